Source: an optimization exercise on an open RTL-to-GDS flow (aim: small area). Production flows keep margins and buffers that such runs may drop. Where RTL was checked, it was by simulation tests only, not by an equivalence proof against the original. Order is by start time. A run may have started before the one above it ended, and the first run may already hold edits. The series may have gaps, and a smaller design here may also do less where the tests do not look. Only the layout flow was run in runs 5 to 7; the RTL was not checked for function there. The clock port is modelled as an ideal driver; clocking choices that lean on that would not hold on a real chip. Power is estimated from default activity; no workload was simulated.

==> design.v <==
`timescale 1ns / 1ps
module LCD_Keypad_Top (clk, rst, data, rs, rw, e,
                       row, col, anode, seven_seg, PIN, key_flag);
input wire clk, rst;
input [3:0] row;
output [3:0] col;
output wire [7:0] data;
output wire [3:0] anode;
output wire [6:0] seven_seg;
output wire [1:0] PIN;
output wire rs, rw, e;
output wire key_flag;
function [4:0] key_of;
    input [5:0] rc;      
    begin
        case (rc)
            6'b000000: key_of = 5'b00001;
            6'b000001: key_of = 5'b00010;
            6'b000010: key_of = 5'b00011;
            6'b000011: key_of = 5'b10001;
            6'b000100: key_of = 5'b00010;
            6'b000101: key_of = 5'b00011;
            6'b000110: key_of = 5'b10001;
            6'b000111: key_of = 5'b00100;
            6'b001000: key_of = 5'b00011;
            6'b001001: key_of = 5'b10001;
            6'b001010: key_of = 5'b00100;
            6'b001011: key_of = 5'b00101;
            6'b001100: key_of = 5'b10001;
            6'b001101: key_of = 5'b00100;
            6'b001110: key_of = 5'b00101;
            6'b001111: key_of = 5'b00110;
            6'b010000: key_of = 5'b00100;
            6'b010001: key_of = 5'b00101;
            6'b010010: key_of = 5'b00110;
            6'b010011: key_of = 5'b10010;
            6'b010100: key_of = 5'b00101;
            6'b010101: key_of = 5'b00110;
            6'b010110: key_of = 5'b10010;
            6'b010111: key_of = 5'b00111;
            6'b011000: key_of = 5'b00110;
            6'b011001: key_of = 5'b10010;
            6'b011010: key_of = 5'b00111;
            6'b011011: key_of = 5'b01000;
            6'b011100: key_of = 5'b00001;
            6'b011101: key_of = 5'b00010;
            6'b011110: key_of = 5'b00011;
            6'b011111: key_of = 5'b10001;
            6'b100000: key_of = 5'b00111;
            6'b100001: key_of = 5'b01000;
            6'b100010: key_of = 5'b01001;
            6'b100011: key_of = 5'b10011;
            6'b100100: key_of = 5'b01000;
            6'b100101: key_of = 5'b01001;
            6'b100110: key_of = 5'b10011;
            6'b100111: key_of = 5'b00000;
            6'b101000: key_of = 5'b01001;
            6'b101001: key_of = 5'b10011;
            6'b101010: key_of = 5'b00000;
            6'b101011: key_of = 5'b10110;
            6'b101100: key_of = 5'b00100;
            6'b101101: key_of = 5'b00101;
            6'b101110: key_of = 5'b00110;
            6'b101111: key_of = 5'b10010;
            6'b110000: key_of = 5'b00000;
            6'b110001: key_of = 5'b10110;
            6'b110010: key_of = 5'b10101;
            6'b110011: key_of = 5'b10100;
            6'b110100: key_of = 5'b00111;
            6'b110101: key_of = 5'b01000;
            6'b110110: key_of = 5'b01001;
            6'b110111: key_of = 5'b10011;
            6'b111000: key_of = 5'b00000;
            6'b111001: key_of = 5'b10110;
            6'b111010: key_of = 5'b10101;
            6'b111011: key_of = 5'b10100;
            6'b111100: key_of = 5'b01111;
            6'b111101: key_of = 5'b01111;
            6'b111110: key_of = 5'b01111;
            6'b111111: key_of = 5'b01111;
        endcase
    end
endfunction
function [6:0] seg_of;
    input [4:0] k;
    begin
        case (k)
            5'b00000: seg_of = 7'b0000001;
            5'b00001: seg_of = 7'b1001111;
            5'b00010: seg_of = 7'b0010010;
            5'b00011: seg_of = 7'b0000110;
            5'b00100: seg_of = 7'b1001100;
            5'b00101: seg_of = 7'b0100100;
            5'b00110: seg_of = 7'b0100000;
            5'b00111: seg_of = 7'b0001111;
            5'b01000: seg_of = 7'b0000000;
            5'b01001: seg_of = 7'b0001100;
            5'b10001: seg_of = 7'b0001000;
            5'b10010: seg_of = 7'b1100000;
            5'b10011: seg_of = 7'b0110001;
            5'b10100: seg_of = 7'b1000010;
            5'b10101: seg_of = 7'b0110000;
            5'b10110: seg_of = 7'b0111000;
            5'b01111: seg_of = 7'b1100010;
            default: seg_of = 7'bxxxxxxx;
        endcase
    end
endfunction
reg [3:0] rsh;
always @(posedge clk) rsh <= {rsh[2:0], rst};
wire reset = &rsh;
localparam KS_INIT = 2'd0, KS_WAIT = 2'd1, KS_READ = 2'd2, KS_SHIFT = 2'd3;
reg [1:0] ks;
reg [9:0] kc;
reg [1:0] ct;            
reg [4:0] kdec;
wire k_wait = (ks == KS_WAIT);
wire k_read = (ks == KS_READ);
wire k_flag = (k_wait & (kc[0] & ~kc[2] & ~kc[3] & kc[4] & kc[8] & ~kc[9])) | (k_read & (~kc[0] & ~kc[1] & ~kc[2] & kc[3] & ~kc[4] & kc[5] & ~kc[7] & kc[8] & kc[9]));
always @(posedge clk) begin
    if (reset | k_flag | ~(k_wait | k_read))
        kc <= 10'd0;
    else
        kc <= {kc[8:0], ~(kc[9] ^ kc[6])};
end
always @(posedge clk) begin
    if (reset) begin
        ks <= KS_INIT;
        kdec <= 5'b01111;
    end else begin
        case (ks)
            KS_INIT: begin
                ct <= 2'd0;
                ks <= KS_WAIT;
            end
            KS_WAIT: if (k_flag) ks <= KS_READ;
            KS_READ: begin
                kdec <= key_of({row, ct});
                if (k_flag) ks <= KS_SHIFT;
            end
            KS_SHIFT: begin
                ct <= ct + 2'd1;
                ks <= KS_WAIT;
            end
        endcase
    end
end
assign col = ~(4'b1000 >> ct);
assign seven_seg = seg_of(kdec);
reg [4:0] kb0, kb1;
reg kflag;
always @(posedge clk) begin
    kb0 <= kdec;
    kb1 <= kb0;
    kflag <= ~(reset | (kb1[3] & kb1[2]));
end
assign key_flag = kflag;
reg [8:0] dc;
reg co;
reg [1:0] sel;
wire dv_t = (dc[0] & dc[1] & ~dc[2] & ~dc[3] & ~dc[4] & ~dc[5] & dc[6] & ~dc[7] & ~dc[8]);
always @(posedge clk) begin
    if (reset | dv_t)
        dc <= 9'd0;
    else
        dc <= {dc[7:0], ~(dc[8] ^ dc[4])};
    if (reset) begin
        co <= 1'b0;
        sel <= 2'd0;
    end else if (dv_t) begin
        co <= ~co;
        if (~co) sel <= sel + 2'd1;
    end
end
assign anode = ~(4'b1000 >> sel);
reg [7:0] ldata;
reg le, lf, lx;
reg [14:0] lc;
reg start_out;
wire lD = ~le & ~lf & ~lx;
wire lrs = ~ldata[7] & (ldata[6] | ldata[5]);
wire lflag = lD & (lrs ? (lc[0] & lc[1] & ~lc[2] & ~lc[3] & lc[4] & ~lc[5] & ~lc[6] & lc[7] & lc[8] & ~lc[9] & lc[10] & lc[11] & ~lc[13] & lc[14]) :
                   ldata[2] ? (lc[9] & ~lc[10] & ~lc[11] & lc[12]) :
                   (ldata[1] | ldata[0]) ? (~lc[1] & ~lc[3] & lc[4] & ~lc[10] & lc[11] & ~lc[12] & lc[13] & lc[14]) : 1'b1);
wire cap = lf & start_out;
reg [7:0] dw;
always @(posedge clk) begin
    if (~lD | lflag)
        lc <= 15'd0;
    else
        lc <= {lc[13:0], ~(lc[14] ^ lc[13])};
    if (reset) begin
        ldata <= 8'd0;
        le <= 1'b1;
        lf <= 1'b1;
        lx <= 1'b0;
    end else begin
        if (cap) ldata <= dw;
        le <= le ^ lx;
        lf <= (lf & ~cap) | (~le & lx);
        lx <= ~lx & (le ? ~lf : lflag);
    end
end
assign data = ldata;
assign rs = lrs;
assign e = le;
assign rw = 1'b0;
localparam S_INIT = 4'd0, S_ENTER = 4'd1, S_SHIFT = 4'd2, S_LOAD = 4'd3, S_KEY = 4'd4,
           S_IDLE = 4'd5, S_HOME = 4'd6, S_MATCH = 4'd7, S_INVAL = 4'd8, S_DONE = 4'd9;
reg [3:0] st;
reg [4:0] cnt;
reg ready;
reg [1:0] bst;           
reg [18:0] bc;
reg [1:0] pin_idx;
reg pin_f, pin_ok;
wire kf = kflag;
wire [4:0] kin = kb1;
wire pin_flag = (pin_idx == 2'd0);
wire s_load = (st == S_LOAD);
wire idle_flag = ((st == S_IDLE) & ~pin_flag) | s_load;
wire complete = (st == S_DONE) & ~reset;
wire count_flag = ((st == S_INIT)  & (cnt == 5'd6))  |
                  ((st == S_ENTER) & (cnt == 5'd15)) |
                  ((st == S_SHIFT) & (cnt == 5'd1))  |
                  ((st == S_HOME)  & (cnt == 5'd2))  |
                  ((st == S_MATCH) & (cnt == 5'd16)) |
                  ((st == S_INVAL) & (cnt == 5'd16)) |
                  ((st == S_KEY)   & (cnt == 5'd1));
wire wait_flag = bst[0];
wire read = ready & kf;
wire bc_t = (bc[0] & ~bc[1] & ~bc[2] & ~bc[3] & bc[4] & bc[5] & bc[6] & ~bc[7] & bc[8] & ~bc[9] & ~bc[10] & bc[11] & ~bc[12] & bc[13] & ~bc[14] & ~bc[15] & bc[16] & bc[17] & ~bc[18]);
wire [4:0] pin_exp = ~pin_f ? 5'b10001 :              
                     (pin_idx == 2'd3) ? 5'b00100 :   
                     (pin_idx == 2'd2) ? 5'b01001 :   
                                         5'b10110;    
wire check_PIN = pin_flag & pin_ok;
reg [7:0] dw_n;
always @(*) begin
    case (st)
        S_INIT:
            case (cnt)
                5'd3: dw_n = 8'h01;
                5'd4: dw_n = 8'h02;
                5'd5: dw_n = 8'h06;
                5'd6: dw_n = 8'hC6;
                default: dw_n = 8'hxx;
            endcase
        S_ENTER:
            case (cnt)
                5'd0: dw_n = 8'h45;
                5'd1: dw_n = 8'h6e;
                5'd2: dw_n = 8'h74;
                5'd3: dw_n = 8'h65;
                5'd4: dw_n = 8'h72;
                5'd5: dw_n = 8'h20;
                5'd6: dw_n = 8'h34;
                5'd7: dw_n = 8'h20;
                5'd8: dw_n = 8'h64;
                5'd9: dw_n = 8'h69;
                5'd10: dw_n = 8'h67;
                5'd11: dw_n = 8'h20;
                5'd12: dw_n = 8'h50;
                5'd13: dw_n = 8'h49;
                5'd14: dw_n = 8'h4e;
                default: dw_n = 8'hxx;
            endcase
        S_SHIFT: dw_n = 8'hC6;
        S_LOAD:  dw_n = {1'b0, kin[4], ~kin[4], ~kin[4], kin[3:0]};
        S_KEY:   dw_n = dw;
        S_HOME:  dw_n = 8'h02;
        S_MATCH:
            case (cnt)
                5'd0: dw_n = 8'h44;
                5'd1: dw_n = 8'h6f;
                5'd2: dw_n = 8'h6f;
                5'd3: dw_n = 8'h72;
                5'd4: dw_n = 8'h20;
                5'd5: dw_n = 8'h69;
                5'd6: dw_n = 8'h73;
                5'd7: dw_n = 8'h20;
                5'd8: dw_n = 8'h55;
                5'd9: dw_n = 8'h6e;
                5'd10: dw_n = 8'h6c;
                5'd11: dw_n = 8'h6f;
                5'd12: dw_n = 8'h63;
                5'd13: dw_n = 8'h6b;
                5'd14: dw_n = 8'h65;
                5'd15: dw_n = 8'h64;
                default: dw_n = 8'hxx;
            endcase
        S_INVAL:
            case (cnt)
                5'd0: dw_n = 8'h49;
                5'd1: dw_n = 8'h6e;
                5'd2: dw_n = 8'h76;
                5'd3: dw_n = 8'h61;
                5'd4: dw_n = 8'h6c;
                5'd5: dw_n = 8'h69;
                5'd6: dw_n = 8'h64;
                5'd7: dw_n = 8'h20;
                5'd8: dw_n = 8'h50;
                5'd9: dw_n = 8'h49;
                5'd10: dw_n = 8'h4e;
                5'd11: dw_n = 8'h20;
                5'd12: dw_n = 8'h20;
                5'd13: dw_n = 8'h20;
                5'd14: dw_n = 8'h20;
                5'd15: dw_n = 8'h20;
                default: dw_n = 8'hxx;
            endcase
        default: dw_n = 8'h00;
    endcase
end
always @(posedge clk) begin
    start_out <= lf & ~idle_flag & ~complete;
    ready <= ~((kf | wait_flag) & s_load);
    dw <= dw_n;
    if (reset)
        cnt <= 5'd3;
    else if (count_flag | idle_flag)
        cnt <= 5'd0;
    else if (start_out & lf)
        cnt <= cnt + 5'd1;
    if (reset)
        bst <= 2'b00;
    else begin
        case (bst)
            2'b00: if (read) bst <= 2'b01;
            2'b01: if (bc_t) bst <= 2'b11;
            2'b11: bst <= kf ? 2'b01 : 2'b00;
            default: bst <= 2'b00;
        endcase
    end
    if (bst == 2'b01)
        bc <= {bc[17:0], ~(bc[18] ^ bc[5])};
    else
        bc <= 19'd0;
    if (reset) begin
        pin_f <= 1'b0;
        pin_idx <= 2'd3;
    end else if (read & s_load) begin
        pin_f <= 1'b1;
        if (pin_f) pin_idx <= pin_idx - 2'd1;
        pin_ok <= (pin_ok | ~pin_f) & (kin == pin_exp);
    end
    if (reset)
        st <= S_INIT;
    else begin
        case (st)
            S_INIT:  if (count_flag) st <= S_ENTER;
            S_ENTER: if (count_flag) st <= S_SHIFT;
            S_SHIFT: if (count_flag) st <= S_LOAD;
            S_LOAD:  if (read) st <= S_KEY;
            S_KEY:   if (count_flag) st <= S_IDLE;
            S_IDLE:  if (pin_flag) st <= S_HOME;
                     else if (ready) st <= S_LOAD;
            S_HOME:  if (count_flag) st <= check_PIN ? S_MATCH : S_INVAL;
            S_MATCH: if (count_flag) st <= S_DONE;
            S_INVAL: if (count_flag) st <= S_DONE;
            S_DONE:  st <= S_DONE;
            default: st <= S_INIT;
        endcase
    end
end
assign PIN = pin_idx;
endmodule
==> run.sh <==
#!/bin/bash
# synth_recipe.tcl (not shown) runs the flow's synth.tcl, then flattens the netlist and writes it again
# the make line also repeats each setting of config.mk as NAME=value (left out here)
make -C /OpenROAD-flow-scripts/flow DESIGN_CONFIG=/design/flow/config.mk WORK_HOME=/design/flow/orfs CLKGATE_MAP_FILE= SYNTH_SCRIPT=/design/flow/synth_recipe.tcl finish
==> config.mk <==
export PLATFORM = sky130hd
export DESIGN_NAME = LCD_Keypad_Top
export DESIGN_NICKNAME = LCD_Keypad_Top
export VERILOG_FILES = /design/flow/design.v
export SDC_FILE = /design/flow/constraint.sdc
export NUM_CORES = 4
export LEC_CHECK = 0
export ABC_AREA = 1
export CAP_MARGIN = 20
export CORE_MARGIN = 2
export CORE_UTILIZATION = 40
export SLEW_MARGIN = 20
==> constraint.sdc <==
create_clock -name core_clock -period 10.0 [get_ports {clk}]
set_input_delay 2.0000 -clock core_clock [delete_from_list [all_inputs] [get_ports {clk}]]
set_output_delay 2.0000 -clock core_clock [all_outputs]
set_load 0.01 [all_outputs]
==> impl_results.md, run 1 <==
* Most frequent cells in the layout: nand2_1 (133), inv_1 (116), nor2_1 (110), dfxtp_1 (105), a21oi_1 (48)
* Share of cells above drive strength 1 at 0.07320
* WL per Instance at 12.81 microns
* Setup repair after global routing missed its margin: false
* DP HPWL at 9053 microns
* Final period utilization at 0.4234
* Min Tclk post-route at 4.234 ns
* Area post-placement at 6165 sq um
* Post-route antenna net violation count at 0
* First-pass GRT wire length at 21430 microns
* HP Class: reg -> reg
* Ys async rst share at 0
* Syn_area_per_cell at 7.489 sq um
* Max clock buf depth at 2
* Pre-Repair DR Iteration Count at 5
* TritonCTS Buffers at 17
* Global Route Usage Sum at 0.1793
* PostCTS Resize Cnt at 0
* Clk pin slew, worst setup/hold paths at 0.05 ns
* Worst Slack Setup Final at 5.766 ns
* DR DRC count at 0
* Count of pins over their slew limit at 0
* Synthesized instance count at 759
* Most common cell after layout, fill and taps aside: nand2_1
* Fmax at 236.2 MHz
* Initial antenna violation count at 0
* NetSw at 918.7 uW
* Maximum VDD drop at 0.2055 mV
* CTS tree: yes
* Drt first-iter violations at 250
* Clock sink count at 116
* Hold buffers post-CTS at 0
* Final setup viols at 0
* H-tree depth at 4
* Syn. warnings at 1
* Internal power at 1.470 mW
* Synthesized cell area at 5684 sq um
* Post-DR vias/cell at 4.921
* Post-synthesis sequential area ratio at 0.4279
* Primary FF master, synth: dfxtp_1
* Actual slew at the worst max-slew pin at 0.7879 ns
* Logic pwr share at 0.397
* Clock Power Share at 0.263
* Final Cell Area at 6779 sq um
* Post-synth net total at 802
* CORE AREA at 13880 sq um
* Synth unique cells at 43
* Place WS at 6.174 ns
* Final Net Count at 836
* Clock skew at 0.009535 ns
* Total wire length at 12630 microns
* DIE WIDTH at 123.2 microns
* Root buffer cell: clkbuf_16
* Switching share of power at 0.3846
* Vias at 4852
* Die Ht at 123.2 microns
* Worst Path Max Fanout at 7
* Footprint of the multi-input gates at 2711 sq um
* Outcome: no timing/DRC/antenna violations
* Sequential share of power at 0.340
* Vias in the first global route at 4625
* GP Congestion at 0.9281
* Fillers at 1379
* Post-route setup TNS at 0 ns
* Die ar. at 15180 sq um
* Number of buffers added on ports at 33
* FP Rows at 43
* CP endpoint kind: output pin
* CP Class: reg -> out
* Ports at 35
* Static Leak at 3.022 nW
* Largest net degree at the start of global routing at 25
* Worst path arrival time at 2.23 ns
* Post-synth EDFFs at 11
* Slew HR at 0.4741
* Number of max-cap violations at 0
* Diode count at 0
* Initial Util at 0.4095
* Clock latency (worst-skew pair) at 0.41 ns
* Data required time of the critical path at 8.00 ns
* Cell area power density at 352.3 nW/um^2
* Worst setup SP type: register
* Final hold vios at 0
* Final Core Density at 0.4884
* Sequential Area at 2432 sq um
* Global route overflow at 0
* Flop and latch count out of synthesis at 116
* Setup Fix Bufs, Post-CTS at 0
* P&R area growth vs syn at 19.26%
==> stage by stage <==
step,instances,hold WS [ns],total power [mW]
3_5_place_dp,954,0.3121,1.763
5_1_grt,986,0.3263,2.584
2_1_floorplan,759,0.3096,1.438
6_report,986,0.3188,2.389
4_1_cts,986,0.3240,2.405
3_3_place_gp,954,0.3105,1.748
==> final timing paths <==
check / start / endpoint / slack (ns) / cells after the start
setup reg to reg: cnt[3]$_SDFFE_PP0P_ / dw[1]$_DFFE_PN_ / 7.91 / 6
hold reg to reg: kb0[3]$_DFF_P_ / kb1[3]$_DFF_P_ / 0.32 / 0
setup / recovery: kdec[0]$_SDFFE_PP1P_ / seven_seg[3] / 5.77 / 6
hold / removal: kb0[3]$_DFF_P_ / kb1[3]$_DFF_P_ / 0.32 / 0
==> power by group through the flow <==
stage	Sequential [mW]	Combinational (mW)	Clock, mW
4_1_cts	0.813	0.952	0.640
3_5_place_dp	0.820	0.943	0
3_3_place_gp	0.813	0.935	0
2_1_floorplan	0.773	0.665	0
6_report	0.813	0.949	0.627
5_1_grt	0.837	1.09	0.658
==> worst max-delay path, stage by stage, from the launching register on <==
cell             delay [ns]
dfxtp_1                0.46
inv_1                  0.14
ha_1                   0.31
nor2_1                 0.12
o21ai_0                0.09
a31oi_1                0.14
clkdlybuf4s50_1        0.56
==> kinds of logic (layout without fill, tap and decap cells) <==
family / count (synthesis) / in the layout / synth area share
xor gates and xnor gates: 4 / 4 / 0.006163
adders and majority gates: 37 / 37 / 0.08144
AOI/OAI and AO/OA: 129 / 129 / 0.1321
buffers and inverters: 141 / 188 / 0.09509
and+or+nand+nor: 331 / 331 / 0.2567
other: 1 / 1 / 0.0006597
DFF: 116 / 116 / 0.4279
==> per-layer routing <==
metal	part of all wire	vias up	global-route usage
met3	0.037	18	0.03921
met5	0	-	0
met2	0.47	119	0.2854
met1	0.48	2208	0.2287
met4	0.019	0	0.09020
li1	-	2507	-
==> flip-flops by register name (all words and copies together) (netlist names), 5 cells and up <==
signal,cells
dc,9
kb1,5
bc,19
kc,10
kb0,5
dw,8
cnt,5
lc,15
ldata,8
kdec,5
==> cell usage after synthesis (all sizes together) (2+ instances only) <==
library cell | n | share of area
o22ai | 2 | 0.0022
a211oi | 2 | 0.0026
o311ai | 2 | 0.0031
a21boi | 2 | 0.0026
ha | 37 | 0.081
o2111ai | 5 | 0.0077
o211ai | 6 | 0.0079
nand2 | 142 | 0.098
a21oi | 50 | 0.045
nor4 | 5 | 0.0055
nor2 | 119 | 0.086
nand3b | 4 | 0.0075
o221ai | 2 | 0.0031
edfxtp | 11 | 0.058
clkinv | 2 | 0.0013
xor2 | 4 | 0.0062
clkbuf | 13 | 0.0088
o21ai | 42 | 0.037
or2 | 3 | 0.0033
inv | 120 | 0.079
a31oi | 5 | 0.0055
buf | 6 | 0.0057
nand4 | 11 | 0.012
nor3 | 8 | 0.0070
o31ai | 7 | 0.0092
dfxtp | 105 | 0.37
nand3 | 39 | 0.037
==> cell type report <==
cell class,count,share of cell area
Inverter,122,0.06755
Multi-Input combinational cell,502,0.4000
Clock buffer,24,0.07272
Tap cell,180,0.03322
Sequential cell,116,0.3588
Timing Repair Buffer,34,0.04983
Clock inverter,8,0.01790
==> run 2, diff against run 1 <==
--- a/config.mk
+++ b/config.mk
@@ -10,3 +10,6 @@
 export CORE_MARGIN = 2
 export CORE_UTILIZATION = 40
+export CTS_BUF_LIST = sky130_fd_sc_hd__clkbuf_4
+export CTS_CLUSTER_DIAMETER = 100
+export CTS_CLUSTER_SIZE = 30
 export SLEW_MARGIN = 20
==> impl_results.md, run 2 <==
* Slew HR at 0.4780 (+0.003907)
* Area post-placement at 6165 sq um (unchanged)
* Global Route Usage Sum at 0.1758 (-0.003476)
* Synth unique cells at 43 (unchanged)
* Internal power at 1.256 mW (-15%)
* First-pass GRT wire length at 21120 microns (-1.5%)
* Clock sink count at 116 (unchanged)
* Post-synth net total at 802 (unchanged)
* Final setup viols at 0 (unchanged)
* Clk pin slew, worst setup/hold paths at 0.10 ns (+0.05 ns)
* Number of buffers added on ports at 33 (unchanged)
* Final period utilization at 0.4360 (+0.01259)
* DP HPWL at 9053 microns (unchanged)
* Data required time of the critical path at 8.00 ns (about the same)
* Most numerous cell in the Yosys netlist: nand2_1
* Post-DR vias/cell at 4.929 (+0.17%)
* Worst r2r src: cnt[3]$_SDFFE_PP0P_
* DR DRC count at 0 (unchanged)
* Ports at 35 (unchanged)
* Synthesized instance count at 759 (unchanged)
* Static Leak at 2.895 nW (-4.2%)
* PostCTS Resize Cnt at 0 (unchanged)
* Synth cell count leaders: nand2_1 (133), inv_1 (116), nor2_1 (110)
* Hold buffers post-CTS at 0 (unchanged)
* Max clock buf depth at 2 (unchanged)
* FF-to-FF setup slack at 7.89 ns (-0.02 ns)
* Most frequent cells in the layout: nand2_1 (133), inv_1 (116), nor2_1 (110), dfxtp_1 (105), a21oi_1 (48)
* Most common cell after layout, fill and taps aside: nand2_1
* Ys async rst share at 0 (unchanged)
* Tot Pwr at 2.140 mW (-10%)
* Synth area leader: dfxtp_1
* Clock latency (worst-skew pair) at 0.52 ns (+0.11 ns)
* Post-route antenna net violation count at 0 (unchanged)
* Worst Path Max Fanout at 7 (unchanged)
* Setup Fix Bufs, Post-CTS at 0 (unchanged)
* Flop and latch count out of synthesis at 116 (unchanged)
* Most flop-heavy register: bc
* Count of pins over their slew limit at 0 (unchanged)
* Cell area power density at 330.0 nW/um^2 (-6.3%)
* CP Class: reg -> out
* GP Congestion at 0.9281 (unchanged)
* Vias in the first global route at 4586 (-0.84%)
* Worst reg-to-reg path cell count at 6 (unchanged)
* Clock Power Share at 0.178 (-0.085)
* H-tree depth at 4 (unchanged)
* Critical path origin: kdec[0]$_SDFFE_PP1P_
* Post-synth EDFFs at 11 (unchanged)
* Sequential share of power at 0.378 (+0.038)
* DIE WIDTH at 123.2 microns (unchanged)
* Drt first-iter violations at 309 (+24%)
* Final Cell Area at 6484 sq um (-4.4%)
* P&R area growth vs syn at 14.07%
* CTS tree: yes
* Synth area leaders: dfxtp_1 (37%), nand2_1 (8.8%), ha_1 (8.1%)
* Initial antenna violation count at 0 (unchanged)
* Maximum VDD drop at 0.1811 mV (-12%)
* Final hold slack at 0.3241 ns (+0.005238 ns)
* Final hold vios at 0 (unchanged)
* Die ar. at 15180 sq um (unchanged)
* Top-area cell type share of the netlist area at 0.3698 (unchanged)
* Min Tclk post-route at 4.360 ns (+0.1259 ns)
* Setup repair after global routing missed its margin: false
* Syn. warnings at 1 (unchanged)
* NetSw at 883.7 uW (-3.8%)
* Synthesized cell area at 5684 sq um (unchanged)
* Setup crit end: seven_seg[3]
* Pre-Repair DR Iteration Count at 5 (unchanged)
* Number of flip-flops in the largest register at 19 (unchanged)
* Logic pwr share at 0.444 (+0.047)
* Share of cells above drive strength 1 at 0.07568 (+0.002481)
* Primary FF master, synth: dfxtp_1
* TritonCTS Buffers at 17 (unchanged)
* WL per Instance at 12.67 microns (-1.1%)
* CP endpoint kind: output pin
* Vias at 4865 (+0.27%)
* Largest net degree at the start of global routing at 25 (unchanged)
* HP Class: reg -> reg
* Syn_area_per_cell at 7.489 sq um (unchanged)
* Worst setup SP type: register
* Root buffer cell: clkbuf_4
* Post-route setup TNS at 0 ns (unchanged)
* Fmax at 229.4 MHz (-2.9%)
* Post-synthesis sequential area ratio at 0.4279 (unchanged)
* Fillers at 1422 (+3.1%)
* Placed Cells at 954 (unchanged)
* Global route overflow at 0 (unchanged)
* Final Net Count at 836 (unchanged)
* FP Rows at 43 (unchanged)
* Worst path arrival time at 2.36 ns (+0.13 ns)
* Outcome: no timing/DRC/antenna violations
* Die Ht at 123.2 microns (unchanged)
* Actual slew at the worst max-slew pin at 0.7821 ns (-0.005854 ns)
* CORE AREA at 13880 sq um (unchanged)
* Clock skew at 0.01974 ns (+0.01020 ns)
* Number of max-cap violations at 0 (unchanged)
* Switching share of power at 0.4130 (+0.02840)
* Total wire length at 12510 microns (-0.98%)
* Initial Util at 0.4095 (unchanged)
* Fin cells at 987 (+0.10%)
* Worst r2r dst: dw[1]$_DFFE_PN_
* Biggest regs: bc x19, lc x15, kc x10
## run 2: cell count changes in the layout (fill, tap and decap cells not counted), sizes merged
cell    change
bufinv      +1
diode       +1
clkbuf      -3
clkinv      +2
## run 2: worst min path at each step
stage | slack, ns | from | depth (start not counted) | end
6_report | 0.32 | kb0[3]$_DFF_P_ | 0 | kb1[3]$_DFF_P_
3_5_place_dp | 0.31 | kb0[1]$_DFF_P_ | 0 | kb1[1]$_DFF_P_
5_1_grt | 0.33 | kb0[3]$_DFF_P_ | 0 | kb1[3]$_DFF_P_
3_3_place_gp | 0.31 | kb0[4]$_DFF_P_ | 0 | kb1[4]$_DFF_P_
2_1_floorplan | 0.31 | kb0[0]$_DFF_P_ | 0 | kb1[0]$_DFF_P_
4_1_cts | 0.34 | kb0[3]$_DFF_P_ | 0 | kb1[3]$_DFF_P_
## run 2: routing by layer
metal,share of wire,global-route usage
met1,0.47,0.2260
met2,0.46,0.2816
met3,0.052,0.04889
met4,0.016,0.06463
met5,0,0
## run 2: per-stage QoR
| step | util | worst slack (ns) |
|---|---|---|
| after global routing | 0.4669 | 5.430 |
| after CTS | 0.4669 | 5.607 |
| final | 0.4671 | 5.640 |
| after global placement | 0.4441 | 6.145 |
| after detailed placement | 0.4441 | 6.174 |
| after floorplan | - | 6.805 |
## run 2: critical path, cell delays in order, from the launching register on
cell             delay [ns]
dfxtp_1                0.48
inv_1                  0.14
ha_1                   0.31
nor2_1                 0.12
o21ai_0                0.09
a31oi_1                0.14
clkdlybuf4s50_1        0.56
## run 2: kinds of logic after synthesis
logic type / synth area share
buf+inv: 0.09509
other cells: 0.0006597
simple gates: 0.2567
flops: 0.4279
xor+xnor: 0.006163
fa+ha+maj: 0.08144
compound gates: 0.1321
## run 2: power by group through the flow
stage / combinational, mW / clock [mW] / sequential (mW)
after floorplan: 0.665 / 0 / 0.773
after CTS: 0.951 / 0.391 / 0.810
after detailed placement: 0.943 / 0 / 0.820
after global placement: 0.935 / 0 / 0.813
after global routing: 1.09 / 0.412 / 0.834
final: 0.949 / 0.381 / 0.810
## run 2: area by class of cell
type / instances / area [sq um] / share of cell area
multi-input cells: 502 / 2711 / 0.4182
diodes: 1 / 2.502 / 0.0003860
repair buffers: 34 / 337.8 / 0.05210
flip-flops and latches: 116 / 2432 / 0.3751
clock inverters: 11 / 158.9 / 0.02451
clock buffers: 21 / 157.7 / 0.02431
inverters: 122 / 457.9 / 0.07063
well taps: 180 / 225.2 / 0.03474
==> run 3, diff against run 2 <==
==> design.v (replaced) <==
`timescale 1ns / 1ps
module LCD_Keypad_Top (clk, rst, data, rs, rw, e,
                       row, col, anode, seven_seg, PIN, key_flag);
input wire clk, rst;
input [3:0] row;
output [3:0] col;
output wire [7:0] data;
output wire [3:0] anode;
output wire [6:0] seven_seg;
output wire [1:0] PIN;
output wire rs, rw, e;
output wire key_flag;
localparam [111:0] SEG_TAB = 112'b1000010_0110000_0111000_0000001_0110001_0001100_0000000_0001111_1100000_0100000_0100100_1001100_0001000_0000110_0010010_1001111;    
localparam [127:0] ASCII_TAB = 128'h44454630433938374236353441333231;  
localparam [127:0] START_MSG = 128'h204e4950206769642034207265746e45;
localparam [127:0] MATCH_MSG = 128'h64656b636f6c6e5520736920726f6f44;
localparam [127:0] INVAL_MSG = 128'h20202020204e49502064696c61766e49;
reg [3:0] rsh;
always @(posedge clk) rsh <= {rsh[2:0], rst};
wire reset = &rsh;
localparam KS_INIT = 2'd0, KS_WAIT = 2'd1, KS_READ = 2'd2, KS_SHIFT = 2'd3;
reg [1:0] ks;
reg [9:0] kc;
reg [1:0] ct;            
reg kv;                  
reg [3:0] ki;            
wire k_wait = (ks == KS_WAIT);
wire k_read = (ks == KS_READ);
wire k_flag = (k_wait & (kc[0] & ~kc[2] & ~kc[3] & kc[4] & kc[8] & ~kc[9])) | (k_read & (~kc[0] & ~kc[1] & ~kc[2] & kc[3] & ~kc[4] & kc[5] & ~kc[7] & kc[8] & kc[9]));
wire [3:0] kbase = (row == 4'b1110) ? 4'd12 :
                   (row == 4'b1101) ? 4'd8 :
                   (row == 4'b1011) ? 4'd4 :
                   (row == 4'b0111) ? 4'd0 : row;
always @(posedge clk) begin
    if (reset | k_flag | ~(k_wait | k_read))
        kc <= 10'd0;
    else
        kc <= {kc[8:0], ~(kc[9] ^ kc[6])};
end
always @(posedge clk) begin
    if (reset) begin
        ks <= KS_INIT;
        kv <= 1'b0;
    end else begin
        case (ks)
            KS_INIT: begin
                ct <= 2'd0;
                ks <= KS_WAIT;
            end
            KS_WAIT: if (k_flag) ks <= KS_READ;
            KS_READ: begin
                kv <= (row != 4'b1111);
                ki <= kbase + {2'b00, ct};
                if (k_flag) ks <= KS_SHIFT;
            end
            KS_SHIFT: begin
                ct <= ct + 2'd1;
                ks <= KS_WAIT;
            end
        endcase
    end
end
assign col = ~(4'b1000 >> ct);
assign seven_seg = kv ? SEG_TAB[7*ki +: 7] : 7'b1100010;
reg [4:0] kb0, kb1;
reg kflag;
always @(posedge clk) begin
    kb0 <= {kv, ki};
    kb1 <= kb0;
    kflag <= ~reset & kb1[4];
end
assign key_flag = kflag;
reg [8:0] dc;
reg co;
reg [1:0] sel;
wire dv_t = (dc[0] & dc[1] & ~dc[2] & ~dc[3] & ~dc[4] & ~dc[5] & dc[6] & ~dc[7] & ~dc[8]);
always @(posedge clk) begin
    if (reset | dv_t)
        dc <= 9'd0;
    else
        dc <= {dc[7:0], ~(dc[8] ^ dc[4])};
    if (reset) begin
        co <= 1'b0;
        sel <= 2'd0;
    end else if (dv_t) begin
        co <= ~co;
        if (~co) sel <= sel + 2'd1;
    end
end
assign anode = ~(4'b1000 >> sel);
reg [7:0] ldata;
reg le, lf, lx;
reg [14:0] lc;
reg start_out;
wire lD = ~le & ~lf & ~lx;
wire lrs = ~ldata[7] & (ldata[6] | ldata[5]);
wire lflag = lD & (lrs ? (lc[0] & lc[1] & ~lc[2] & ~lc[3] & lc[4] & ~lc[5] & ~lc[6] & lc[7] & lc[8] & ~lc[9] & lc[10] & lc[11] & ~lc[13] & lc[14]) :
                   ldata[2] ? (lc[9] & ~lc[10] & ~lc[11] & lc[12]) :
                   (ldata[1] | ldata[0]) ? (~lc[1] & ~lc[3] & lc[4] & ~lc[10] & lc[11] & ~lc[12] & lc[13] & lc[14]) : 1'b1);
wire cap = lf & start_out;
reg [7:0] dw;
always @(posedge clk) begin
    if (~lD | lflag)
        lc <= 15'd0;
    else
        lc <= {lc[13:0], ~(lc[14] ^ lc[13])};
    if (reset) begin
        ldata <= 8'd0;
        le <= 1'b1;
        lf <= 1'b1;
        lx <= 1'b0;
    end else begin
        if (cap) ldata <= dw;
        le <= le ^ lx;
        lf <= (lf & ~cap) | (~le & lx);
        lx <= ~lx & (le ? ~lf : lflag);
    end
end
assign data = ldata;
assign rs = lrs;
assign e = le;
assign rw = 1'b0;
localparam S_INIT = 4'd0, S_ENTER = 4'd1, S_SHIFT = 4'd2, S_LOAD = 4'd3, S_KEY = 4'd4,
           S_IDLE = 4'd5, S_HOME = 4'd6, S_MATCH = 4'd7, S_INVAL = 4'd8, S_DONE = 4'd9;
reg [3:0] st;
reg [4:0] cnt;
reg ready;
reg [1:0] bst;           
reg [18:0] bc;
reg [1:0] pin_idx;
reg pin_f, pin_ok;
wire kf = kflag;
wire [4:0] kin = kb1;
wire pin_flag = (pin_idx == 2'd0);
wire s_load = (st == S_LOAD);
wire idle_flag = ((st == S_IDLE) & ~pin_flag) | s_load;
wire complete = (st == S_DONE) & ~reset;
wire count_flag = ((st == S_INIT)  & cnt[2] & cnt[1]) |
                  ((st == S_ENTER) & (&cnt[3:0])) |
                  ((st == S_SHIFT) & cnt[0]) |
                  ((st == S_HOME)  & cnt[1]) |
                  ((st == S_MATCH) & cnt[4]) |
                  ((st == S_INVAL) & cnt[4]) |
                  ((st == S_KEY)   & cnt[0]);
wire wait_flag = bst[0];
wire read = ready & kf;
wire bc_t = (bc[0] & ~bc[1] & ~bc[2] & ~bc[3] & bc[4] & bc[5] & bc[6] & ~bc[7] & bc[8] & ~bc[9] & ~bc[10] & bc[11] & ~bc[12] & bc[13] & ~bc[14] & ~bc[15] & bc[16] & bc[17] & ~bc[18]);
wire pin_hit = kin[4] & (kin[3:0] == (~pin_f ? 4'd3 :
                                      ~pin_idx[1] ? 4'd13 :   
                                      pin_idx[0] ? 4'd4 :    
                                                   4'd10));   
wire check_PIN = pin_flag & pin_ok;
reg [7:0] dw_n;
always @(*) begin
    case (st)
        S_INIT:
            case (cnt[2:0])
                3'd3: dw_n = 8'h01;
                3'd4: dw_n = 8'h02;
                3'd5: dw_n = 8'h06;
                default: dw_n = 8'hxx;
            endcase
        S_ENTER: dw_n = START_MSG[8*cnt[3:0] +: 8];
        S_SHIFT: dw_n = 8'hC6;
        S_LOAD:  dw_n = kin[4] ? ASCII_TAB[8*kin[3:0] +: 8] : 8'h3F;
        S_KEY:   dw_n = dw;
        S_HOME:  dw_n = 8'h02;
        S_MATCH: dw_n = MATCH_MSG[8*cnt[3:0] +: 8];
        S_INVAL: dw_n = INVAL_MSG[8*cnt[3:0] +: 8];
        S_IDLE, S_DONE: dw_n = 8'h00;
        default: dw_n = 8'hxx;
    endcase
end
always @(posedge clk) begin
    start_out <= lf & ~idle_flag & ~complete;
    ready <= ~((kf | wait_flag) & s_load);
    dw <= dw_n;
    if (reset)
        cnt <= 5'd3;
    else if (count_flag | idle_flag)
        cnt <= 5'd0;
    else if (cap)
        cnt <= cnt + 5'd1;
    if (reset)
        bst <= 2'b00;
    else begin
        case (bst)
            2'b00: if (read) bst <= 2'b01;
            2'b01: if (bc_t) bst <= 2'b11;
            default: bst <= kf ? 2'b01 : 2'b00;
        endcase
    end
    if (bst == 2'b01)
        bc <= {bc[17:0], ~(bc[18] ^ bc[5])};
    else
        bc <= 19'd0;
    if (reset) begin
        pin_f <= 1'b0;
        pin_idx <= 2'd3;
    end else if (read & s_load) begin
        pin_f <= 1'b1;
        if (pin_f) pin_idx <= {pin_idx[1] & pin_idx[0], ~pin_idx[0]};
        pin_ok <= (pin_ok | ~pin_f) & pin_hit;
    end
    if (reset)
        st <= S_INIT;
    else begin
        case (st)
            S_INIT:  if (count_flag) st <= S_ENTER;
            S_ENTER: if (count_flag) st <= S_SHIFT;
            S_SHIFT: if (count_flag) st <= S_LOAD;
            S_LOAD:  if (read) st <= S_KEY;
            S_KEY:   if (count_flag) st <= S_IDLE;
            S_IDLE:  if (pin_flag) st <= S_HOME;
                     else if (ready) st <= S_LOAD;
            S_HOME:  if (count_flag) st <= check_PIN ? S_MATCH : S_INVAL;
            S_MATCH: if (count_flag) st <= S_DONE;
            S_INVAL: if (count_flag) st <= S_DONE;
            S_DONE:  st <= S_DONE;
            default: st <= 4'bxxxx;
        endcase
    end
end
assign PIN = pin_idx;
endmodule
==> flow/run.sh (new file) <==
#!/bin/bash
# Own layout flow: the standard layout (standard.sh), with three changes:
#  - synthesis maps logic with an area-oriented ABC script (flow/area.abc) and
#    skips ORFS's half/full-adder extraction; everything before and after the
#    ABC call (fsm/share skipped, flip-flop mapping, flatten, renames) is the
#    standard synthesis script unchanged, so the registers are the same;
#  - ports are buffered with sky130_fd_sc_hd__buf_1;
#  - CTS uses small clock buffers and no dummy loads.
# Each tool's full output goes to the ORFS logs; make's output to flow_make.log.
set -euo pipefail
W=$PWD
F=$W/flow
# the standard synthesis script, with ORFS's synth.tcl replaced by a copy
# that takes its ABC script from MY_ABC_SCRIPT
sed "s#^source \$::env(SCRIPTS_DIR)/synth.tcl\$#source $W/my_synth.tcl#" synth_recipe.tcl > my_synth_recipe.tcl
grep -q "my_synth.tcl" my_synth_recipe.tcl
awk '{print} /^source \$::env\(SCRIPTS_DIR\)\/synth_preamble.tcl$/ {print "if { [env_var_exists_and_non_empty MY_ABC_SCRIPT] } { lset abc_args 1 $::env(MY_ABC_SCRIPT) }"}' \
    "$FLOW_HOME/scripts/synth.tcl" > my_synth.tcl
grep -q "MY_ABC_SCRIPT" my_synth.tcl
CTS="-sink_clustering_enable -repair_clock_nets -dont_use_dummy_load -buf_list $(cat $F/cts_bufs.txt) $(cat $F/cts_args.txt)"
bash standard.sh \
    SYNTH_SCRIPT=$W/my_synth_recipe.tcl MY_ABC_SCRIPT=$F/area.abc ADDER_MAP_FILE= \
    "BUFFER_PORTS_ARGS=-buffer_cell sky130_fd_sc_hd__buf_1" \
    "CTS_ARGS=$CTS" \
    finish > $W/flow_make.log 2>&1
test -s out/final.def
==> flow/area.abc (new file) <==
strash
ifraig
dc2
dch -f
amap
topo
==> flow/cts_args.txt (new file) <==
-sink_clustering_size 30 -sink_clustering_max_diameter 100
==> flow/cts_bufs.txt (new file) <==
sky130_fd_sc_hd__clkbuf_2 sky130_fd_sc_hd__clkbuf_4
==> standard.sh (new file) <==
#!/bin/bash
# synth_recipe.tcl (not shown) runs the flow's synth.tcl, then flattens the netlist and writes it again
# the make line also repeats each setting of config.mk as NAME=value (left out here)
make -C /OpenROAD-flow-scripts/flow DESIGN_CONFIG=/design/flow/config.mk WORK_HOME=/design/flow/orfs CLKGATE_MAP_FILE= SYNTH_SCRIPT=/design/flow/synth_recipe.tcl "${@:-finish}"
--- a/config.mk
+++ b/config.mk
@@ -10,6 +10,3 @@
 export CORE_MARGIN = 2
 export CORE_UTILIZATION = 40
-export CTS_BUF_LIST = sky130_fd_sc_hd__clkbuf_4
-export CTS_CLUSTER_DIAMETER = 100
-export CTS_CLUSTER_SIZE = 30
 export SLEW_MARGIN = 20
removed: run.sh
==> impl_results.md, run 3 <==
* Outcome: aborted with a tool error
* Stop stage: clock tree synthesis
* Err: [ERROR STA-0564] clock_tree_synthesis positional arguments not supported.
* Synthesized instance count at 579 (-24%)
* Synth area leaders: dfxtp_1 (43%), nor2_1 (11%), edfxtp_1 (9.6%)
* Syn_area_per_cell at 8.080 sq um (+7.9%)
* Synthesized cell area at 4678 sq um (-18%)
* Ports at 35 (unchanged)
* Ys async rst share at 0 (unchanged)
* Synth unique cells at 38 (-12%)
* Die Ht at 112.1 microns (-9.0%)
* Post-synth EDFFs at 15 (+4)
* Area post-placement at 4989 sq um (-19%)
* DIE WIDTH at 112.1 microns (-9.0%)
* DP HPWL at 7136 microns (-21%)
* Post-synth net total at 585 (-27%)
* Most numerous cell in the Yosys netlist: nor2_1
* Synth cell count leaders: nor2_1 (138), dfxtp_1 (101), clkinv_1 (90)
* Top-area cell type share of the netlist area at 0.4322 (+0.06240)
* Synth area leader: dfxtp_1
* FP Rows at 39 (-9.3%)
* Place WS at 6.183 ns (+0.008680 ns)
* Initial Util at 0.4097 (about the same)
* Flop and latch count out of synthesis at 116 (unchanged)
* Primary FF master, synth: dfxtp_1
* Number of buffers added on ports at 33 (unchanged)
* Post-synthesis sequential area ratio at 0.5285 (+0.1006)
* GP Congestion at 0.9165 (-1.2%)
* Syn. warnings at 1 (unchanged)
run 3: cell families after synthesis:
logic type             after synthesis  share of synthesized area
flip-flops                         116                     0.5285
AO/OA/AOI/OAI                      107                     0.1514
buffers and inverters               91                    0.07382
other                                1                  0.0008016
AND/OR/NAND/NOR                    264                     0.2455
run 3: worst min path at each step:
| stage | slack, ns | endpoint |
|---|---|---|
| 3_5_place_dp | 0.31 | kb1[1]$_DFF_P_ |
| 3_3_place_gp | 0.31 | kb1[4]$_DFF_P_ |
| 2_1_floorplan | 0.31 | kb1[0]$_DFF_P_ |
run 3: stage by stage:
stage	std cells	util
2_1_floorplan	579	-
3_3_place_gp	756	0.4369
3_5_place_dp	756	0.4369
run 3: power groups by stage:
| stage | Clock [mW] | Combinational [mW] | Sequential [mW] |
|---|---|---|---|
| detailed placement | 0 | 0.466 | 0.693 |
| global placement | 0 | 0.461 | 0.690 |
| floorplan | 0 | 0.343 | 0.680 |
==> run 4, diff against run 3 <==
--- a/flow/run.sh
+++ b/flow/run.sh
@@ -18,5 +18,5 @@
     "$FLOW_HOME/scripts/synth.tcl" > my_synth.tcl
 grep -q "MY_ABC_SCRIPT" my_synth.tcl
-CTS="-sink_clustering_enable -repair_clock_nets -dont_use_dummy_load -buf_list $(cat $F/cts_bufs.txt) $(cat $F/cts_args.txt)"
+CTS="-sink_clustering_enable -repair_clock_nets -dont_use_dummy_load -buf_list {$(cat $F/cts_bufs.txt)} $(cat $F/cts_args.txt)"
 bash standard.sh \
     SYNTH_SCRIPT=$W/my_synth_recipe.tcl MY_ABC_SCRIPT=$F/area.abc ADDER_MAP_FILE= \
==> impl_results.md, run 4 <==
* Outcome: no timing/DRC/antenna violations
* Number of flip-flops in the largest register at 19
* Slew HR at 0.4852
* Hold buffers post-CTS at 0
* Global route overflow at 0
* Final hold slack at 0.3323 ns
* Final setup viols at 0
* TritonCTS Buffers at 17
* DR DRC count at 0
* Flop and latch count out of synthesis at 116 (unchanged)
* Largest net degree at the start of global routing at 25
* Global Route Usage Sum at 0.1626
* DIE WIDTH at 112.1 microns (unchanged)
* Maximum VDD drop at 0.1554 mV
* CP endpoint kind: output pin
* Worst r2r src: rsh[1]$_DFF_P_
* Most numerous cell in the Yosys netlist: nor2_1
* Fillers at 1176
* Worst reg-to-reg path cell count at 4
* Most common cell after layout, fill and taps aside: nor2_1
* Pre-Repair DR Iteration Count at 4
* Worst r2r dst: kc[0]$_SDFF_PP0_
* Drt first-iter violations at 203
* DP HPWL at 7136 microns (unchanged)
* Setup repair after global routing missed its margin: false
* Count of pins over their slew limit at 0
* Synth unique cells at 38 (unchanged)
* PostCTS Resize Cnt at 0
* Top-area cell type share of the netlist area at 0.4322 (unchanged)
* CP Class: reg -> out
* FF-to-FF setup slack at 7.21 ns
* Compound-gate portion of the synthesized area at 0.1514 (unchanged)
* Clock latency (worst-skew pair) at 0.48 ns
* Worst Hold Launch: kb0[3]$_DFF_P_
* Die Ht at 112.1 microns (unchanged)
* FP Rows at 39 (unchanged)
* Worst setup SP type: register
* Clock skew at 0.02335 ns
* Synth area leaders: dfxtp_1 (43%), nor2_1 (11%), edfxtp_1 (9.6%)
* Final Net Count at 638
* Clock sink count at 116
* Biggest regs: bc x19, lc x15, kc x10
* CP bufs+invs at 2
* Synthesized instance count at 579 (unchanged)
* Cells on Worst Hold Path at 0
* Ys async rst share at 0 (unchanged)
* Max stage delay on crit path at 0.42 ns
* H-tree depth at 4
* Data required time of the critical path at 8.00 ns
* Main combinational cell family by area after synthesis: simple AND/OR/NAND/NOR gates
* Worst path arrival time at 1.85 ns
* Vias in the first global route at 3794
* CORE AREA at 11420 sq um
* Fmax at 259.9 MHz
* Most flop-heavy register: bc
* Ports at 35 (unchanged)
* Number of buffers added on ports at 33 (unchanged)
* Syn. warnings at 1 (unchanged)
* Crit-path cells: clkinv_1 -> nor2_1 -> nor2_1 -> nor2_1 -> nor2_1 -> nor3_1 -> buf_1
* Max clock buf depth at 2
* Die ar. at 12580 sq um
* Worst Path Max Fanout at 5
* First-pass GRT wire length at 16660 microns
* Initial antenna violation count at 0
* Clk pin slew, worst setup/hold paths at 0.09 ns
* Post-Synth XOR/XNOR Area at 0 (unchanged)
* HP Class: reg -> reg
* Cell area power density at 267.5 nW/um^2
* Post-synthesis sequential area ratio at 0.5285 (unchanged)
* Post-Synth Adder-Cell Area at 0 (unchanged)
* Synth cell count leaders: nor2_1 (138), dfxtp_1 (101), clkinv_1 (90)
* WL per Instance at 12.63 microns
* Crit path top cell by count: nor2_1
* Post-synth EDFFs at 15 (unchanged)
* Static Leak at 1.868 nW
* Actual slew at the worst max-slew pin at 0.7664 ns
* Synthesized cell area at 4678 sq um (unchanged)
* Number of max-cap violations at 0
* P&R area growth vs syn at 9.361%
* Min Tclk post-route at 3.847 ns
* Post-synth net total at 585 (unchanged)
* Primary FF master, synth: dfxtp_1
* Top delay family on crit path: simple AND/OR/NAND/NOR gates
* Post-route setup TNS at 0 ns
* Final period utilization at 0.3847
* Root buffer cell: clkbuf_4
* Post-DR vias/cell at 5.239
* Synth area leader: dfxtp_1
* Total wire length at 9763 microns
* Most frequent cells in the layout: nor2_1 (138), dfxtp_1 (101), clkinv_1 (90), nand2_1 (47), buf_1 (33)
* Syn_area_per_cell at 8.080 sq um (unchanged)
* Post-route antenna net violation count at 0
* Vias at 4050
* CTS tree: yes
* Diode count at 0
* Mux cell area share after synthesis at 0 (unchanged)
* GP Congestion at 0.9165 (unchanged)
* Simple-Gate Fraction of Synth Area at 0.2455 (unchanged)
* Setup Fix Bufs, Post-CTS at 0
* Hold EP: kb1[3]$_DFF_P_
* Share of cells above drive strength 1 at 0.03016
* Critical path's slowest cell: edfxtp_1
* Crit. path cell count at 7
* Initial Util at 0.4097 (unchanged)
* Final hold vios at 0
[run 4: cell counts after synthesis]
No cell type changed its count.
[run 4: report_power, final]
group	internal (mW)	switching, mW	total (mW)
clock	0.0777	0.138	0.216
sequential	0.604	0.0796	0.683
combinational	0.163	0.306	0.469
total	0.844	0.524	1.37
[run 4: worst max-delay path by stage]
stage,start,end,slack (ns)
2_1_floorplan,row[1],ki[3]$_DFFE_PP_,6.51
3_3_place_gp,row[1],ki[3]$_DFFE_PP_,6.35
3_5_place_dp,row[0],ki[3]$_DFFE_PP_,6.18
4_1_cts,ki[0]$_DFFE_PP_,seven_seg[3],6.09
5_1_grt,ki[1]$_DFFE_PP_,seven_seg[3],5.95
6_report,ki[0]$_DFFE_PP_,seven_seg[3],6.15
[run 4: cell families (layout without fill, tap and decap cells)]
family / Yosys count / count (layout)
AND/OR/NAND/NOR: 264 / 264
buffers and inverters: 91 / 142
flip-flops: 116 / 116
AO/OA/AOI/OAI: 107 / 107
other: 1 / 1
[run 4: layout make-up]
class / count / area [sq um] / area share
well taps: 143 / 178.9 / 0.03497
repair buffers: 35 / 138.9 / 0.02715
flip-flops and latches: 116 / 2472 / 0.4832
inverters: 90 / 337.8 / 0.06603
clock buffers: 17 / 127.6 / 0.02494
multi-input cells: 372 / 1861 / 0.3637
[run 4: metrics by stage]
stage | cells | worst slack [ns] | instance area (sq um) | power [mW] | util
6_report | 773 | 6.153 | 5116 | 1.368 | 0.4481
5_1_grt | 773 | 5.950 | 5116 | 1.481 | 0.4481
3_5_place_dp | 756 | 6.183 | 4989 | 1.159 | 0.4369
3_3_place_gp | 756 | 6.350 | 4989 | 1.151 | 0.4369
2_1_floorplan | 579 | 6.505 | 4678 | 1.023 | -
4_1_cts | 773 | 6.090 | 5116 | 1.376 | 0.4481
[run 4: routing by layer]
layer / GRT usage / vias to the layer above / part of all wire
met3: 0.05778 / 19 / 0.061
met2: 0.2659 / 108 / 0.48
met5: 0 / - / 0
met1: 0.1905 / 1853 / 0.44
met4: 0.07886 / 0 / 0.018
li1: - / 2070 / -
[run 4: worst register-to-register path: stages (launching register included)]
cell	delay (ns)
dfxtp_1	0.32
nand4_1	0.48
clkinv_1	0.79
or4_1	0.90
a211oi_1	0.21
==> run 5, diff against run 4 <==
--- a/design.v
+++ b/design.v
@@ -13,5 +13,5 @@
 localparam [111:0] SEG_TAB = 112'b1000010_0110000_0111000_0000001_0110001_0001100_0000000_0001111_1100000_0100000_0100100_1001100_0001000_0000110_0010010_1001111;    
 localparam [127:0] ASCII_TAB = 128'h44454630433938374236353441333231;  
-localparam [127:0] START_MSG = 128'h204e4950206769642034207265746e45;
+localparam [127:0] START_MSG = 128'hxx4e4950206769642034207265746e45;
 localparam [127:0] MATCH_MSG = 128'h64656b636f6c6e5520736920726f6f44;
 localparam [127:0] INVAL_MSG = 128'h20202020204e49502064696c61766e49;
@@ -124,5 +124,5 @@
            S_IDLE = 4'd5, S_HOME = 4'd6, S_MATCH = 4'd7, S_INVAL = 4'd8, S_DONE = 4'd9;
 reg [3:0] st;
-reg [4:0] cnt;
+reg [3:0] cnt;
 reg ready;
 reg [1:0] bst;           
@@ -140,6 +140,6 @@
                   ((st == S_SHIFT) & cnt[0]) |
                   ((st == S_HOME)  & cnt[1]) |
-                  ((st == S_MATCH) & cnt[4]) |
-                  ((st == S_INVAL) & cnt[4]) |
+                  ((st == S_MATCH) & cap & (&cnt)) |
+                  ((st == S_INVAL) & cap & (&cnt)) |
                   ((st == S_KEY)   & cnt[0]);
 wire wait_flag = bst[0];
@@ -161,11 +161,11 @@
                 default: dw_n = 8'hxx;
             endcase
-        S_ENTER: dw_n = START_MSG[8*cnt[3:0] +: 8];
+        S_ENTER: dw_n = START_MSG[8*cnt +: 8];
         S_SHIFT: dw_n = 8'hC6;
         S_LOAD:  dw_n = kin[4] ? ASCII_TAB[8*kin[3:0] +: 8] : 8'h3F;
         S_KEY:   dw_n = dw;
         S_HOME:  dw_n = 8'h02;
-        S_MATCH: dw_n = MATCH_MSG[8*cnt[3:0] +: 8];
-        S_INVAL: dw_n = INVAL_MSG[8*cnt[3:0] +: 8];
+        S_MATCH: dw_n = MATCH_MSG[8*cnt +: 8];
+        S_INVAL: dw_n = INVAL_MSG[8*cnt +: 8];
         S_IDLE, S_DONE: dw_n = 8'h00;
         default: dw_n = 8'hxx;
@@ -177,9 +177,9 @@
     dw <= dw_n;
     if (reset)
-        cnt <= 5'd3;
+        cnt <= 4'd3;
     else if (count_flag | idle_flag)
-        cnt <= 5'd0;
+        cnt <= 4'd0;
     else if (cap)
-        cnt <= cnt + 5'd1;
+        cnt <= cnt + 4'd1;
     if (reset)
         bst <= 2'b00;
==> flow/area.abc (replaced) <==
strash
ifraig
dc2
dch -f
amap
strash
dch -f
amap
topo
==> flow/cts_args.txt (replaced) <==
-sink_clustering_size 40 -sink_clustering_max_diameter 150
==> flow/cts_bufs.txt (replaced) <==
sky130_fd_sc_hd__clkbuf_8
==> impl_results.md, run 5 <==
* Outcome: no timing/DRC/antenna violations
* TritonCTS Buffers at 17 (unchanged)
* Min Tclk post-route at 3.747 ns (-0.1003 ns)
* Cells on Worst Hold Path at 0 (unchanged)
* P&R area growth vs syn at 11.52%
* First-pass GRT wire length at 15840 microns (-5.0%)
* Synthesized cell area at 4593 sq um (-1.8%)
* Final Net Count at 614 (-3.8%)
* Syn_area_per_cell at 8.246 sq um (+2.1%)
* Tot Pwr at 1.460 mW (+6.7%)
* Final hold vios at 0 (unchanged)
* Top delay family on crit path: flip-flops
* CP endpoint kind: output pin
* Synth area leaders: dfxtp_1 (44%), nor2_1 (11%), edfxtp_1 (9.8%)
* Most numerous cell in the Yosys netlist: nor2_1
* Max stage delay on crit path at 0.45 ns (+0.03 ns)
* Actual slew at the worst max-slew pin at 0.8260 ns (+0.05968 ns)
* Hold buffers post-CTS at 0 (unchanged)
* Ports at 35 (unchanged)
* Synth unique cells at 41 (+7.9%)
* Cell area power density at 285.1 nW/um^2 (+6.6%)
* Mux cell area share after synthesis at 0 (unchanged)
* DR DRC count at 0 (unchanged)
* Fmax at 266.9 MHz (+2.7%)
* CP Class: reg -> out
* Count of pins over their slew limit at 0 (unchanged)
* Critical path's slowest cell: edfxtp_1
* Clock latency (worst-skew pair) at 0.41 ns (-0.07 ns)
* Post-Synth XOR/XNOR Area at 0 (unchanged)
* Share of cells above drive strength 1 at 0.02805 (-0.002106)
* Worst reg-to-reg path cell count at 11 (+7)
* WL per Instance at 12.48 microns (-1.2%)
* Die ar. at 12360 sq um (-1.7%)
* Post-route setup TNS at 0 ns (unchanged)
* Worst Path Max Fanout at 7 (+2)
* Root buffer cell: clkbuf_8
* Total wire length at 9344 microns (-4.3%)
* Most flop-heavy register: bc
* Worst path arrival time at 1.75 ns (-0.10 ns)
* Vias at 3913 (-3.4%)
* Post-synth net total at 563 (-3.8%)
* FP Rows at 39 (unchanged)
* Syn. warnings at 1 (unchanged)
* Clk pin slew, worst setup/hold paths at 0.05 ns (-0.04 ns)
* Number of max-cap violations at 0 (unchanged)
* Ys async rst share at 0 (unchanged)
* Worst setup SP type: register
* Clock skew at 0.01824 ns (-0.005113 ns)
* Global route overflow at 0 (unchanged)
* Max clock buf depth at 2 (unchanged)
* Post-route antenna net violation count at 0 (unchanged)
* GP Congestion at 0.9002 (-1.8%)
* Post-Synth Adder-Cell Area at 0 (unchanged)
* Die Ht at 111.2 microns (-0.88%)
* Vias in the first global route at 3609 (-4.9%)
* Setup repair after global routing missed its margin: false
* Setup Fix Bufs, Post-CTS at 0 (unchanged)
* CTS tree: yes
* Data required time of the critical path at 8.00 ns (about the same)
* Global Route Usage Sum at 0.1559 (-0.006715)
* CORE AREA at 11320 sq um (-0.85%)
* Clock sink count at 115 (-0.86%)
* Post-synth EDFFs at 15 (unchanged)
* Primary FF master, synth: dfxtp_1
* Number of buffers added on ports at 33 (unchanged)
* DIE WIDTH at 111.2 microns (-0.88%)
* Post-DR vias/cell at 5.224 (-0.29%)
* Crit path top cell by count: nor2_1
* Post-synthesis sequential area ratio at 0.5339 (+0.005431)
* Drt first-iter violations at 283 (+39%)
* Maximum VDD drop at 0.1548 mV (-0.38%)
* Synth cell count leaders: nor2_1 (131), dfxtp_1 (100), clkinv_1 (85)
* Largest net degree at the start of global routing at 29 (+16%)
* Diode count at 0 (unchanged)
* Most common cell after layout, fill and taps aside: nor2_1
* Synthesized instance count at 557 (-3.8%)
* H-tree depth at 4 (unchanged)
* CP bufs+invs at 2 (unchanged)
* Synth area leader: dfxtp_1
* Slew HR at 0.4459 (-0.03926)
* Final period utilization at 0.3747 (-0.01003)
* Initial Util at 0.4057 (-0.003984)
* Biggest regs: bc x19, lc x15, kc x10
* PostCTS Resize Cnt at 0 (unchanged)
* Pre-Repair DR Iteration Count at 5 (+1)
* Crit-path cells: clkinv_1 -> nor2_1 -> nor2_1 -> a21oi_1 -> o21ai_0 -> buf_1
* Place WS at 6.337 ns (+0.1538 ns)
* Final setup viols at 0 (unchanged)
* Most frequent cells in the layout: nor2_1 (131), dfxtp_1 (100), clkinv_1 (85), nand2_1 (41), buf_1 (33)
* Number of flip-flops in the largest register at 19 (unchanged)
* DP HPWL at 6817 microns (-4.5%)
* Compound-gate portion of the synthesized area at 0.1591 (+0.007707)
* Crit. path cell count at 6 (-1)
* Static Leak at 1.848 nW (-1.0%)
* Worst Slack Setup Final at 6.253 ns (+0.1003 ns)
* Main combinational cell family by area after synthesis: simple AND/OR/NAND/NOR gates
* Simple-Gate Fraction of Synth Area at 0.2351 (-0.01043)
* Flop and latch count out of synthesis at 115 (-0.86%)
* Initial antenna violation count at 0 (unchanged)
* HP Class: reg -> reg
* Top-area cell type share of the netlist area at 0.4358 (+0.003647)
[run 5: cell types whose count changed after synthesis, moves of 3 or more]
| cell | delta |
|---|---|
| nand2_1 | -6 |
| nor2_1 | -7 |
| nand4_1 | -3 |
| clkinv_1 | -5 |
| a21oi_1 | -5 |
| o221ai_1 | -4 |
| a311oi_1 | +4 |
[run 5: final cells by class]
cell class / count / area [sq um]
Timing Repair Buffer: 33 / 123.9
Tap cell: 143 / 178.9
Clock buffer: 17 / 234.0
Inverter: 85 / 319.1
Sequential cell: 115 / 2452
Fill cell: 1153 / 6198
Multi-Input combinational cell: 356 / 1814
[run 5: metal layers]
metal,global-route usage,wire length (microns),up-vias
met4,0.07407,102,0
met2,0.2455,4440,108
met1,0.1962,4268,1792
li1,-,-,2001
met5,0,0,-
met3,0.04647,533,12
[run 5: cell families (layout without fill, tap and decap cells)]
group,after synthesis,after routing
compound gates,107,107
buf+inv,86,135
flops,115,115
other cells,1,1
simple gates,248,248
[run 5: worst paths after layout]
check                startpoint                 end  slack (ns)
min              kb0[3]$_DFF_P_      kb1[3]$_DFF_P_        0.31
max             ki[2]$_DFFE_PP_        seven_seg[5]        6.25
max reg2reg  st[3]$_SDFFE_PP0P_  st[0]$_SDFFE_PP0P_        6.81
min reg2reg      kb0[3]$_DFF_P_      kb1[3]$_DFF_P_        0.31
[run 5: where the power goes]
| part | switching (mW) | leakage, nW | internal [mW] |
|---|---|---|---|
| Clock | 0.145 | 0.122 | 0.149 |
| Combinational | 0.308 | 0.748 | 0.172 |
| Sequential | 0.0835 | 0.978 | 0.603 |
| Total | 0.537 | 1.85 | 0.923 |
[run 5: through the flow]
stage | area [sq um] | hold WS [ns] | std cells | utilization
4_1_cts | 5122 | 0.3133 | 749 | 0.4525
3_5_place_dp | 4888 | 0.3121 | 732 | 0.4318
2_1_floorplan | 4593 | 0.3096 | 557 | -
3_3_place_gp | 4888 | 0.3114 | 732 | 0.4318
6_report | 5122 | 0.3115 | 749 | 0.4525
5_1_grt | 5122 | 0.3175 | 749 | 0.4525
==> run 6, diff against run 5 <==
==> flow/cts_args.txt (replaced) <==
-sink_clustering_size 30 -sink_clustering_max_diameter 100
==> flow/cts_bufs.txt (replaced) <==
sky130_fd_sc_hd__clkbuf_4
--- a/config.mk
+++ b/config.mk
@@ -9,4 +9,5 @@
 export CAP_MARGIN = 20
 export CORE_MARGIN = 2
-export CORE_UTILIZATION = 40
+export CORE_UTILIZATION = 65
+export PLACE_DENSITY = 0.8
 export SLEW_MARGIN = 20
==> impl_results.md, run 6 <==
* Pre-Repair DR Iteration Count at 5 (unchanged)
* Tot Pwr at 1.379 mW (-5.6%)
* Place WS at 6.317 ns (-0.01905 ns)
* Share of cells above drive strength 1 at 0.02965 (+0.001601)
* Die Ht at 88.06 microns (-21%)
* CP Class: reg -> out
* Clock Power Share at 0.152 (-0.049)
* Largest net degree at the start of global routing at 20 (-31%)
* Global route overflow at 0 (unchanged)
* Syn. warnings at 1 (unchanged)
* CP endpoint kind: output pin
* Root buffer cell: clkbuf_4
* Setup repair after global routing missed its margin: false
* Vias at 3977 (+1.6%)
* Maximum VDD drop at 0.1644 mV (+6.2%)
* Slew HR at 0.4754 (+0.02952)
* Post-synth EDFFs at 15 (unchanged)
* FF-to-FF setup slack at 6.76 ns (-0.05 ns)
* Drt first-iter violations at 369 (+30%)
* Synthesized cell area at 4593 sq um (unchanged)
* Cell area power density at 277.8 nW/um^2 (-2.6%)
* Clock latency (worst-skew pair) at 0.48 ns (+0.07 ns)
* Most common cell after layout, fill and taps aside: nor2_1
* Hold EP: kb1[4]$_DFF_P_
* Crit path top cell by count: nor2_1
* Data required time of the critical path at 8.00 ns (about the same)
* Crit-path cells: clkinv_1 -> nor2_1 -> nor2_1 -> a21oi_1 -> o21ai_0 -> buf_1
* Synth area leader: dfxtp_1
* Most flop-heavy register: bc
* Number of flip-flops in the largest register at 19 (unchanged)
* WL per Instance at 13.62 microns (+9.1%)
* Syn_area_per_cell at 8.246 sq um (unchanged)
* Final Net Count at 615 (+0.16%)
* Setup Fix Bufs, Post-CTS at 0 (unchanged)
* Outcome: no timing/DRC/antenna violations
* Post-route antenna net violation count at 0 (unchanged)
* TritonCTS Buffers at 17 (unchanged)
* Post-DR vias/cell at 5.657 (+8.3%)
* DP HPWL at 6995 microns (+2.6%)
* Min Tclk post-route at 3.821 ns (+0.07391 ns)
* Global Route Usage Sum at 0.2626 (+0.1067)
* FP Rows at 30 (-23%)
* H-tree depth at 4 (unchanged)
* Top delay family on crit path: flip-flops
* Worst Hold Launch: kb0[4]$_DFF_P_
* Flop and latch count out of synthesis at 115 (unchanged)
* Internal power at 851.2 uW (-7.8%)
* Final hold slack at 0.3192 ns (+0.007703 ns)
* Footprint of the multi-input gates at 1814 sq um (unchanged)
* Biggest regs: bc x19, lc x15, kc x10
* GP Congestion at 0.9373 (+4.1%)
* Initial Util at 0.6723 (+0.2666)
* Sequential Area at 2452 sq um (unchanged)
* Static Leak at 1.810 nW (-2.1%)
* Primary FF master, synth: dfxtp_1
* CP bufs+invs at 2 (unchanged)
* Worst r2r dst: st[0]$_SDFFE_PP0P_
* Synth cell count leaders: nor2_1 (131), dfxtp_1 (100), clkinv_1 (85)
* Most frequent cells in the layout: nor2_1 (131), dfxtp_1 (100), clkinv_1 (85), nand2_1 (41), buf_1 (33)
* Worst r2r src: st[3]$_SDFFE_PP0P_
* Fmax at 261.7 MHz (-1.9%)
* Actual slew at the worst max-slew pin at 0.7809 ns (-0.04518 ns)
* Critical path's slowest cell: edfxtp_1
* Worst reg-to-reg path cell count at 11 (unchanged)
* Cells on Worst Hold Path at 0 (unchanged)
* Count of pins over their slew limit at 0 (unchanged)
* Final hold vios at 0 (unchanged)
* Clk pin slew, worst setup/hold paths at 0.07 ns (+0.02 ns)
* DR DRC count at 0 (unchanged)
* Worst Slack Setup Final at 6.179 ns (-0.07391 ns)
* Vias in the first global route at 3691 (+2.3%)
* Synth area leaders: dfxtp_1 (44%), nor2_1 (11%), edfxtp_1 (9.8%)
* Post-synthesis sequential area ratio at 0.5339 (unchanged)
* Top-area cell type share of the netlist area at 0.4358 (unchanged)
* Worst setup SP type: register
* Synthesized instance count at 557 (unchanged)
* Ports at 35 (unchanged)
* Final period utilization at 0.3821 (+0.007391)
* Logic pwr share at 0.351 (+0.022)
* Synth unique cells at 41 (unchanged)
* Diode count at 0 (unchanged)
* Post-route setup TNS at 0 ns (unchanged)
* Hold buffers post-CTS at 0 (unchanged)
* Max stage delay on crit path at 0.46 ns (about the same)
* Total wire length at 9572 microns (+2.4%)
* Most numerous cell in the Yosys netlist: nor2_1
* Switching share of power at 0.3828 (+0.01511)
* Ys async rst share at 0 (unchanged)
* First-pass GRT wire length at 15700 microns (-0.87%)
* Post-synth net total at 563 (unchanged)
* Die ar. at 7755 sq um (-37%)
* Clock skew at 0.03955 ns (+0.02131 ns)
* Sequential share of power at 0.497 (+0.027)
* Critical path origin: ki[2]$_DFFE_PP_
* Number of buffers added on ports at 33 (unchanged)
* Worst path arrival time at 1.82 ns (+0.07 ns)
* Fillers at 555 (-52%)
* CORE AREA at 6832 sq um (-40%)
* HP Class: reg -> reg
* Clock sink count at 115 (unchanged)
* Initial antenna violation count at 0 (unchanged)
* Final setup viols at 0 (unchanged)
* Max clock buf depth at 2 (unchanged)
* Worst Path Max Fanout at 7 (unchanged)
* P&R area growth vs syn at 8.090%
* Number of max-cap violations at 0 (unchanged)
* NetSw at 528.1 uW (-1.7%)
* CTS tree: yes
* PostCTS Resize Cnt at 0 (unchanged)
* DIE WIDTH at 88.06 microns (-21%)
-- run 6: cell types whose count changed in the layout (fill, tap and decap cells not counted), sizes merged --
cell and change:
buf +1
-- run 6: kinds of logic after synthesis --
kind of cell,count (synthesis),share of synthesized area
and+or+nand+nor,248,0.2351
DFF,115,0.5339
AOI/OAI and AO/OA,107,0.1591
buffers and inverters,86,0.07110
other,1,0.0008164
-- run 6: power by group through the flow --
| stage | clock network, mW | registers (mW) | logic, mW |
|---|---|---|---|
| 2_1_floorplan | 0 | 0.683 | 0.352 |
| 3_3_place_gp | 0 | 0.689 | 0.464 |
| 3_5_place_dp | 0 | 0.694 | 0.477 |
| 4_1_cts | 0.215 | 0.684 | 0.479 |
| 5_1_grt | 0.236 | 0.700 | 0.545 |
| 6_report | 0.209 | 0.686 | 0.484 |
-- run 6: worst max-delay path by stage --
stage                     depth (start not counted)  slack, ns               to
after floorplan                                  10       6.62  ki[3]$_DFFE_PP_
after global placement                           11       6.45  ki[3]$_DFFE_PP_
after detailed placement                         12       6.32  ki[3]$_DFFE_PP_
after global routing                              6       5.97     seven_seg[5]
final                                             6       6.18     seven_seg[5]
after CTS                                         6       6.16     seven_seg[5]
-- run 6: per-layer routing --
layer	track usage	vias up	share of wire
li1	-	1997	-
met4	0.1006	0	0.016
met2	0.4635	147	0.49
met3	0.08294	17	0.064
met1	0.2970	1816	0.43
met5	0	-	0
-- run 6: area by class of cell --
class                           instances  share of cell area
Sequential cell                       115              0.4940
Multi-Input combinational cell        356              0.3654
Inverter                               85             0.06426
Timing Repair Buffer                   34             0.02646
Clock buffer                           17             0.02571
Tap cell                               96             0.02419
-- run 6: stage by stage --
stage,std cells,utilization,instance area (sq um)
final,703,0.7267,4965
after global routing,703,0.7267,4965
after CTS,703,0.7267,4965
after detailed placement,686,0.7081,4837
after global placement,686,0.7081,4837
after floorplan,557,-,4593
-- run 6: worst register-to-register path, cell delays in order (launching register included) --
cell and delay [ns]:
dfxtp_1 0.37, clkinv_1 0.15, nand4_1 0.30, clkinv_1 0.27, nor2_1 0.24, clkinv_1 0.17
nor2_1 0.27, clkinv_1 0.25, o21ai_0 0.26, o221ai_1 0.23, or3_1 0.38, o221a_1 0.23
==> run 7, diff against run 6 <==
==> flow/cts_args.txt (replaced) <==
-sink_clustering_size 100 -sink_clustering_max_diameter 500
==> flow/cts_bufs.txt (replaced) <==
sky130_fd_sc_hd__clkbuf_16
--- a/config.mk
+++ b/config.mk
@@ -9,5 +9,4 @@
 export CAP_MARGIN = 20
 export CORE_MARGIN = 2
-export CORE_UTILIZATION = 65
-export PLACE_DENSITY = 0.8
+export CORE_UTILIZATION = 40
 export SLEW_MARGIN = 20
==> impl_results.md, run 7 <==
* Outcome: no timing/DRC/antenna violations
* Number of max-cap violations at 0 (unchanged)
* Min Tclk post-route at 3.751 ns (-0.06977 ns)
* FF-to-FF setup slack at 6.80 ns (+0.04 ns)
* Largest net degree at the start of global routing at 29 (+45%)
* Post-route antenna net violation count at 0 (unchanged)
* Final setup viols at 0 (unchanged)
* Synth cell count leaders: nor2_1 (131), dfxtp_1 (100), clkinv_1 (85)
* Number of flip-flops in the largest register at 19 (unchanged)
* DP HPWL at 6817 microns (-2.5%)
* First-pass GRT wire length at 15980 microns (+1.8%)
* FP Rows at 39 (+30%)
* Most numerous cell in the Yosys netlist: nor2_1
* Synthesized instance count at 557 (unchanged)
* Initial antenna violation count at 0 (unchanged)
* WL per Instance at 12.61 microns (-7.4%)
* Slew HR at 0.4387 (-0.03671)
* Final period utilization at 0.3751 (-0.006977)
* Compound-gate portion of the synthesized area at 0.1591 (unchanged)
* CP endpoint kind: output pin
* Setup Fix Bufs, Post-CTS at 0 (unchanged)
* Worst Hold Launch: kb0[3]$_DFF_P_
* Top-area cell type share of the netlist area at 0.4358 (unchanged)
* Most frequent cells in the layout: nor2_1 (131), dfxtp_1 (100), clkinv_1 (85), nand2_1 (41), buf_1 (33)
* Fmax at 266.6 MHz (+1.9%)
* CP bufs+invs at 2 (unchanged)
* Static Leak at 1.936 nW (+7.0%)
* Hold buffers post-CTS at 0 (unchanged)
* Final Core Density at 0.4694 (-0.2574)
* Max stage delay on crit path at 0.46 ns (about the same)
* Cells on Worst Hold Path at 0 (unchanged)
* TritonCTS Buffers at 17 (unchanged)
* Cell area power density at 306.4 nW/um^2 (+10%)
* Place WS at 6.337 ns (+0.01905 ns)
* Drt first-iter violations at 284 (-23%)
* Syn. warnings at 1 (unchanged)
* Synth area leader: dfxtp_1
* Global route overflow at 0 (unchanged)
* Clock sink count at 115 (unchanged)
* Syn_area_per_cell at 8.246 sq um (unchanged)
* Worst r2r src: st[3]$_SDFFE_PP0P_
* Post-DR vias/cell at 5.244 (-7.3%)
* Most flop-heavy register: bc
* Crit-path cells: clkinv_1 -> nor2_1 -> nor2_1 -> a21oi_1 -> o21ai_0 -> buf_1
* Tot Pwr at 1.628 mW (+18%)
* Diode count at 0 (unchanged)
* Most common cell after layout, fill and taps aside: nor2_1
* Count of pins over their slew limit at 0 (unchanged)
* Maximum VDD drop at 0.2067 mV (+26%)
* Crit path top cell by count: nor2_1
* Vias at 3928 (-1.2%)
* Worst Slack Setup Final at 6.249 ns (+0.06977 ns)
* Critical path's slowest cell: edfxtp_1
* CTS tree: yes
* Synthesized cell area at 4593 sq um (unchanged)
* DIE WIDTH at 111.2 microns (+26%)
* Clk pin slew, worst setup/hold paths at 0.04 ns (-0.03 ns)
* Max clock buf depth at 2 (unchanged)
* Worst Path Max Fanout at 7 (unchanged)
* Post-Synth XOR/XNOR Area at 0 (unchanged)
* Pre-Repair DR Iteration Count at 5 (unchanged)
* Synth area leaders: dfxtp_1 (44%), nor2_1 (11%), edfxtp_1 (9.8%)
* Top delay family on crit path: flip-flops
* Ports at 35 (unchanged)
* P&R area growth vs syn at 15.69%
* Share of cells above drive strength 1 at 0.02805 (-0.001601)
* PostCTS Resize Cnt at 0 (unchanged)
* Ys async rst share at 0 (unchanged)
* Simple-Gate Fraction of Synth Area at 0.2351 (unchanged)
* Worst reg-to-reg path cell count at 11 (unchanged)
* H-tree depth at 4 (unchanged)
* Final Net Count at 614 (-0.16%)
* Post-route setup TNS at 0 ns (unchanged)
* CP Class: reg -> out
* Post-Synth Adder-Cell Area at 0 (unchanged)
* Main combinational cell family by area after synthesis: simple AND/OR/NAND/NOR gates
* Biggest regs: bc x19, lc x15, kc x10
* Mux cell area share after synthesis at 0 (unchanged)
* Initial Util at 0.4057 (-0.2666)
* Primary FF master, synth: dfxtp_1
* Flop and latch count out of synthesis at 115 (unchanged)
* Hold EP: kb1[3]$_DFF_P_
* Post-synth EDFFs at 15 (unchanged)
* Die ar. at 12360 sq um (+59%)
* Number of buffers added on ports at 33 (unchanged)
* Post-synth net total at 563 (unchanged)
* Post-synthesis sequential area ratio at 0.5339 (unchanged)
* Final hold vios at 0 (unchanged)
* Worst r2r dst: st[0]$_SDFFE_PP0P_
* Worst path arrival time at 1.75 ns (-0.07 ns)
* Clock latency (worst-skew pair) at 0.40 ns (-0.08 ns)
* Clock skew at 0.01385 ns (-0.02570 ns)
* Worst setup SP type: register
* Actual slew at the worst max-slew pin at 0.8368 ns (+0.05591 ns)
* Root buffer cell: clkbuf_16
* Total wire length at 9443 microns (-1.3%)
* Synth unique cells at 41 (unchanged)
* GP Congestion at 0.9002 (-4.0%)
* HP Class: reg -> reg
* CORE AREA at 11320 sq um (+66%)
* Die Ht at 111.2 microns (+26%)
* Data required time of the critical path at 8.00 ns (about the same)
* Setup repair after global routing missed its margin: false
* Global Route Usage Sum at 0.1571 (-0.1056)
* DR DRC count at 0 (unchanged)
* Vias in the first global route at 3631 (-1.6%)
* Final hold slack at 0.3150 ns (-0.004260 ns)
-- run 7: cell counts after synthesis --
No cell type changed its count.
-- run 7: worst register-to-register path: stages, from the launching register on --
cell      delay [ns]
dfxtp_1         0.36
clkinv_1        0.15
nand4_1         0.30
clkinv_1        0.28
nor2_1          0.23
clkinv_1        0.17
nor2_1          0.25
clkinv_1        0.25
o21ai_0         0.26
o221ai_1        0.24
or3_1           0.39
o221a_1         0.23
-- run 7: metal layers --
layer  share of wire  global-route usage
met1            0.46              0.1976
met2            0.47              0.2508
met3           0.053             0.04811
met4           0.015             0.06584
met5               0                   0
-- run 7: how the worst max path moves through the flow --
| stage | start | to | cells after the start |
|---|---|---|---|
| after detailed placement | row[3] | ki[3]$_DFFE_PP_ | 11 |
| after CTS | ki[2]$_DFFE_PP_ | seven_seg[5] | 6 |
| after floorplan | row[1] | ki[3]$_DFFE_PP_ | 10 |
| after global placement | row[1] | ki[3]$_DFFE_PP_ | 11 |
| final | ki[2]$_DFFE_PP_ | seven_seg[5] | 6 |
| after global routing | ki[2]$_DFFE_PP_ | seven_seg[5] | 6 |
-- run 7: kinds of logic after synthesis --
logic type             count (synthesis)
buffers and inverters                 86
DFF                                  115
and+or+nand+nor                      248
AOI/OAI and AO/OA                    107
other                                  1
-- run 7: power breakdown --
part | switching (mW) | internal, mW | leakage, nW
combinational | 0.311 | 0.172 | 0.748
sequential | 0.0830 | 0.604 | 0.978
clock | 0.167 | 0.291 | 0.209
total | 0.561 | 1.07 | 1.94
-- run 7: area by class of cell --
class / instances / area (sq um)
Fill cell: 1118 / 6007
Sequential cell: 115 / 2452
Multi-Input combinational cell: 356 / 1814
Clock buffer: 17 / 425.4
Inverter: 85 / 319.1
Tap cell: 143 / 178.9
Timing Repair Buffer: 33 / 123.9
-- run 7: stage by stage --
step,instance area (sq um),std cells
after floorplan,4593,557
after global placement,4888,732
after detailed placement,4888,732
after CTS,5314,749
after global routing,5314,749
final,5314,749
==> run 8, diff against run 7 <==
--- a/design.v
+++ b/design.v
@@ -27,5 +27,5 @@
 wire k_wait = (ks == KS_WAIT);
 wire k_read = (ks == KS_READ);
-wire k_flag = (k_wait & (kc[0] & ~kc[2] & ~kc[3] & kc[4] & kc[8] & ~kc[9])) | (k_read & (~kc[0] & ~kc[1] & ~kc[2] & kc[3] & ~kc[4] & kc[5] & ~kc[7] & kc[8] & kc[9]));
+wire k_flag = (k_wait & (kc[1] & ~kc[2] & ~kc[3] & kc[5] & ~kc[6] & ~kc[8])) | (k_read & (~kc[0] & ~kc[1] & ~kc[2] & ~kc[3] & kc[4] & kc[5] & ~kc[6] & ~kc[7] & kc[9]));
 wire [3:0] kbase = (row == 4'b1110) ? 4'd12 :
                    (row == 4'b1101) ? 4'd8 :
@@ -36,5 +36,5 @@
         kc <= 10'd0;
     else
-        kc <= {kc[8:0], ~(kc[9] ^ kc[6])};
+        kc <= {~kc[8], ~kc[7], ~kc[6], ~kc[5], ~kc[4], ~kc[3], ~kc[2], ~kc[1], ~kc[0], ~(~kc[9] ^ kc[6])};
 end
 always @(posedge clk) begin
@@ -74,10 +74,10 @@
 reg co;
 reg [1:0] sel;
-wire dv_t = (dc[0] & dc[1] & ~dc[2] & ~dc[3] & ~dc[4] & ~dc[5] & dc[6] & ~dc[7] & ~dc[8]);
+wire dv_t = (~dc[0] & dc[1] & dc[2] & dc[3] & dc[4] & dc[5] & ~dc[6] & ~dc[7] & ~dc[8]);
 always @(posedge clk) begin
     if (reset | dv_t)
         dc <= 9'd0;
     else
-        dc <= {dc[7:0], ~(dc[8] ^ dc[4])};
+        dc <= {~dc[7], ~dc[6], ~dc[5], ~dc[4], ~dc[3], ~dc[2], ~dc[1], ~dc[0], ~(dc[8] ^ dc[4])};
     if (reset) begin
         co <= 1'b0;
@@ -95,7 +95,7 @@
 wire lD = ~le & ~lf & ~lx;
 wire lrs = ~ldata[7] & (ldata[6] | ldata[5]);
-wire lflag = lD & (lrs ? (lc[0] & lc[1] & ~lc[2] & ~lc[3] & lc[4] & ~lc[5] & ~lc[6] & lc[7] & lc[8] & ~lc[9] & lc[10] & lc[11] & ~lc[13] & lc[14]) :
-                   ldata[2] ? (lc[9] & ~lc[10] & ~lc[11] & lc[12]) :
-                   (ldata[1] | ldata[0]) ? (~lc[1] & ~lc[3] & lc[4] & ~lc[10] & lc[11] & ~lc[12] & lc[13] & lc[14]) : 1'b1);
+wire lflag = lD & (lrs ? (lc[0] & ~lc[1] & lc[2] & lc[3] & lc[4] & ~lc[5] & ~lc[6] & ~lc[7] & lc[8] & ~lc[9] & lc[11] & ~lc[12] & ~lc[13] & ~lc[14]) :
+                   ldata[2] ? (lc[0] & lc[11] & lc[14]) :
+                   (ldata[1] | ldata[0]) ? (lc[0] & ~lc[1] & ~lc[2] & ~lc[3] & ~lc[4] & lc[5] & lc[6] & ~lc[8] & ~lc[14]) : 1'b1);
 wire cap = lf & start_out;
 reg [7:0] dw;
@@ -104,5 +104,5 @@
         lc <= 15'd0;
     else
-        lc <= {lc[13:0], ~(lc[14] ^ lc[13])};
+        lc <= {~lc[13], ~lc[12], ~lc[11], ~lc[10], ~lc[9], ~lc[8], ~lc[7], ~lc[6], ~lc[5], ~lc[4], ~lc[3], ~lc[2], ~lc[1], ~lc[0], ~(lc[14] ^ ~lc[13])};
     if (reset) begin
         ldata <= 8'd0;
@@ -145,5 +145,5 @@
 wire wait_flag = bst[0];
 wire read = ready & kf;
-wire bc_t = (bc[0] & ~bc[1] & ~bc[2] & ~bc[3] & bc[4] & bc[5] & bc[6] & ~bc[7] & bc[8] & ~bc[9] & ~bc[10] & bc[11] & ~bc[12] & bc[13] & ~bc[14] & ~bc[15] & bc[16] & bc[17] & ~bc[18]);
+wire bc_t = (~bc[0] & bc[1] & bc[2] & bc[3] & bc[4] & ~bc[5] & bc[6] & ~bc[7] & ~bc[8] & bc[9] & bc[10] & bc[11] & ~bc[12] & ~bc[13] & bc[14] & bc[15] & bc[16] & ~bc[17] & bc[18]);
 wire pin_hit = kin[4] & (kin[3:0] == (~pin_f ? 4'd3 :
                                       ~pin_idx[1] ? 4'd13 :   
@@ -192,5 +192,5 @@
     end
     if (bst == 2'b01)
-        bc <= {bc[17:0], ~(bc[18] ^ bc[5])};
+        bc <= {~bc[17], ~bc[16], ~bc[15], ~bc[14], ~bc[13], ~bc[12], ~bc[11], ~bc[10], ~bc[9], ~bc[8], ~bc[7], ~bc[6], ~bc[5], ~bc[4], ~bc[3], ~bc[2], ~bc[1], ~bc[0], ~(bc[18] ^ ~bc[5])};
     else
         bc <= 19'd0;
==> flow/cts_args.txt (replaced) <==
-sink_clustering_size 30 -sink_clustering_max_diameter 100
==> flow/cts_bufs.txt (replaced) <==
sky130_fd_sc_hd__clkbuf_4
==> impl_results.md, run 8 <==
* Outcome: no timing/DRC/antenna violations
* Data required time of the critical path at 8.00 ns (about the same)
* Worst path arrival time at 1.84 ns (+0.09 ns)
* Final hold vios at 0 (unchanged)
* Setup crit end: seven_seg[5]
* Actual slew at the worst max-slew pin at 0.9913 ns (+0.1546 ns)
* Synth unique cells at 42 (+2.4%)
* First-pass GRT wire length at 15620 microns (-2.2%)
* Number of max-cap violations at 0 (unchanged)
* Synth area leaders: dfxtp_1 (45%), nor2_1 (12%), edfxtp_1 (10%)
* Die Ht at 109.6 microns (-1.4%)
* FF-to-FF setup slack at 7.06 ns (+0.26 ns)
* Largest net degree at the start of global routing at 28 (-3.4%)
* Initial antenna violation count at 0 (unchanged)
* Place WS at 6.074 ns (-0.2622 ns)
* CP endpoint kind: output pin
* Switching share of power at 0.3868 (+0.04241)
* Clock sink count at 115 (unchanged)
* Initial Util at 0.4100 (+0.004296)
* Worst Path Max Fanout at 7 (unchanged)
* Ports at 35 (unchanged)
* CP Class: reg -> out
* Top-area cell type share of the netlist area at 0.4484 (+0.01258)
* Final Core Density at 0.4492 (-0.02018)
* NetSw at 595.1 uW (+6.1%)
* Post-route antenna net violation count at 0 (unchanged)
* Setup repair after global routing missed its margin: false
* Clock latency (worst-skew pair) at 0.47 ns (+0.07 ns)
* Static Leak at 1.814 nW (-6.3%)
* Min Tclk post-route at 3.845 ns (+0.09395 ns)
* Setup Fix Bufs, Post-CTS at 0 (unchanged)
* Flop and latch count out of synthesis at 115 (unchanged)
* Cell area power density at 314.5 nW/um^2 (+2.6%)
* H-tree depth at 4 (unchanged)
* Placed Cells at 707 (-3.4%)
* Slew HR at 0.3321 (-0.1066)
* Internal power at 943.2 uW (-12%)
* CORE AREA at 10890 sq um (-3.8%)
* Global Route Usage Sum at 0.1656 (+0.008526)
* Vias at 3840 (-2.2%)
* Synthesized instance count at 534 (-4.1%)
* Biggest regs: bc x19, lc x15, kc x10
* Vias in the first global route at 3507 (-3.4%)
* Count of pins over their slew limit at 0 (unchanged)
* Most frequent cells in the layout: nor2_1 (143), dfxtp_1 (100), clkinv_1 (58), nand2_1 (40), buf_1 (33)
* Sequential share of power at 0.517 (+0.095)
* Most numerous cell in the Yosys netlist: nor2_1
* Diode count at 0 (unchanged)
* Logic pwr share at 0.345 (+0.048)
* Synth area leader: dfxtp_1
* P&R area growth vs syn at 9.557%
* Maximum VDD drop at 0.1642 mV (-21%)
* Fmax at 260.1 MHz (-2.4%)
* FP Rows at 38 (-2.6%)
* Post-DR vias/cell at 5.304 (+1.1%)
* Share of cells above drive strength 1 at 0.03082 (+0.002769)
* GP Congestion at 0.9459 (+5.1%)
* Synthesized cell area at 4464 sq um (-2.8%)
* Global route overflow at 0 (unchanged)
* DP HPWL at 6573 microns (-3.6%)
* Clk pin slew, worst setup/hold paths at 0.09 ns (+0.05 ns)
* Drt first-iter violations at 222 (-22%)
* Hold buffers post-CTS at 0 (unchanged)
* Final Cell Area at 4891 sq um (-8.0%)
* Most common cell after layout, fill and taps aside: nor2_1
* Primary FF master, synth: dfxtp_1
* Die ar. at 12020 sq um (-2.7%)
* Critical path origin: ki[2]$_DFFE_PP_
* Worst setup SP type: register
* Worst reg-to-reg path cell count at 11 (unchanged)
* Post-synth EDFFs at 15 (unchanged)
* Synth cell count leaders: nor2_1 (143), dfxtp_1 (100), clkinv_1 (58)
* PostCTS Resize Cnt at 0 (unchanged)
* Syn_area_per_cell at 8.360 sq um (+1.4%)
* Pre-Repair DR Iteration Count at 5 (unchanged)
* Number of flip-flops in the largest register at 19 (unchanged)
* Final setup viols at 0 (unchanged)
* Worst Slack Setup Final at 6.155 ns (-0.09395 ns)
* Tot Pwr at 1.538 mW (-5.5%)
* TritonCTS Buffers at 17 (unchanged)
* Worst r2r dst: dw[0]$_DFFE_PN_
* Post-synth net total at 540 (-4.1%)
* Clock Power Share at 0.138 (-0.143)
* Final Net Count at 592 (-3.6%)
* Post-route setup TNS at 0 ns (unchanged)
* Final period utilization at 0.3845 (+0.009395)
* DR DRC count at 0 (unchanged)
* Fillers at 1076 (-3.8%)
* Post-synthesis sequential area ratio at 0.5493 (+0.01541)
* Syn. warnings at 1 (unchanged)
* Most flop-heavy register: bc
* DIE WIDTH at 109.6 microns (-1.4%)
* CTS tree: yes
* HP Class: reg -> reg
* Area post-placement at 4763 sq um (-2.6%)
* Number of buffers added on ports at 33 (unchanged)
* Total wire length at 9215 microns (-2.4%)
* Final hold slack at 0.3297 ns (+0.01470 ns)
* Clock skew at 0.02750 ns (+0.01365 ns)
* WL per Instance at 12.73 microns (+0.96%)
* Max clock buf depth at 2 (unchanged)
* Fin cells at 724 (-3.3%)
* Ys async rst share at 0 (unchanged)
* Root buffer cell: clkbuf_4
* Worst r2r src: st[2]$_SDFFE_PP0P_
==> run 8: cell types whose count changed after synthesis, moves of 3 or more <==
cell and delta:
nor2b_1 -11, nor2_1 +12, nand4_1 -3, a31oi_1 +6, o21ai_0 +5, clkinv_1 -27
==> run 8: worst min path at each step <==
stage                     endpoint           start  cells after the start  slack [ns]
global placement    kb1[3]$_DFF_P_  kb0[3]$_DFF_P_                      0        0.31
finish              kb1[3]$_DFF_P_  kb0[3]$_DFF_P_                      0        0.33
detailed placement  kb1[0]$_DFF_P_  kb0[0]$_DFF_P_                      0        0.31
floorplan           kb1[0]$_DFF_P_  kb0[0]$_DFF_P_                      0        0.31
CTS                 kb1[3]$_DFF_P_  kb0[3]$_DFF_P_                      0        0.33
global route        kb1[3]$_DFF_P_  kb0[3]$_DFF_P_                      0        0.34
==> run 8: cell type report <==
cell class	instances	area, sq um	area share
flip-flops and latches	115	2452	0.5014
multi-input cells	360	1787	0.3653
inverters	58	217.7	0.04451
well taps	140	175.2	0.03581
repair buffers	34	131.4	0.02686
clock buffers	17	127.6	0.02609
==> run 8: metal layers <==
metal / track usage / wire length [microns]
met1: 0.2017 / 4228
met2: 0.2703 / 4320
met3: 0.05453 / 548
met4: 0.06600 / 117
met5: 0 / 0
==> run 8: power groups by stage <==
stage | Clock [mW] | Combinational, mW | Sequential, mW
2_1_floorplan | 0 | 0.388 | 0.781
3_3_place_gp | 0 | 0.518 | 0.801
3_5_place_dp | 0 | 0.530 | 0.804
4_1_cts | 0.223 | 0.532 | 0.796
5_1_grt | 0.241 | 0.614 | 0.820
6_report | 0.212 | 0.531 | 0.795
==> run 8: kinds of logic (layout without fill, tap and decap cells) <==
group	Yosys count	count (layout)	share of synthesized area
and+or+nand+nor	245	245	0.2332
AOI/OAI and AO/OA	114	114	0.1662
DFF	115	115	0.5493
buffers and inverters	59	109	0.05045
other	1	1	0.0008400
==> run 8: worst max-delay path, cell delays in order (launching register included) <==
cell and delay [ns]:
edfxtp_1 0.47, clkinv_1 0.16, nor2_1 0.21, nor2_1 0.07, a21oi_1 0.19, o21ai_0 0.12
buf_1 0.14
==> run 9, diff against run 8 <==
--- a/flow/run.sh
+++ b/flow/run.sh
@@ -6,5 +6,7 @@
 #    standard synthesis script unchanged, so the registers are the same;
 #  - ports are buffered with sky130_fd_sc_hd__buf_1;
-#  - CTS uses small clock buffers and no dummy loads.
+#  - the clock tree is built by flow/manual_cts.tcl before CTS (four
+#    clkbuf_16, each driving the flip-flops of one quarter of the placement),
+#    and TritonCTS is told to leave the clock net alone.
 # Each tool's full output goes to the ORFS logs; make's output to flow_make.log.
 set -euo pipefail
@@ -22,5 +24,5 @@
     SYNTH_SCRIPT=$W/my_synth_recipe.tcl MY_ABC_SCRIPT=$F/area.abc ADDER_MAP_FILE= \
     "BUFFER_PORTS_ARGS=-buffer_cell sky130_fd_sc_hd__buf_1" \
-    "CTS_ARGS=$CTS" \
+    "CTS_ARGS=$CTS" PRE_CTS_TCL=$F/manual_cts.tcl \
     finish > $W/flow_make.log 2>&1
 test -s out/final.def
==> flow/cts_bufs.txt (replaced) <==
sky130_fd_sc_hd__clkbuf_2 sky130_fd_sc_hd__clkbuf_4
==> flow/manual_cts.tcl (new file) <==
# Manual clock tree: the flip-flops are split into NCLK groups by placement
# (halves by x, then halves by y), each driven by one clock buffer placed at
# its group's centre; the clock port drives only those buffers.
proc manual_clock_tree { bufmaster nx ny } {
  set db [ord::get_db]
  set block [ord::get_db_block]
  set clknet [$block findNet clk]
  set master [$db findMaster $bufmaster]
  set pts {}
  foreach it [$clknet getITerms] {
    set inst [$it getInst]
    set loc [$inst getLocation]
    lappend pts [list $it [lindex $loc 0] [lindex $loc 1]]
  }
  set groups {}
  set byx [lsort -integer -index 1 $pts]
  set n [llength $byx]
  for {set i 0} {$i < $nx} {incr i} {
    set part [lrange $byx [expr {$i * $n / $nx}] [expr {($i + 1) * $n / $nx - 1}]]
    set byy [lsort -integer -index 2 $part]
    set m [llength $byy]
    for {set j 0} {$j < $ny} {incr j} {
      lappend groups [lrange $byy [expr {$j * $m / $ny}] [expr {($j + 1) * $m / $ny - 1}]]
    }
  }
  set k 0
  foreach g $groups {
    set sx 0; set sy 0
    foreach p $g { set sx [expr {$sx + [lindex $p 1]}]; set sy [expr {$sy + [lindex $p 2]}] }
    set cx [expr {$sx / [llength $g]}]; set cy [expr {$sy / [llength $g]}]
    set buf [odb::dbInst_create $block $master clkbuf_manual_$k]
    set net [odb::dbNet_create $block clknet_manual_$k]
    $net setSigType CLOCK
    [$buf findITerm A] connect $clknet
    [$buf findITerm X] connect $net
    foreach p $g { set it [lindex $p 0]; $it disconnect; $it connect $net }
    $buf setLocation $cx $cy
    $buf setPlacementStatus PLACED
    incr k
  }
  puts "manual clock tree: $k buffers of $bufmaster"
}
manual_clock_tree sky130_fd_sc_hd__clkbuf_16 2 2
set_cts_config -skip_nets clk
==> impl_results.md, run 9 <==
* Outcome: no timing/DRC/antenna violations
* Clock latency (worst-skew pair) at 0.17 ns (-0.30 ns)
* FP Rows at 38 (unchanged)
* Largest net degree at the start of global routing at 30 (+7.1%)
* Number of max-cap violations at 0 (unchanged)
* Die Ht at 109.6 microns (unchanged)
* Data required time of the critical path at 9.93 ns (+1.93 ns)
* Synth unique cells at 42 (unchanged)
* Final Cell Area at 4863 sq um (-0.56%)
* Syn. warnings at 1 (unchanged)
* Number of flip-flops in the largest register at 19 (unchanged)
* Most frequent cells in the layout: nor2_1 (143), dfxtp_1 (100), clkinv_1 (58), nand2_1 (40), buf_1 (33)
* Worst r2r dst: st[2]$_SDFFE_PP0P_
* Setup Fix Bufs, Post-CTS at 0 (unchanged)
* Switching share of power at 0.3774 (-0.009434)
* Setup repair after global routing missed its margin: false
* Post-synth EDFFs at 15 (unchanged)
* Slew HR at 0.3199 (-0.01226)
* PostCTS Resize Cnt at 0 (unchanged)
* Cell area power density at 310.1 nW/um^2 (-1.4%)
* Hold EP: kb1[2]$_DFF_P_
* Internal power at 939.0 uW (-0.45%)
* GP Congestion at 0.9459 (unchanged)
* Synth cell count leaders: nor2_1 (143), dfxtp_1 (100), clkinv_1 (58)
* Hold buffers post-CTS at 0 (unchanged)
* Most numerous cell in the Yosys netlist: nor2_1
* NetSw at 569.2 uW (-4.4%)
* Worst path arrival time at 3.69 ns (+1.85 ns)
* Post-synthesis sequential area ratio at 0.5493 (unchanged)
* Vias at 3748 (-2.4%)
* CORE AREA at 10890 sq um (unchanged)
* Synth area leaders: dfxtp_1 (45%), nor2_1 (12%), edfxtp_1 (10%)
* Post-route antenna net violation count at 0 (unchanged)
* Syn_area_per_cell at 8.360 sq um (unchanged)
* Sequential share of power at 0.526 (+0.009)
* Top delay family on crit path: simple AND/OR/NAND/NOR gates
* FF-to-FF setup slack at 7.06 ns (about the same)
* Final hold slack at 0.3359 ns (+0.006219 ns)
* Initial Util at 0.4100 (unchanged)
* Primary FF master, synth: dfxtp_1
* CP bufs+invs at 3 (+1)
* Share of cells above drive strength 1 at 0.008757 (-0.02207)
* Footprint of the multi-input gates at 1787 sq um (unchanged)
* Maximum VDD drop at 0.1496 mV (-8.8%)
* Final Net Count at 579 (-2.2%)
* Clock Power Share at 0.121 (-0.017)
* Worst Hold Launch: kb0[2]$_DFF_P_
* Final period utilization at 0.3761 (-0.008384)
* P&R area growth vs syn at 8.940%
* Actual slew at the worst max-slew pin at 1.010 ns (+0.01819 ns)
* Min Tclk post-route at 3.761 ns (-0.08384 ns)
* CP endpoint kind: register
* Placed Cells at 707 (unchanged)
* Top-area cell type share of the netlist area at 0.4484 (unchanged)
* Synth area leader: dfxtp_1
* Diode count at 0 (unchanged)
* Fin cells at 711 (-1.8%)
* Critical path's slowest cell: nor3_1
* Max stage delay on crit path at 0.34 ns (-0.13 ns)
* Initial antenna violation count at 0 (unchanged)
* Number of buffers added on ports at 33 (unchanged)
* Worst Path Max Fanout at 3 (-4)
* Logic pwr share at 0.352 (+0.007)
* Worst r2r src: st[2]$_SDFFE_PP0P_
* Crit-path cells: buf_1 -> clkinv_1 -> nor2_1 -> clkinv_1 -> nor3_1 -> nor4_1 -> nand2_1 -> o21ai_0 -> o21ai_0 -> nand2_1 -> nand2_1 -> o21ai_0
* Worst setup SP type: input pin
* DR DRC count at 0 (unchanged)
* Worst reg-to-reg path cell count at 12 (+1)
* Clk pin slew, worst setup/hold paths at 0.11 ns (+0.02 ns)
* Fmax at 265.9 MHz (+2.2%)
* Sequential Area at 2452 sq um (unchanged)
* Post-DR vias/cell at 5.271 (-0.61%)
* Vias in the first global route at 3395 (-3.2%)
* Cells on Worst Hold Path at 0 (unchanged)
* Static Leak at 1.785 nW (-1.6%)
* Count of pins over their slew limit at 0 (unchanged)
* Most flop-heavy register: bc
* Synthesized instance count at 534 (unchanged)
* Post-synth net total at 540 (unchanged)
* Area post-placement at 4763 sq um (unchanged)
* Post-route setup TNS at 0 ns (unchanged)
* Tot Pwr at 1.508 mW (-2.0%)
* Total wire length at 8965 microns (-2.7%)
* Clock skew at 0.009717 ns (-0.01778 ns)
* Global route overflow at 0 (unchanged)
* Drt first-iter violations at 171 (-23%)
* DIE WIDTH at 109.6 microns (unchanged)
* CP Class: in -> reg
* Fillers at 1081 (+0.46%)
* Final hold vios at 0 (unchanged)
* Flop and latch count out of synthesis at 115 (unchanged)
* Ys async rst share at 0 (unchanged)
* Die ar. at 12020 sq um (unchanged)
* WL per Instance at 12.61 microns (-0.93%)
* First-pass GRT wire length at 15140 microns (-3.1%)
* Pre-Repair DR Iteration Count at 4 (-1)
* DP HPWL at 6573 microns (unchanged)
* Global Route Usage Sum at 0.1486 (-0.01697)
* Synthesized cell area at 4464 sq um (unchanged)
* Biggest regs: bc x19, lc x15, kc x10
* Ports at 35 (unchanged)
* Final setup viols at 0 (unchanged)
* Most common cell after layout, fill and taps aside: nor2_1
* HP Class: reg -> reg
==> run 9: final cells by class <==
type | count | share of cell area
buffer | 4 | 0.02058
inverter | 58 | 0.04476
multi-input combinational | 360 | 0.3674
sequential | 115 | 0.5042
tap | 140 | 0.03602
timing repair buffer | 34 | 0.02701
==> run 9: routing by layer <==
metal | wire, microns | global-route usage | up-vias
met5 | 0 | 0 | -
met4 | 116 | 0.02170 | 0
met3 | 459 | 0.01126 | 13
met2 | 4214 | 0.2663 | 87
met1 | 4174 | 0.2001 | 1711
li1 | - | - | 1937
==> run 9: per-stage QoR <==
| step | setup slack, ns | util |
|---|---|---|
| floorplan | 6.427 | - |
| global placement | 6.202 | 0.4375 |
| detailed placement | 6.074 | 0.4375 |
| CTS | 6.065 | 0.4467 |
| global route | 5.918 | 0.4467 |
| finish | 6.239 | 0.4467 |
==> run 9: cell families (layout without fill, tap and decap cells) <==
family                 after synthesis  in the layout  synth area share
AOI/OAI and AO/OA                  114            114            0.1662
buffers and inverters               59             96           0.05045
DFF                                115            115            0.5493
other                                1              1         0.0008400
and+or+nand+nor                    245            245            0.2332
==> run 9: power groups by stage <==
| stage | combinational (mW) | sequential [mW] | clock (mW) |
|---|---|---|---|
| floorplan | 0.388 | 0.781 | 0 |
| global placement | 0.518 | 0.801 | 0 |
| detailed placement | 0.530 | 0.804 | 0 |
| CTS | 0.531 | 0.808 | 0.142 |
| global route | 0.614 | 0.820 | 0.204 |
| finish | 0.531 | 0.794 | 0.183 |
==> run 9: worst max path at each step <==
stage	start	cells after the start	end
after floorplan	row[0]	11	ki[3]$_DFFE_PP_
after global placement	row[0]	12	ki[3]$_DFFE_PP_
after detailed placement	row[0]	12	ki[3]$_DFFE_PP_
after CTS	row[0]	12	ki[3]$_DFFE_PP_
after global routing	row[0]	12	ki[3]$_DFFE_PP_
final	row[0]	12	ki[3]$_DFFE_PP_
==> run 10, diff against run 9 <==
==> flow/area.abc (replaced) <==
strash
ifraig
dc2
dch -f
amap
strash
dch -f
amap
strash
dch -f
amap
topo
==> flow/cts_bufs.txt (replaced) <==
sky130_fd_sc_hd__clkbuf_4
==> impl_results.md, run 10 <==
* Outcome: no timing/DRC/antenna violations
* Setup Fix Bufs, Post-CTS at 0 (unchanged)
* Static Leak at 1.756 nW (-1.6%)
* Largest net degree at the start of global routing at 30 (unchanged)
* Die ar. at 11980 sq um (-0.38%)
* Clock skew at 0.01040 ns (+0.0006803 ns)
* Synth area leader: dfxtp_1
* First-pass GRT wire length at 14970 microns (-1.1%)
* Primary FF master, synth: dfxtp_1
* Worst setup SP type: input pin
* Final Core Density at 0.4477 (+0.001036)
* Top-area cell type share of the netlist area at 0.4502 (+0.001766)
* Worst Slack Setup Final at 6.172 ns (-0.06682 ns)
* Switching share of power at 0.3768 (-0.0005714)
* Number of max-cap violations at 0 (unchanged)
* Worst reg-to-reg path cell count at 11 (-1)
* Most numerous cell in the Yosys netlist: nor2_1
* Syn. warnings at 1 (unchanged)
* Synthesized cell area at 4447 sq um (-0.39%)
* Fillers at 1092 (+1.0%)
* Count of pins over their slew limit at 0 (unchanged)
* Flop and latch count out of synthesis at 115 (unchanged)
* Sequential share of power at 0.532 (+0.006)
* Pre-Repair DR Iteration Count at 5 (+1)
* Biggest regs: bc x19, lc x15, kc x10
* Top layer in use: met4
* Worst r2r dst: cnt[2]$_SDFFE_PP0P_
* Post-synth EDFFs at 15 (unchanged)
* Logic pwr share at 0.346 (-0.006)
* Diode count at 0 (unchanged)
* Most frequent cells in the layout: nor2_1 (142), dfxtp_1 (100), clkinv_1 (54), nand2_1 (37), o21ai_0 (35)
* Maximum VDD drop at 0.1230 mV (-18%)
* Final hold vios at 0 (unchanged)
* Metal3 WL at 435 microns (-5.2%)
* Clk pin slew, worst setup/hold paths at 0.10 ns (about the same)
* DP HPWL at 6758 microns (+2.8%)
* Footprint of the multi-input gates at 1784 sq um (-0.14%)
* Synth unique cells at 42 (unchanged)
* Most common cell after layout, fill and taps aside: nor2_1
* Initial Util at 0.4102 (about the same)
* Global route overflow at 0 (unchanged)
* Setup repair after global routing missed its margin: false
* Worst Path Max Fanout at 3 (unchanged)
* Clock latency (worst-skew pair) at 0.17 ns (about the same)
* Worst Hold Launch: kb0[4]$_DFF_P_
* WL per Instance at 12.60 microns (about the same)
* Fmax at 261.3 MHz (-1.7%)
* Post-synthesis sequential area ratio at 0.5515 (+0.002164)
* Initial antenna violation count at 0 (unchanged)
* Routed wl met2 at 4047 microns (-4.0%)
* PostCTS Resize Cnt at 0 (unchanged)
* Worst path arrival time at 3.75 ns (+0.06 ns)
* Post-route antenna net violation count at 0 (unchanged)
* Slew HR at 0.3808 (+0.06089)
* Ports at 35 (unchanged)
* Vias at 3745 (-0.080%)
* Ys async rst share at 0 (unchanged)
* HP Class: reg -> reg
* Vias in the first global route at 3312 (-2.4%)
* CP Class: in -> reg
* Total wire length at 8894 microns (-0.79%)
* Placed Cells at 702 (-0.71%)
* Number of buffers added on ports at 33 (unchanged)
* Drt first-iter violations at 208 (+22%)
* Most flop-heavy register: bc
* Data required time of the critical path at 9.92 ns (about the same)
* Synth area leaders: dfxtp_1 (45%), nor2_1 (12%), edfxtp_1 (10%)
* Hold EP: kb1[4]$_DFF_P_
* Cell area power density at 307.8 nW/um^2 (-0.74%)
* Die Ht at 109.4 microns (-0.19%)
* Internal power at 930.9 uW (-0.85%)
* Actual slew at the worst max-slew pin at 0.9218 ns (-0.08776 ns)
* Post-synth net total at 534 (-1.1%)
* FP Rows at 38 (unchanged)
* Sequential Area at 2452 sq um (unchanged)
* CORE AREA at 10840 sq um (-0.44%)
* Post-DR vias/cell at 5.305 (+0.63%)
* Post-route setup TNS at 0 ns (unchanged)
* Final period utilization at 0.3828 (+0.006682)
* DIE WIDTH at 109.4 microns (-0.19%)
* Place WS at 5.989 ns (-0.08581 ns)
* Clock Power Share at 0.122 (about the same)
* Synth cell count leaders: nor2_1 (142), dfxtp_1 (100), clkinv_1 (54)
* Global Route Usage Sum at 0.1479 (-0.0007524)
* NetSw at 563.0 uW (-1.1%)
* Number of flip-flops in the largest register at 19 (unchanged)
* Syn_area_per_cell at 8.422 sq um (+0.74%)
* Fin cells at 706 (-0.70%)
* Final setup viols at 0 (unchanged)
* FF-to-FF setup slack at 7.01 ns (-0.05 ns)
* Min Tclk post-route at 3.828 ns (+0.06682 ns)
* GP Congestion at 0.8888 (-6.0%)
* Final Net Count at 574 (-0.86%)
* CP endpoint kind: register
* Worst r2r src: st[2]$_SDFFE_PP0P_
* Synthesized instance count at 528 (-1.1%)
* Hold buffers post-CTS at 0 (unchanged)
* Share of cells above drive strength 1 at 0.01060 (+0.001844)
* DR DRC count at 0 (unchanged)
* Cells on Worst Hold Path at 0 (unchanged)
* P&R area growth vs syn at 9.145%
* Tot Pwr at 1.494 mW (-0.94%)
* Met1 wire length at 4239 microns (+1.6%)
==> run 10: cell count changes in the layout (fill, tap and decap cells not counted), sizes merged, moves of 3 or more <==
| cell | change |
|---|---|
| a211oi | -3 |
| nand2 | -3 |
| a22oi | -4 |
| a21oi | +4 |
| o21a | +3 |
| nor2b | -3 |
| clkinv | -4 |
| nor3 | -5 |
| o21ai | +4 |
==> run 10: worst max path at each step <==
stage / endpoint / start / cells after the start / slack (ns)
after floorplan: ki[3]$_DFFE_PP_ / row[0] / 11 / 6.43
final: ki[3]$_DFFE_PP_ / row[0] / 12 / 6.17
after global placement: ki[3]$_DFFE_PP_ / row[0] / 12 / 6.22
after CTS: ki[3]$_DFFE_PP_ / row[0] / 12 / 5.99
after global routing: ki[3]$_DFFE_PP_ / row[0] / 12 / 5.89
after detailed placement: ki[3]$_DFFE_PP_ / row[0] / 12 / 5.99
==> run 10: layout make-up <==
type | count | share of cell area
Timing Repair Buffer | 35 | 0.02862
Buffer | 4 | 0.02062
Sequential cell | 115 | 0.5053
Multi-Input combinational cell | 358 | 0.3676
Tap cell | 140 | 0.03609
Inverter | 54 | 0.04176
==> run 10: through the flow <==
stage,cell area [sq um],hold slack [ns]
global route,4853,0.3505
detailed placement,4753,0.3121
finish,4853,0.3360
floorplan,4447,0.3096
global placement,4753,0.3109
CTS,4853,0.3121
==> run 10: layer usage <==
metal / up-vias / track usage
li1: 1924 / -
met1: 1724 / 0.2030
met2: 85 / 0.2549
met3: 12 / 0.01363
met4: 0 / 0.02893
met5: - / 0
==> run 10: power groups by stage <==
stage / Clock, mW / Combinational [mW] / Sequential [mW]
5_1_grt: 0.204 / 0.594 / 0.823
4_1_cts: 0.142 / 0.519 / 0.808
6_report: 0.183 / 0.517 / 0.794
3_3_place_gp: 0 / 0.508 / 0.804
2_1_floorplan: 0 / 0.380 / 0.782
3_5_place_dp: 0 / 0.519 / 0.805
==> run 10: kinds of logic (layout without fill, tap and decap cells) <==
logic type / count (synthesis) / after routing / share of synthesized area
flip-flops: 115 / 115 / 0.5515
AO/OA/AOI/OAI: 121 / 121 / 0.1759
buffers and inverters: 55 / 93 / 0.04727
AND/OR/NAND/NOR: 236 / 236 / 0.2245
other: 1 / 1 / 0.0008433
==> run 10: critical path, cell delays in order <==
cell and delay [ns]:
buf_1 0.12, clkinv_1 0.12, nor2_1 0.19, clkinv_1 0.14, nor3_1 0.33, nor4_1 0.11, nand2_1 0.09, o21ai_0 0.13
o21ai_0 0.25, nand2_1 0.12, nand2_1 0.08, o21ai_0 0.07
==> run 11, diff against run 10 <==
==> flow/area.abc (replaced) <==
strash
ifraig
dc2
&get -n
&deepsyn -T 120 -I 4
&put
dch -f
amap
strash
dch -f
amap
topo
==> impl_results.md, run 11 <==
* Final Net Count at 560 (-2.4%)
* Count of pins over their slew limit at 0 (unchanged)
* Synth area leaders: dfxtp_1 (46%), nor2_1 (11%), edfxtp_1 (10%)
* Sequential Area at 2452 sq um (unchanged)
* FP Rows at 38 (unchanged)
* Worst reg-to-reg path cell count at 12 (+1)
* Ys async rst share at 0 (unchanged)
* Number of flip-flops in the largest register at 19 (unchanged)
* Synthesized cell area at 4359 sq um (-2.0%)
* Global route overflow at 0 (unchanged)
* Static Leak at 1.772 nW (+0.88%)
* Critical path's slowest cell: edfxtp_1
* Most frequent cells in the layout: nor2_1 (133), dfxtp_1 (100), clkinv_1 (59), nand2_1 (53), buf_1 (33)
* Number of buffers added on ports at 33 (unchanged)
* Max stage delay on crit path at 0.43 ns (+0.10 ns)
* Post-synthesis sequential area ratio at 0.5626 (+0.01108)
* Setup Fix Bufs, Post-CTS at 0 (unchanged)
* Drt first-iter violations at 232 (+12%)
* Largest net degree at the start of global routing at 31 (+3.3%)
* Die ar. at 11750 sq um (-1.9%)
* Maximum VDD drop at 0.1294 mV (+5.2%)
* Slew HR at 0.3296 (-0.05116)
* GP Congestion at 0.8868 (-0.23%)
* Post-route setup TNS at 0 ns (unchanged)
* Post-route antenna net violation count at 0 (unchanged)
* Die Ht at 108.4 microns (-0.95%)
* Worst r2r src: cnt[0]$_SDFFE_PP1P_
* Setup repair after global routing missed its margin: false
* Most flop-heavy register: bc
* Vias at 3618 (-3.4%)
* Data required time of the critical path at 8.00 ns (-1.92 ns)
* Flop and latch count out of synthesis at 115 (unchanged)
* Global Route Usage Sum at 0.1483 (+0.0004010)
* Place WS at 6.524 ns (+0.5355 ns)
* PostCTS Resize Cnt at 0 (unchanged)
* Footprint of the multi-input gates at 1678 sq um (-6.0%)
* Vias in the first global route at 3322 (+0.30%)
* CP bufs+invs at 2 (-1)
* Synthesized instance count at 516 (-2.3%)
* Cells on Worst Hold Path at 0 (unchanged)
* Syn_area_per_cell at 8.448 sq um (+0.31%)
* Internal power at 897.2 uW (-3.6%)
* Synth cell count leaders: nor2_1 (133), dfxtp_1 (100), clkinv_1 (59)
* Outcome: no timing/DRC/antenna violations
* Initial Util at 0.4057 (-0.004521)
* Syn. warnings at 1 (unchanged)
* Top-area cell type share of the netlist area at 0.4592 (+0.009045)
* Clk pin slew, worst setup/hold paths at 0.11 ns (about the same)
* Fmax at 271.0 MHz (+3.7%)
* Crit-path cells: clkinv_1 -> nor2_1 -> nand2_1 -> nand2_1 -> o21ai_0 -> o21ai_0 -> o32ai_1 -> buf_1
* P&R area growth vs syn at 8.984%
* Clock Power Share at 0.128 (+0.006)
* Top delay family on crit path: compound AO/OA/AOI/OAI gates
* DIE WIDTH at 108.4 microns (-0.95%)
* Worst setup SP type: register
* Post-synth EDFFs at 15 (unchanged)
* Fillers at 1090 (-0.18%)
* Worst Slack Setup Final at 6.310 ns (+0.1375 ns)
* Hold EP: kb1[3]$_DFF_P_
* Worst Path Max Fanout at 5 (+2)
* Synth area leader: dfxtp_1
* CORE AREA at 10750 sq um (-0.88%)
* Hold buffers post-CTS at 0 (unchanged)
* HP Class: reg -> reg
* CP endpoint kind: output pin
* DP HPWL at 6377 microns (-5.6%)
* Pre-Repair DR Iteration Count at 5 (unchanged)
* Final period utilization at 0.3690 (-0.01375)
* DR DRC count at 0 (unchanged)
* WL per Instance at 12.32 microns (-2.2%)
* Clock skew at 0.01544 ns (+0.005043 ns)
* Most common cell after layout, fill and taps aside: nor2_1
* Worst Hold Launch: kb0[3]$_DFF_P_
* Post-DR vias/cell at 5.228 (-1.4%)
* Final setup viols at 0 (unchanged)
* CP Class: reg -> out
* Synth unique cells at 40 (-4.8%)
* Worst r2r dst: st[2]$_SDFFE_PP0P_
* Actual slew at the worst max-slew pin at 0.9803 ns (+0.05849 ns)
* Share of cells above drive strength 1 at 0.007246 (-0.003354)
* Number of max-cap violations at 0 (unchanged)
* Post-synth net total at 522 (-2.2%)
* Logic pwr share at 0.336 (-0.010)
* Clock latency (worst-skew pair) at 0.17 ns (about the same)
* Ports at 35 (unchanged)
* Total wire length at 8527 microns (-4.1%)
* First-pass GRT wire length at 14860 microns (-0.74%)
* Min Tclk post-route at 3.690 ns (-0.1375 ns)
* Switching share of power at 0.3666 (-0.01027)
* Cell area power density at 298.2 nW/um^2 (-3.1%)
* Sequential share of power at 0.535 (+0.003)
* Biggest regs: bc x19, lc x15, kc x10
* Most numerous cell in the Yosys netlist: nor2_1
* Initial antenna violation count at 0 (unchanged)
* Worst path arrival time at 1.69 ns (-2.06 ns)
* Primary FF master, synth: dfxtp_1
* Diode count at 0 (unchanged)
* Final hold vios at 0 (unchanged)
* NetSw at 519.2 uW (-7.8%)
* FF-to-FF setup slack at 6.91 ns (-0.10 ns)
==> run 11: changes by cell type after synthesis, moves of 3 or more <==
| cell | before | now |
|---|---|---|
| clkinv_1 | 54 | 59 |
| nor4_1 | 6 | 1 |
| a21oi_1 | 21 | 17 |
| nand3_1 | 5 | 10 |
| o22ai_1 | 4 | 15 |
| nand2_1 | 37 | 53 |
| o21ai_0 | 35 | 26 |
| a22oi_1 | 8 | 3 |
| nor2_1 | 142 | 133 |
| nor3_1 | 23 | 16 |
| a31oi_1 | 15 | 3 |
| or3_1 | 5 | 2 |
==> run 11: how the worst max path moves through the flow <==
stage	start	end	slack (ns)	cells past startpoint
after global routing	ki[2]$_DFFE_PP_	seven_seg[0]	6.17	8
after detailed placement	row[0]	ki[2]$_DFFE_PP_	6.52	9
after CTS	row[0]	ki[1]$_DFFE_PP_	6.52	9
after global placement	row[0]	ki[1]$_DFFE_PP_	6.59	9
after floorplan	kv$_SDFFE_PP0P_	seven_seg[4]	6.69	5
final	ki[2]$_DFFE_PP_	seven_seg[0]	6.31	8
==> run 11: cells by family (layout without fill, tap and decap cells) <==
family,count (synthesis),in the layout,synth area share
AO/OA/AOI/OAI,106,106,0.1610
buffers and inverters,60,96,0.05253
flip-flops,115,115,0.5626
AND/OR/NAND/NOR,234,234,0.2230
other,1,1,0.0008603
==> run 11: per-layer routing <==
layer | vias to the layer above | track usage | wire (microns) | part of all wire
met2 | 88 | 0.2646 | 4017 | 0.47
met1 | 1673 | 0.2010 | 3985 | 0.47
met3 | 11 | 0.01145 | 398 | 0.047
met4 | 0 | 0.02106 | 125 | 0.015
met5 | - | 0 | 0 | 0
li1 | 1846 | - | - | -
==> run 11: through the flow <==
step	utilization	total power [mW]	std cells	hold slack, ns	area [sq um]
after floorplan	-	1.100	516	0.3096	4359
after global placement	0.4328	1.232	688	0.3097	4651
after detailed placement	0.4328	1.243	688	0.3121	4651
after CTS	0.4421	1.391	692	0.3121	4751
after global routing	0.4421	1.534	692	0.3367	4751
final	0.4421	1.416	692	0.3291	4751
==> run 11: power groups by stage <==
stage | clock network (mW) | logic [mW] | registers (mW)
6_report | 0.182 | 0.476 | 0.758
3_5_place_dp | 0 | 0.475 | 0.768
2_1_floorplan | 0 | 0.354 | 0.746
5_1_grt | 0.207 | 0.548 | 0.779
3_3_place_gp | 0 | 0.467 | 0.765
4_1_cts | 0.142 | 0.478 | 0.770
==> run 11: area by class of cell <==
| type | count | area share |
|---|---|---|
| Buffer | 4 | 0.02107 |
| Inverter | 59 | 0.04662 |
| Multi-Input combinational cell | 341 | 0.3532 |
| Sequential cell | 115 | 0.5162 |
| Tap cell | 140 | 0.03687 |
| Timing Repair Buffer | 33 | 0.02607 |
==> run 12, diff against run 11 <==
==> flow/area.abc (replaced) <==
strash
ifraig
dc2
&get -n
&deepsyn -T 120 -I 8
&put
dch -f
amap
strash
dch -f
amap
topo
==> impl_results.md, run 12 <==
* Outcome: no timing/DRC/antenna violations
* CP endpoint kind: output pin
* Post-DR vias/cell at 5.228 (unchanged)
* Synth unique cells at 40 (unchanged)
* Vias in the first global route at 3322 (unchanged)
* Flop and latch count out of synthesis at 115 (unchanged)
* Worst reg-to-reg path cell count at 12 (unchanged)
* Diode count at 0 (unchanged)
* Crit. path cell count at 8 (unchanged)
* Setup Fix Bufs, Post-CTS at 0 (unchanged)
* Biggest regs: bc x19, lc x15, kc x10
* Pre-Repair DR Iteration Count at 5 (unchanged)
* Cell area power density at 298.2 nW/um^2 (unchanged)
* Synth area leaders: dfxtp_1 (46%), nor2_1 (11%), edfxtp_1 (10%)
* Die ar. at 11750 sq um (unchanged)
* FF-to-FF setup slack at 6.91 ns (about the same)
* Top delay family on crit path: compound AO/OA/AOI/OAI gates
* Final Net Count at 560 (unchanged)
* Clk pin slew, worst setup/hold paths at 0.11 ns (about the same)
* Global route overflow at 0 (unchanged)
* Clock skew at 0.01544 ns (unchanged)
* Syn_area_per_cell at 8.448 sq um (unchanged)
* GP Congestion at 0.8868 (unchanged)
* Setup crit end: seven_seg[0]
* Actual slew at the worst max-slew pin at 0.9803 ns (unchanged)
* Max stage delay on crit path at 0.43 ns (about the same)
* Worst path arrival time at 1.69 ns (about the same)
* Crit-path cells: clkinv_1 -> nor2_1 -> nand2_1 -> nand2_1 -> o21ai_0 -> o21ai_0 -> o32ai_1 -> buf_1
* Clock latency (worst-skew pair) at 0.17 ns (about the same)
* Final hold vios at 0 (unchanged)
* HP Class: reg -> reg
* Number of flip-flops in the largest register at 19 (unchanged)
* Share of cells above drive strength 1 at 0.007246 (unchanged)
* Most frequent cells in the layout: nor2_1 (133), dfxtp_1 (100), clkinv_1 (59), nand2_1 (53), buf_1 (33)
* DIE WIDTH at 108.4 microns (unchanged)
* Initial antenna violation count at 0 (unchanged)
* Grt met2 use at 0.2646 (unchanged)
* Count of pins over their slew limit at 0 (unchanged)
* Synthesized instance count at 516 (unchanged)
* Initial Util at 0.4057 (unchanged)
* Synthesized cell area at 4359 sq um (unchanged)
* Critical path origin: ki[2]$_DFFE_PP_
* Global Route met3 Usage at 0.01145 (unchanged)
* CORE AREA at 10750 sq um (unchanged)
* Slew HR at 0.3296 (unchanged)
* Worst Slack Setup Final at 6.310 ns (unchanged)
* Static Leak at 1.772 nW (unchanged)
* Worst Path Max Fanout at 5 (unchanged)
* Worst setup SP type: register
* Largest net degree at the start of global routing at 31 (unchanged)
* CP bufs+invs at 2 (unchanged)
* PostCTS Resize Cnt at 0 (unchanged)
* WL per Instance at 12.32 microns (unchanged)
* Hold buffers post-CTS at 0 (unchanged)
* Die Ht at 108.4 microns (unchanged)
* CP Class: reg -> out
* Ports at 35 (unchanged)
* Fmax at 271.0 MHz (unchanged)
* Total wire length at 8527 microns (unchanged)
* Post-route antenna net violation count at 0 (unchanged)
* DP HPWL at 6377 microns (unchanged)
* Most numerous cell in the Yosys netlist: nor2_1
* Number of max-cap violations at 0 (unchanged)
* Global Route Usage Sum at 0.1483 (unchanged)
* Synth cell count leaders: nor2_1 (133), dfxtp_1 (100), clkinv_1 (59)
* Setup repair after global routing missed its margin: false
* Final setup viols at 0 (unchanged)
* Drt first-iter violations at 232 (unchanged)
* Worst r2r dst: st[2]$_SDFFE_PP0P_
* Most common cell after layout, fill and taps aside: nor2_1
* Post-synth EDFFs at 15 (unchanged)
* Final period utilization at 0.3690 (unchanged)
* Min Tclk post-route at 3.690 ns (unchanged)
* Worst Hold Launch: kb0[3]$_DFF_P_
* First-pass GRT wire length at 14860 microns (unchanged)
* Vias at 3618 (unchanged)
* GRT Max-Usage Layer: met2
* Post-synth net total at 522 (unchanged)
* Maximum VDD drop at 0.1294 mV (unchanged)
* DR DRC count at 0 (unchanged)
* Worst r2r src: cnt[0]$_SDFFE_PP1P_
* P&R area growth vs syn at 8.984% (unchanged)
* Post-route setup TNS at 0 ns (unchanged)
* Top-area cell type share of the netlist area at 0.4592 (unchanged)
* Number of buffers added on ports at 33 (unchanged)
* Primary FF master, synth: dfxtp_1
* Place WS at 6.524 ns (unchanged)
* Ys async rst share at 0 (unchanged)
* Synth area leader: dfxtp_1
* Syn. warnings at 1 (unchanged)
* Data required time of the critical path at 8.00 ns (about the same)
* Met1 usage at 0.2010 (unchanged)
* Post-synthesis sequential area ratio at 0.5626 (unchanged)
* Critical path's slowest cell: edfxtp_1
* Most flop-heavy register: bc
* FP Rows at 38 (unchanged)
[run 12: where the power goes]
group          internal, mW  switching (mW)  leakage (nW)
sequential            0.647           0.111         0.983
clock                0.0740           0.108        0.0493
combinational         0.176           0.300         0.739
total                 0.897           0.519          1.77
[run 12: through the flow]
stage          instances  power (mW)  hold slack (ns)  instance area, sq um  utilization
6_report             692       1.416           0.3291                  4751       0.4421
3_3_place_gp         688       1.232           0.3097                  4651       0.4328
4_1_cts              692       1.391           0.3121                  4751       0.4421
5_1_grt              692       1.534           0.3367                  4751       0.4421
3_5_place_dp         688       1.243           0.3121                  4651       0.4328
2_1_floorplan        516       1.100           0.3096                  4359            -
[run 12: per-layer routing]
layer	share of wire	up-vias
met2	0.47	88
li1	-	1846
met3	0.047	11
met4	0.015	0
met1	0.47	1673
met5	0	-
[run 12: area by class of cell]
type	instances	area [sq um]
multi-input cells	341	1678
fillers	1090	5995
repair buffers	33	123.9
well taps	140	175.2
inverters	59	221.5
plain buffers	4	100.1
flip-flops and latches	115	2452
[run 12: kinds of logic after synthesis]
logic type      after synthesis  share of synthesized area
flops                       115                     0.5626
other cells                   1                  0.0008603
simple gates                234                     0.2230
buf+inv                      60                    0.05253
compound gates              106                     0.1610
[run 12: how the worst min path moves through the flow]
stage,to,cells after the start
2_1_floorplan,kb1[0]$_DFF_P_,0
3_3_place_gp,kb1[4]$_DFF_P_,0
3_5_place_dp,kb1[2]$_DFF_P_,0
4_1_cts,kb1[2]$_DFF_P_,0
5_1_grt,kb1[0]$_DFF_P_,0
6_report,kb1[3]$_DFF_P_,0

==> afterwards: timing with drivers on the ports <==
The results above use ideal ports. As a check the final layouts listed here were re-extracted and re-timed, cells and wires unchanged.
Step 1 sets driving cells, clkbuf_16 on the clock port and buf_2 on the other inputs (assumed; they add their load-dependent delay and slew).
Step 2, shift: input delay + t, output delay - t, t = (earliest + latest rising clock arrival at the registers) / 2. This alone moves slack from input paths to output paths.
Slacks: ideal ports / drivers / drivers and shift; pairs: ideal ports / drivers.
| run | t (ns) | slack for setup (ns) | hold WS [ns] | worst register clock-pin slew, ns | worst data-port slew with drivers (ns) |
|---|---|---|---|---|---|
| run 1 | 0.448 | 5.766 / 5.725 / 6.131 | 0.319 / 0.319 / 0.319 | 0.06 / 0.06 | 0.03 |
| run 2 | 0.553 | 5.640 / 5.601 / 6.142 | 0.324 / 0.324 / 0.324 | 0.11 / 0.11 | 0.03 |
| run 4 | 0.506 | 6.153 / 6.121 / 6.168 | 0.332 / 0.332 / 0.332 | 0.10 / 0.10 | 0.03 |
| run 5 | 0.434 | 6.253 / 6.223 / 6.304 | 0.312 / 0.312 / 0.312 | 0.06 / 0.06 | 0.03 |
| run 6 | 0.493 | 6.179 / 6.148 / 6.286 | 0.319 / 0.319 / 0.319 | 0.10 / 0.10 | 0.03 |
| run 7 | 0.428 | 6.249 / 6.214 / 6.288 | 0.315 / 0.315 / 0.315 | 0.05 / 0.05 | 0.03 |
| run 8 | 0.489 | 6.155 / 6.122 / 6.060 | 0.330 / 0.330 / 0.330 | 0.09 / 0.09 | 0.03 |
| run 9 | 0.239 | 6.239 / 6.292 / 6.053 | 0.336 / 0.336 / 0.336 | 0.11 / 0.11 | 0.03 |
| run 10 | 0.244 | 6.172 / 6.233 / 5.989 | 0.336 / 0.336 / 0.336 | 0.11 / 0.11 | 0.03 |
| run 11 | 0.242 | 6.310 / 6.231 / 6.473 | 0.329 / 0.329 / 0.329 | 0.11 / 0.11 | 0.03 |
| run 12 | 0.242 | 6.310 / 6.231 / 6.473 | 0.329 / 0.329 / 0.329 | 0.11 / 0.11 | 0.03 |
After both steps setup and hold are still met in every run listed. For run 9, which loses most, drivers alone change the setup slack by +0.053 ns; drivers and shift together by -0.186 ns.
